Background: an optimization exercise with open tools, aiming at small area. Do not read the settings as production practice. Where RTL was checked, it was by simulation tests only, not by an equivalence proof against the original. Runs are listed by start time; runs that overlapped did not see each other's results, and the first one shown may already differ from the original design. Not every run is shown, and edits may drop behaviour that the tests do not exercise. For runs 2 and 11, only the layout was checked, not whether the RTL still works. No activity file was given, so power comes from the tool's default toggle rates.

==> design/flow/design.v <==
module Decode_Queue(
  input         clock,
  input         reset,
  input         io_clk,
  input         io_reset,
  input  [95:0] io_decoded_insn1,
  input  [95:0] io_decoded_insn2,
  input         io_wr_en1,
  input         io_wr_en2,
  input  [1:0]  io_pop_count,
  output [95:0] io_entry_out1,
  output [95:0] io_entry_out2,
  output        io_fifo_full,
  output        io_fifo_empty,
  output [3:0]  io_head_ptr,
  output [3:0]  io_tail_ptr,
  output [1:0]  io_out_count
);
  reg [95:0] fifo_0;  
  reg [95:0] fifo_1;  
  reg [95:0] fifo_2;  
  reg [95:0] fifo_3;  
  reg [95:0] fifo_4;  
  reg [95:0] fifo_5;  
  reg [95:0] fifo_6;  
  reg [95:0] fifo_7;  
  reg [95:0] fifo_8;  
  reg [95:0] fifo_9;  
  reg [95:0] fifo_10;  
  reg [95:0] fifo_11;  
  reg [95:0] fifo_12;  
  reg [95:0] fifo_13;  
  reg [95:0] fifo_14;  
  reg [95:0] fifo_15;  
  reg [3:0] head;  
  reg [3:0] tail;  
  reg [4:0] count;  
  wire [4:0] _GEN_2 = io_reset ? 5'h0 : count;  
  wire  _T = ~io_fifo_full;  
  wire [95:0] _GEN_3 = 4'h0 == tail ? io_decoded_insn1 : fifo_0;  
  wire [95:0] _GEN_4 = 4'h1 == tail ? io_decoded_insn1 : fifo_1;  
  wire [95:0] _GEN_5 = 4'h2 == tail ? io_decoded_insn1 : fifo_2;  
  wire [95:0] _GEN_6 = 4'h3 == tail ? io_decoded_insn1 : fifo_3;  
  wire [95:0] _GEN_7 = 4'h4 == tail ? io_decoded_insn1 : fifo_4;  
  wire [95:0] _GEN_8 = 4'h5 == tail ? io_decoded_insn1 : fifo_5;  
  wire [95:0] _GEN_9 = 4'h6 == tail ? io_decoded_insn1 : fifo_6;  
  wire [95:0] _GEN_10 = 4'h7 == tail ? io_decoded_insn1 : fifo_7;  
  wire [95:0] _GEN_11 = 4'h8 == tail ? io_decoded_insn1 : fifo_8;  
  wire [95:0] _GEN_12 = 4'h9 == tail ? io_decoded_insn1 : fifo_9;  
  wire [95:0] _GEN_13 = 4'ha == tail ? io_decoded_insn1 : fifo_10;  
  wire [95:0] _GEN_14 = 4'hb == tail ? io_decoded_insn1 : fifo_11;  
  wire [95:0] _GEN_15 = 4'hc == tail ? io_decoded_insn1 : fifo_12;  
  wire [95:0] _GEN_16 = 4'hd == tail ? io_decoded_insn1 : fifo_13;  
  wire [95:0] _GEN_17 = 4'he == tail ? io_decoded_insn1 : fifo_14;  
  wire [95:0] _GEN_18 = 4'hf == tail ? io_decoded_insn1 : fifo_15;  
  wire [3:0] _tail_T_1 = tail + 4'h1;  
  wire [4:0] _count_T_1 = count + 5'h1;  
  wire [95:0] _GEN_19 = io_wr_en1 & ~io_fifo_full ? _GEN_3 : fifo_0;  
  wire [95:0] _GEN_20 = io_wr_en1 & ~io_fifo_full ? _GEN_4 : fifo_1;  
  wire [95:0] _GEN_21 = io_wr_en1 & ~io_fifo_full ? _GEN_5 : fifo_2;  
  wire [95:0] _GEN_22 = io_wr_en1 & ~io_fifo_full ? _GEN_6 : fifo_3;  
  wire [95:0] _GEN_23 = io_wr_en1 & ~io_fifo_full ? _GEN_7 : fifo_4;  
  wire [95:0] _GEN_24 = io_wr_en1 & ~io_fifo_full ? _GEN_8 : fifo_5;  
  wire [95:0] _GEN_25 = io_wr_en1 & ~io_fifo_full ? _GEN_9 : fifo_6;  
  wire [95:0] _GEN_26 = io_wr_en1 & ~io_fifo_full ? _GEN_10 : fifo_7;  
  wire [95:0] _GEN_27 = io_wr_en1 & ~io_fifo_full ? _GEN_11 : fifo_8;  
  wire [95:0] _GEN_28 = io_wr_en1 & ~io_fifo_full ? _GEN_12 : fifo_9;  
  wire [95:0] _GEN_29 = io_wr_en1 & ~io_fifo_full ? _GEN_13 : fifo_10;  
  wire [95:0] _GEN_30 = io_wr_en1 & ~io_fifo_full ? _GEN_14 : fifo_11;  
  wire [95:0] _GEN_31 = io_wr_en1 & ~io_fifo_full ? _GEN_15 : fifo_12;  
  wire [95:0] _GEN_32 = io_wr_en1 & ~io_fifo_full ? _GEN_16 : fifo_13;  
  wire [95:0] _GEN_33 = io_wr_en1 & ~io_fifo_full ? _GEN_17 : fifo_14;  
  wire [95:0] _GEN_34 = io_wr_en1 & ~io_fifo_full ? _GEN_18 : fifo_15;  
  wire [4:0] _GEN_36 = io_wr_en1 & ~io_fifo_full ? _count_T_1 : _GEN_2;  
  wire  _T_5 = ~io_fifo_empty;  
  wire [95:0] _GEN_72 = 4'h1 == head ? fifo_1 : fifo_0;  
  wire [95:0] _GEN_73 = 4'h2 == head ? fifo_2 : _GEN_72;  
  wire [95:0] _GEN_74 = 4'h3 == head ? fifo_3 : _GEN_73;  
  wire [95:0] _GEN_75 = 4'h4 == head ? fifo_4 : _GEN_74;  
  wire [95:0] _GEN_76 = 4'h5 == head ? fifo_5 : _GEN_75;  
  wire [95:0] _GEN_77 = 4'h6 == head ? fifo_6 : _GEN_76;  
  wire [95:0] _GEN_78 = 4'h7 == head ? fifo_7 : _GEN_77;  
  wire [95:0] _GEN_79 = 4'h8 == head ? fifo_8 : _GEN_78;  
  wire [95:0] _GEN_80 = 4'h9 == head ? fifo_9 : _GEN_79;  
  wire [95:0] _GEN_81 = 4'ha == head ? fifo_10 : _GEN_80;  
  wire [95:0] _GEN_82 = 4'hb == head ? fifo_11 : _GEN_81;  
  wire [95:0] _GEN_83 = 4'hc == head ? fifo_12 : _GEN_82;  
  wire [95:0] _GEN_84 = 4'hd == head ? fifo_13 : _GEN_83;  
  wire [95:0] _GEN_85 = 4'he == head ? fifo_14 : _GEN_84;  
  wire [95:0] _GEN_86 = 4'hf == head ? fifo_15 : _GEN_85;  
  wire [3:0] _head_T_1 = head + 4'h1;  
  wire [4:0] _count_T_5 = count - 5'h1;  
  wire [4:0] _GEN_93 = {{3'd0}, io_pop_count};  
  wire [4:0] _io_out_count_T_1 = _GEN_93 > count ? count : {{3'd0}, io_pop_count};  
  assign io_entry_out1 = io_pop_count >= 2'h1 & ~io_fifo_empty ? _GEN_86 : 96'h0;  
  assign io_entry_out2 = io_pop_count == 2'h2 & _T_5 ? _GEN_86 : 96'h0;  
  assign io_fifo_full = count == 5'h10;  
  assign io_fifo_empty = count == 5'h0;  
  assign io_head_ptr = head;  
  assign io_tail_ptr = tail;  
  assign io_out_count = _io_out_count_T_1[1:0];  
  always @(posedge clock) begin
    if (reset) begin  
      fifo_0 <= 96'h0;  
    end else if (io_wr_en2 & _T) begin  
      if (4'h0 == tail) begin  
        fifo_0 <= io_decoded_insn2;  
      end else begin
        fifo_0 <= _GEN_19;
      end
    end else begin
      fifo_0 <= _GEN_19;
    end
    if (reset) begin  
      fifo_1 <= 96'h0;  
    end else if (io_wr_en2 & _T) begin  
      if (4'h1 == tail) begin  
        fifo_1 <= io_decoded_insn2;  
      end else begin
        fifo_1 <= _GEN_20;
      end
    end else begin
      fifo_1 <= _GEN_20;
    end
    if (reset) begin  
      fifo_2 <= 96'h0;  
    end else if (io_wr_en2 & _T) begin  
      if (4'h2 == tail) begin  
        fifo_2 <= io_decoded_insn2;  
      end else begin
        fifo_2 <= _GEN_21;
      end
    end else begin
      fifo_2 <= _GEN_21;
    end
    if (reset) begin  
      fifo_3 <= 96'h0;  
    end else if (io_wr_en2 & _T) begin  
      if (4'h3 == tail) begin  
        fifo_3 <= io_decoded_insn2;  
      end else begin
        fifo_3 <= _GEN_22;
      end
    end else begin
      fifo_3 <= _GEN_22;
    end
    if (reset) begin  
      fifo_4 <= 96'h0;  
    end else if (io_wr_en2 & _T) begin  
      if (4'h4 == tail) begin  
        fifo_4 <= io_decoded_insn2;  
      end else begin
        fifo_4 <= _GEN_23;
      end
    end else begin
      fifo_4 <= _GEN_23;
    end
    if (reset) begin  
      fifo_5 <= 96'h0;  
    end else if (io_wr_en2 & _T) begin  
      if (4'h5 == tail) begin  
        fifo_5 <= io_decoded_insn2;  
      end else begin
        fifo_5 <= _GEN_24;
      end
    end else begin
      fifo_5 <= _GEN_24;
    end
    if (reset) begin  
      fifo_6 <= 96'h0;  
    end else if (io_wr_en2 & _T) begin  
      if (4'h6 == tail) begin  
        fifo_6 <= io_decoded_insn2;  
      end else begin
        fifo_6 <= _GEN_25;
      end
    end else begin
      fifo_6 <= _GEN_25;
    end
    if (reset) begin  
      fifo_7 <= 96'h0;  
    end else if (io_wr_en2 & _T) begin  
      if (4'h7 == tail) begin  
        fifo_7 <= io_decoded_insn2;  
      end else begin
        fifo_7 <= _GEN_26;
      end
    end else begin
      fifo_7 <= _GEN_26;
    end
    if (reset) begin  
      fifo_8 <= 96'h0;  
    end else if (io_wr_en2 & _T) begin  
      if (4'h8 == tail) begin  
        fifo_8 <= io_decoded_insn2;  
      end else begin
        fifo_8 <= _GEN_27;
      end
    end else begin
      fifo_8 <= _GEN_27;
    end
    if (reset) begin  
      fifo_9 <= 96'h0;  
    end else if (io_wr_en2 & _T) begin  
      if (4'h9 == tail) begin  
        fifo_9 <= io_decoded_insn2;  
      end else begin
        fifo_9 <= _GEN_28;
      end
    end else begin
      fifo_9 <= _GEN_28;
    end
    if (reset) begin  
      fifo_10 <= 96'h0;  
    end else if (io_wr_en2 & _T) begin  
      if (4'ha == tail) begin  
        fifo_10 <= io_decoded_insn2;  
      end else begin
        fifo_10 <= _GEN_29;
      end
    end else begin
      fifo_10 <= _GEN_29;
    end
    if (reset) begin  
      fifo_11 <= 96'h0;  
    end else if (io_wr_en2 & _T) begin  
      if (4'hb == tail) begin  
        fifo_11 <= io_decoded_insn2;  
      end else begin
        fifo_11 <= _GEN_30;
      end
    end else begin
      fifo_11 <= _GEN_30;
    end
    if (reset) begin  
      fifo_12 <= 96'h0;  
    end else if (io_wr_en2 & _T) begin  
      if (4'hc == tail) begin  
        fifo_12 <= io_decoded_insn2;  
      end else begin
        fifo_12 <= _GEN_31;
      end
    end else begin
      fifo_12 <= _GEN_31;
    end
    if (reset) begin  
      fifo_13 <= 96'h0;  
    end else if (io_wr_en2 & _T) begin  
      if (4'hd == tail) begin  
        fifo_13 <= io_decoded_insn2;  
      end else begin
        fifo_13 <= _GEN_32;
      end
    end else begin
      fifo_13 <= _GEN_32;
    end
    if (reset) begin  
      fifo_14 <= 96'h0;  
    end else if (io_wr_en2 & _T) begin  
      if (4'he == tail) begin  
        fifo_14 <= io_decoded_insn2;  
      end else begin
        fifo_14 <= _GEN_33;
      end
    end else begin
      fifo_14 <= _GEN_33;
    end
    if (reset) begin  
      fifo_15 <= 96'h0;  
    end else if (io_wr_en2 & _T) begin  
      if (4'hf == tail) begin  
        fifo_15 <= io_decoded_insn2;  
      end else begin
        fifo_15 <= _GEN_34;
      end
    end else begin
      fifo_15 <= _GEN_34;
    end
    if (reset) begin  
      head <= 4'h0;  
    end else if (io_pop_count == 2'h2 & _T_5) begin  
      head <= _head_T_1;  
    end else if (io_pop_count >= 2'h1 & ~io_fifo_empty) begin  
      head <= _head_T_1;  
    end else if (io_reset) begin  
      head <= 4'h0;  
    end
    if (reset) begin  
      tail <= 4'h0;  
    end else if (io_wr_en2 & _T) begin  
      tail <= _tail_T_1;  
    end else if (io_wr_en1 & ~io_fifo_full) begin  
      tail <= _tail_T_1;  
    end else if (io_reset) begin  
      tail <= 4'h0;  
    end
    if (reset) begin  
      count <= 5'h0;  
    end else if (io_pop_count == 2'h2 & _T_5) begin  
      count <= _count_T_5;  
    end else if (io_pop_count >= 2'h1 & ~io_fifo_empty) begin  
      count <= _count_T_5;  
    end else if (io_wr_en2 & _T) begin  
      count <= _count_T_1;  
    end else begin
      count <= _GEN_36;
    end
  end
endmodule
==> design/flow/run.sh <==
#!/bin/bash
# synth_recipe.tcl (not shown) runs the flow's synth.tcl, then flattens the netlist and writes it again
# the make line also repeats each setting of config.mk as NAME=value (left out here)
make -C /OpenROAD-flow-scripts/flow DESIGN_CONFIG=/design/flow/config.mk WORK_HOME=/design/flow/orfs CLKGATE_MAP_FILE= SYNTH_SCRIPT=/design/flow/synth_recipe.tcl finish
==> design/flow/config.mk <==
export PLATFORM = sky130hd
export DESIGN_NAME = Decode_Queue
export DESIGN_NICKNAME = Decode_Queue
export VERILOG_FILES = /design/flow/design.v
export SDC_FILE = /design/flow/constraint.sdc
export NUM_CORES = 4
export LEC_CHECK = 0
export CAP_MARGIN = 20
export CORE_MARGIN = 2
export CORE_UTILIZATION = 40
export SETUP_SLACK_MARGIN = 0.2
export SLEW_MARGIN = 20
==> design/flow/constraint.sdc <==
create_clock -name core_clock -period 8.0 [get_ports {clock}]
set_input_delay 1.6000 -clock core_clock [delete_from_list [all_inputs] [get_ports {clock}]]
set_output_delay 1.6000 -clock core_clock [all_outputs]
set_load 0.01 [all_outputs]
==> impl_metrics.yaml, run 1 <==
place:
  dp_cells: 12900
  dp_hpwl_um: 206000
  port_buffers: 402
  gp_congestion: 0.873
  pre_cts_slack_ns: 1.76
run:
  maxCapViolCount: 0
cts:
  clkLatencyLatePin_ns: 0.86
  numCtsBuffers: 176
  clk_path_buf_depth: 3
  post_cts_buffers: 0
  clock_sinks: 1549
  clk_pin_slew_ns: 0.06
  cts_resized: 0
  postCtsHoldBufs: 0
  cts_max_level: 4
  tritoncts: "built"
  cts-root-buf: "clkbuf_16"
sta:
  finalSetupTns_ns: 0
  drv_slew: 0
  relSlewSlack: 0.162
  rsz0062_at_grt: "no"
  worst_slack_ns: 0.718
  tightest_slew_ns: 1.26
  setup_violations: 0
  fin_skew_ns: 0.0302
  hold_ws_ns: 0.480
  timing.final.crit_share: 0.910
  max_freq_ghz: 0.137
  fin_crit_ns: 7.28
  hold_viol_final: 0
hold_path:
  min_to: "fifo_1[64]"
  hold_path_depth: 2
  min_from: "fifo_1[64]"
  hold_path_class: "reg2reg"
grt:
  antenna_found_initial: 49
  grt_overflow: 0
  grt_pass1_wl_um: 558000
  grt_pass1_vias: 82200
  grt_max_degree: 205
  grt_usage: 0.330
synth:
  synth_cells: 10900
  synth_top_cells_by_area: "dfxtp_1 (36%), mux2i_1 (15%), a211oi_1 (11%)"
  synth_area_per_cell_um2: 8.00
  netlist-cell-type-count: 64
  syn_area_um2: 86800
  synth-seq-area-share: 0.357
  synthArstFlopShare: 0
  synth-seq-cells: 1549
  postSynthNetCount: 11100
  ys.flop_type: "dfxtp_1"
  yosys_warnings: 1
  netlist.area_leader.share: 0.357
  post-synth-top-area-cell: "dfxtp_1"
  synth_edf_count: 0
detailed_routing:
  wl_um: 382000
  drtIter0Drc: 11300
  drt-vias-per-instance: 6.55
  routedWlPerCell_um: 28.9
  final_antenna_net_count: 0
  post-route-drc-count: 0
  vias: 86500
  first_pass_iters: 6
finish:
  final_cells: 13200
  drive_above_1_share: 0.0511
  area_delta_synth_final_pct: 11.7
  nNetsFinal: 10400
  mostFrequentLayoutCells: "nor2_1 (1832), dfxtp_1 (1547), mux2i_1 (1259), a211oi_1 (1258), nand2_1 (679)"
  layout.cells.most_common: "nor2_1"
die:
  initial_core_util: 0.403
  fp.dieW_um: 470
  dieArea_um2: 221000
  fp.dieH_um: 470
  io_pins: 404
  rows: 170
  core_area_um2: 215000
critical_path:
  cpLargestDelayFamily: "buffers and inverters"
  max_stage_delay_ns: 0.69
  setup.worst_path.start_class: "flop"
  reg2reg_setup_slack_ns: 3.98
  worstSetupEndpointType: "primary output"
  path_class: "reg2out"
  critPathRequiredTime_ns: 6.40
  worstPathCellList: "inv_1, ha_4, buf_4, nor4b_4, buf_12, a32oi_1, a31oi_1, a21oi_1, o22ai_1, and2_1, clkdlybuf4s50_1"
  critPathBufInv: 4
  critPathArrivalTime_ns: 5.68
  critPathSlowestCell: "ha_4"
  critPathMaxFanout: 60
  r2r_start: "count[0]"
  r2r_end: "fifo_12[94]"
  rr_worst_depth: 9
pwr:
  vdd_drop_max_mv: 0.251
  p_leak_nw: 29.9
  power_mw: 22.4
  p_per_area_nw_per_um2: 232
run_status:
  status: "complete, no violations"
layer usage:
metal	wire, um	GRT usage	vias up
li1	-	-	38100
met1	151000	0.428	41700
met2	164000	0.501	5432
met3	42300	0.0741	1277
met4	24200	0.193	32
met5	234	0	-
power breakdown:
| part | switching (mW) | leakage (nW) | internal [mW] |
|---|---|---|---|
| Clock | 3.56 | 2.83 | 4.75 |
| Sequential | 0.113 | 12.5 | 7.90 |
| Combinational | 4.08 | 14.6 | 2.04 |
| Total | 7.75 | 29.9 | 14.7 |
cell usage after synthesis (19+ instances only):
cell type and n:
nand2_1 682, o221ai_1 160, nor2_1 1848, nand2b_1 84, dfxtp_1 1549, a311oi_1 290, a211oi_1 1259, a21o_1 79
o21ai_0 493, clkbuf_1 1064, a31oi_1 83, o21a_1 81, a21oi_1 404, a221oi_1 107, nor2b_1 311, a221o_1 29
or3_1 19, mux2i_1 1259, buf_4 28, nand3_1 31, nor3_1 159, o21ai_1 33, o22ai_1 99, nor3b_1 81
buf_2 166, buf_1 127, o2111ai_1 74, inv_1 96
sequential cells by signal, summed over array words and instances, names as in the netlist:
name	count
fifo_6	96
count	5
fifo_4	96
fifo_0	96
fifo_5	96
fifo_8	96
tail	4
fifo_13	96
fifo_9	96
fifo_7	96
fifo_10	96
fifo_1	96
fifo_15	96
fifo_11	96
fifo_3	96
head	4
fifo_12	96
fifo_14	96
fifo_2	96
logic make-up (layout without fill, tap and decap cells):
logic type / count (synthesis) / after routing / share of synthesized area
AO/OA/AOI/OAI: 3269 / 3269 / 0.264
adder cells (fa/ha/maj): 12 / 12 / 0.00173
buffers and inverters: 1498 / 999 / 0.0701
flip-flops: 1549 / 1549 / 0.357
multiplexers: 1259 / 1259 / 0.145
other: 0 / 28 / 0
AND/OR/NAND/NOR: 3264 / 3264 / 0.162
cell type report:
type / instances / area (um2)
antenna: 28 / 70.1
clock inverter: 48 / 578
sequential: 1549 / 31000
multi-input combinational: 7804 / 50200
fill: 20700 / 118000
tap: 2838 / 3550
timing repair buffer: 587 / 5920
inverter: 98 / 383
clock buffer: 266 / 5180
worst max path at each step:
stage                        end  slack [ns]            start  depth (start not counted)
2_1_floorplan  io_entry_out1[94]        3.71  io_pop_count[1]                          6
3_3_place_gp   io_entry_out1[10]        1.53          head[3]                          7
3_5_place_dp   io_entry_out1[10]        1.76          head[1]                         10
4_1_cts        io_entry_out1[10]        0.85          head[0]                          9
5_1_grt        io_entry_out2[62]        0.75          head[0]                         10
6_report       io_entry_out2[62]        0.72          head[1]                         11
worst reg2reg max path, cell delays in order (launching register included):
cell and delay [ns]:
dfxtp_1 0.50, inv_1 0.11, ha_1 0.27, nand3_2 0.15, and3_1 0.57, nand3_4 0.83, buf_4 0.65, buf_4 0.46
nor2_1 0.24, a211oi_1 0.07
metrics by stage:
step | area (um2) | util
finish | 96900 | 0.450
global route | 96900 | 0.450
CTS | 96700 | 0.450
detailed placement | 91000 | 0.423
global placement | 90900 | 0.423
floorplan | 86800 | -
==> run 2: changes to the inputs <==
==> design/flow/design.v (replaced) <==
module Decode_Queue(
  input         clock,
  input         reset,
  input         io_clk,
  input         io_reset,
  input  [95:0] io_decoded_insn1,
  input  [95:0] io_decoded_insn2,
  input         io_wr_en1,
  input         io_wr_en2,
  input  [1:0]  io_pop_count,
  output [95:0] io_entry_out1,
  output [95:0] io_entry_out2,
  output        io_fifo_full,
  output        io_fifo_empty,
  output [3:0]  io_head_ptr,
  output [3:0]  io_tail_ptr,
  output [1:0]  io_out_count
);
  wire [95:0] fifo [0:15];
  reg [15:0] vld;
  reg [3:0]  head;
  reg [3:0]  tail;
  reg [4:0]  count;
  wire full  = count[4];
  wire empty = count == 5'h0;
  wire pop   = (io_pop_count != 2'h0) & ~empty;
  wire wr    = (io_wr_en1 | io_wr_en2) & ~full;
  wire [95:0] wdata = io_wr_en2 ? io_decoded_insn2 : io_decoded_insn1;
  genvar i;
  generate
    for (i = 0; i < 16; i = i + 1) begin : g_ent
      wire we  = wr & (tail == i);
      wire nwe = ~wr | (tail != i);
      dq_entry u_ent (.clock(clock), .we(we), .nwe(nwe), .d(wdata), .q(fifo[i]));
    end
  endgenerate
  always @(posedge clock) begin
    if (reset)
      vld <= 16'h0;
    else if (wr)
      vld <= vld | (16'h1 << tail);
  end
  wire [15:0] hsel = (16'h1 << head) & vld & {16{pop}};
  reg  [95:0] rd;
  integer k;
  always @(*) begin
    rd = 96'h0;
    for (k = 0; k < 16; k = k + 1)
      rd = rd | (fifo[k] & {96{hsel[k]}});
  end
  assign io_entry_out1 = rd;
  assign io_entry_out2 = rd & {96{io_pop_count == 2'h2}};
  assign io_fifo_full  = full;
  assign io_fifo_empty = empty;
  assign io_head_ptr   = head;
  assign io_tail_ptr   = tail;
  assign io_out_count  = (count[4:2] != 3'h0) ? io_pop_count :
                         ({3'h0, io_pop_count} > count) ? count[1:0] : io_pop_count;
  always @(posedge clock) begin
    if (reset) begin
      head  <= 4'h0;
      tail  <= 4'h0;
      count <= 5'h0;
    end else begin
      if (pop)
        head <= head + 4'h1;
      else if (io_reset)
        head <= 4'h0;
      if (wr)
        tail <= tail + 4'h1;
      else if (io_reset)
        tail <= 4'h0;
      if (pop)
        count <= count - 5'h1;
      else if (wr)
        count <= count + 5'h1;
      else if (io_reset)
        count <= 5'h0;
    end
  end
endmodule
module dq_entry(
  input         clock,
  input         we,
  input         nwe,
  input  [95:0] d,
  output [95:0] q
);
  reg [95:0] r;
  always @(posedge clock)
    r <= (r & {96{nwe}}) | (d & {96{we}});
  assign q = r;
endmodule
--- a/design/flow/config.mk
+++ b/design/flow/config.mk
@@ -8,5 +8,7 @@
 export CAP_MARGIN = 20
 export CORE_MARGIN = 2
-export CORE_UTILIZATION = 40
+export CORE_UTILIZATION = 60
+export CTS_BUF_LIST = sky130_fd_sc_hd__clkbuf_4 sky130_fd_sc_hd__clkbuf_8
 export SETUP_SLACK_MARGIN = 0.2
 export SLEW_MARGIN = 20
+export SYNTH_HIERARCHICAL = 1
==> impl_metrics.yaml, run 2 <==
synth:
  postSynthNetCount: 5678
  netlist-cell-type-count: 54
  syn_area_um2: 61600
  ys.flop_type: "dfxtp_1"
  synth-seq-cells: 1565
  post-synth-top-area-cell: "dfxtp_1"
  synth_area_per_cell_um2: 11.3
  yosys_warnings: 8
  synthTopCellsByCount: "dfxtp_1 (1565), a22o_1 (1537), a22oi_1 (376), nor2_1 (330), a221oi_1 (324)"
  synth_cells: 5461
  synth_top_cells_by_area: "dfxtp_1 (51%), a22o_1 (22%), a221oi_1 (4.6%)"
  synth-seq-area-share: 0.509
  synth_edf_count: 0
  yosysMostFrequentCell: "dfxtp_1"
  netlist.area_leader.share: 0.509
  synthArstFlopShare: 0
sta:
  worst_slack_ns: 0.956
  tightest_slew_ns: 1.22
  drv_slew: 0
  rsz0062_at_grt: "no"
  finalSetupTns_ns: 0
  relSlewSlack: 0.184
  timing.final.crit_share: 0.881
  setup_violations: 0
  hold_viol_final: 0
  fin_skew_ns: 0.0309
  fin_crit_ns: 7.04
  max_freq_ghz: 0.142
detailed_routing:
  wl_um: 217000
  first_pass_iters: 6
  post-route-drc-count: 0
  drtIter0Drc: 6050
  vias: 51700
  drt-vias-per-instance: 7.25
  final_antenna_net_count: 0
  routedWlPerCell_um: 30.4
grt:
  grt_overflow: 0
  grt_usage: 0.395
  grt_pass1_wl_um: 322000
  grt_max_degree: 98
  antenna_found_initial: 2
  grt_pass1_vias: 49900
critical_path:
  worstPathCellList: "buf_4, and4b_4, buf_4, a22oi_1, nand2_1, nor4_2, nor2_1, clkdlybuf4s50_1"
  critPathSlowestCell: "and4b_4"
  cp.depth: 8
  path_class: "reg2out"
  rr_worst_depth: 6
  worstSetupEndpointType: "primary output"
  max_stage_delay_ns: 1.23
  cpLargestDelayFamily: "buffers and inverters"
  critPathArrivalTime_ns: 5.44
  critPathBufInv: 3
  critPathMaxFanout: 50
  critPathRequiredTime_ns: 6.40
  path_common_cell: "buf_4"
  setup.worst_path.start_class: "flop"
pwr:
  seqPwrFrac: 0.473
  p_leak_nw: 26.5
  p_per_area_nw_per_um2: 318
  comb_power_share: 0.206
  swShare: 0.290
  power.switching_mw: 6.35
  clkPwrFrac: 0.321
  internal_power_mw: 15.6
  vdd_drop_max_mv: 0.217
cts:
  clkLatencyLatePin_ns: 0.97
  cts-root-buf: "clkbuf_8"
  clk_pin_slew_ns: 0.07
  cts_max_level: 4
  clk_path_buf_depth: 3
  postCtsHoldBufs: 0
  post_cts_buffers: 0
  clock_sinks: 1565
  tritoncts: "built"
  numCtsBuffers: 237
  cts_resized: 0
finish:
  layout.cells.most_common: "dfxtp_1"
  multi_input_area_um2: 26000
  nNetsFinal: 5782
  top_regs: "g_ent.u_ent.r x1536, vld x16, count x5"
  regMostFlops: "g_ent.u_ent.r"
  mostFrequentLayoutCells: "dfxtp_1 (1563), a22o_1 (1537), clkdlybuf4s50_1 (401), a22oi_1 (376), nor2_1 (330)"
  nFillCells: 7879
  area_delta_synth_final_pct: 12.1
  largest_register_ffs: 1536
  drive_above_1_share: 0.143
  seqCellArea_um2: 31300
die:
  fp.dieH_um: 324
  fp.dieW_um: 324
  initial_core_util: 0.605
  rows: 117
  io_pins: 404
  dieArea_um2: 105000
  core_area_um2: 102000
place:
  port_buffers: 402
  gp_congestion: 0.814
  pre_cts_slack_ns: 1.83
  dp_hpwl_um: 113000
run_status:
  status: "complete, no violations"
hold_path:
  hold_path_class: "reg2reg"
  hold_path_depth: 2
run:
  maxCapViolCount: 0
-- run 2: cell count changes after synthesis, sizes merged, moves of 173 or more --
| cell | delta |
|---|---|
| a22o | +1535 |
| nor2 | -1524 |
| mux2i | -1259 |
| a211oi | -1258 |
| clkbuf | -949 |
| nand2 | -563 |
| o21ai | -516 |
| a22oi | +360 |
| nor2b | -310 |
| a21oi | -295 |
| a311oi | -289 |
| a221oi | +268 |
| buf | +173 |
-- run 2: layer usage --
metal  track usage  wire length, um  up-vias
met5             0                0        -
met4         0.174             9140        0
met3        0.0884            24500      648
met2         0.610            95700     3339
met1         0.529            87600    25800
li1              -                -    21800
-- run 2: power groups by stage --
stage                     Sequential (mW)  Clock, mW  Combinational (mW)
after floorplan                      10.3          0                3.23
after global placement               10.4          0                4.35
after detailed placement             10.5          0                4.43
after CTS                            10.3       7.04                4.45
after global routing                 10.5       7.40                4.78
final                                10.4       7.03                4.52
-- run 2: area by class of cell --
type / instances / area share
diodes: 4 / 0.000145
clock buffers: 380 / 0.0692
inverters: 28 / 0.00221
repair buffers: 489 / 0.0682
clock inverters: 50 / 0.00524
multi-input cells: 3244 / 0.376
well taps: 1368 / 0.0248
flip-flops and latches: 1565 / 0.454
-- run 2: path summary, 6_finish.rpt --
kind / from / to / slack, ns
setup / recovery: head[2] / io_entry_out2[43] / 0.96
hold / removal: vld[12] / vld[12] / 0.48
setup reg to reg: count[4] / g_ent[6].u_ent.r[22] / 3.56
hold reg to reg: vld[12] / vld[12] / 0.48
-- run 2: cell families (layout without fill, tap and decap cells) --
logic type      after synthesis  count (layout)  synth area share
compound gates             2440            2440             0.338
other cells                   0               4                 0
flops                      1565            1565             0.509
simple gates                691             691            0.0601
mux                          96              96            0.0176
fa+ha+maj                    17              17           0.00346
buf+inv                     652             947            0.0724
-- run 2: worst min-delay path: cells and delay by family (launching register included) --
family	cells	cell delay [ns]
and+or+nand+nor	2	0.12
DFF	1	0.33
-- run 2: Yosys stat by module, one instance, submodules excluded --
module / cells / times used / flops+latches
Decode_Queue: 2037 / 1 / 29
dq_entry: 214 / 16 / 96
-- run 2: per-stage QoR --
| step | util | cell area [um2] | hold slack, ns | cells | total power [mW] |
|---|---|---|---|---|---|
| floorplan | - | 61600 | 0.431 | 5461 | 13.5 |
| global placement | 0.628 | 63900 | 0.451 | 6694 | 14.8 |
| detailed placement | 0.628 | 63900 | 0.463 | 6694 | 14.9 |
| CTS | 0.678 | 69000 | 0.478 | 7124 | 21.8 |
| global route | 0.678 | 69000 | 0.492 | 7127 | 22.7 |
| finish | 0.678 | 69000 | 0.477 | 7128 | 21.9 |
==> run 3: changes to the inputs <==
--- a/design/flow/design.v
+++ b/design/flow/design.v
@@ -17,5 +17,4 @@
   output [1:0]  io_out_count
 );
-  wire [95:0] fifo [0:15];
   reg [15:0] vld;
   reg [3:0]  head;
@@ -26,11 +25,17 @@
   wire pop   = (io_pop_count != 2'h0) & ~empty;
   wire wr    = (io_wr_en1 | io_wr_en2) & ~full;
-  wire [95:0] wdata = io_wr_en2 ? io_decoded_insn2 : io_decoded_insn1;
-  genvar i;
+  wire [95:0] wdata;
+  genvar i, j;
+  generate
+    for (j = 0; j < 96; j = j + 1) begin : g_wd
+      dq_ao22 u_wd (.a1(io_decoded_insn2[j]), .a2(io_wr_en2),
+                    .b1(io_decoded_insn1[j]), .b2(~io_wr_en2), .y(wdata[j]));
+    end
+  endgenerate
+  wire [95:0] fifo [0:15];
   generate
     for (i = 0; i < 16; i = i + 1) begin : g_ent
       wire we  = wr & (tail == i);
-      wire nwe = ~wr | (tail != i);
-      dq_entry u_ent (.clock(clock), .we(we), .nwe(nwe), .d(wdata), .q(fifo[i]));
+      dq_entry u_ent (.clock(clock), .we(we), .nwe(~we), .d(wdata), .q(fifo[i]));
     end
   endgenerate
@@ -42,13 +47,25 @@
   end
   wire [15:0] hsel = (16'h1 << head) & vld & {16{pop}};
-  reg  [95:0] rd;
-  integer k;
-  always @(*) begin
-    rd = 96'h0;
-    for (k = 0; k < 16; k = k + 1)
-      rd = rd | (fifo[k] & {96{hsel[k]}});
-  end
-  assign io_entry_out1 = rd;
-  assign io_entry_out2 = rd & {96{io_pop_count == 2'h2}};
+  wire        p2   = io_pop_count == 2'h2;
+  generate
+    for (j = 0; j < 96; j = j + 1) begin : g_rd
+      wire [5:0] t;
+      wire       a;
+      dq_aoi222 u_t0 (.a1(hsel[0]),  .a2(fifo[0][j]),  .b1(hsel[1]),  .b2(fifo[1][j]),
+                      .c1(hsel[2]),  .c2(fifo[2][j]),  .y(t[0]));
+      dq_aoi222 u_t1 (.a1(hsel[3]),  .a2(fifo[3][j]),  .b1(hsel[4]),  .b2(fifo[4][j]),
+                      .c1(hsel[5]),  .c2(fifo[5][j]),  .y(t[1]));
+      dq_aoi222 u_t2 (.a1(hsel[6]),  .a2(fifo[6][j]),  .b1(hsel[7]),  .b2(fifo[7][j]),
+                      .c1(hsel[8]),  .c2(fifo[8][j]),  .y(t[2]));
+      dq_aoi222 u_t3 (.a1(hsel[9]),  .a2(fifo[9][j]),  .b1(hsel[10]), .b2(fifo[10][j]),
+                      .c1(hsel[11]), .c2(fifo[11][j]), .y(t[3]));
+      dq_aoi222 u_t4 (.a1(hsel[12]), .a2(fifo[12][j]), .b1(hsel[13]), .b2(fifo[13][j]),
+                      .c1(hsel[14]), .c2(fifo[14][j]), .y(t[4]));
+      dq_nand2  u_t5 (.a(hsel[15]), .b(fifo[15][j]), .y(t[5]));
+      dq_and3   u_a  (.a(t[0]), .b(t[1]), .c(t[2]), .y(a));
+      dq_nand4  u_o1 (.a(a), .b(t[3]), .c(t[4]), .d(t[5]), .y(io_entry_out1[j]));
+      dq_and2   u_o2 (.a(io_entry_out1[j]), .b(p2), .y(io_entry_out2[j]));
+    end
+  endgenerate
   assign io_fifo_full  = full;
   assign io_fifo_empty = empty;
@@ -92,2 +109,20 @@
   assign q = r;
 endmodule
+module dq_ao22(input a1, input a2, input b1, input b2, output y);
+  assign y = (a1 & a2) | (b1 & b2);
+endmodule
+module dq_aoi222(input a1, input a2, input b1, input b2, input c1, input c2, output y);
+  assign y = ~((a1 & a2) | (b1 & b2) | (c1 & c2));
+endmodule
+module dq_nand2(input a, input b, output y);
+  assign y = ~(a & b);
+endmodule
+module dq_and2(input a, input b, output y);
+  assign y = a & b;
+endmodule
+module dq_and3(input a, input b, input c, output y);
+  assign y = a & b & c;
+endmodule
+module dq_nand4(input a, input b, input c, input d, output y);
+  assign y = ~(a & b & c & d);
+endmodule
==> impl_metrics.yaml, run 3 <==
place:
  port_buffers: 402
  gp_congestion: 0.796
  dp_cells: 6011
  dp_hpwl_um: 104000
die:
  io_pins: 404
  fp.dieH_um: 311
  dieArea_um2: 96900
  core_area_um2: 93500
  initial_core_util: 0.606
  fp.dieW_um: 311
  rows: 112
finish:
  drive_above_1_share: 0.113
  largest_register_ffs: 1536
  nFillCells: 6837
  layout.cells.most_common: "a22o_1"
  area_delta_synth_final_pct: 16.2
  top_regs: "g_ent.u_ent.r x1536, vld x16, count x5"
  mostFrequentLayoutCells: "a22o_1 (1632), dfxtp_1 (1565), a222oi_1 (480), clkdlybuf4s50_1 (400), clkbuf_8 (313)"
  final_cells: 6439
  nNetsFinal: 5209
  regMostFlops: "g_ent.u_ent.r"
cts:
  cts_resized: 0
  clk_path_buf_depth: 3
  cts-root-buf: "clkbuf_8"
  clkLatencyLatePin_ns: 0.92
  cts_max_level: 4
  postCtsHoldBufs: 0
  clk_pin_slew_ns: 0.06
  post_cts_buffers: 0
  tritoncts: "built"
  clock_sinks: 1565
  numCtsBuffers: 233
pwr:
  seqPwrFrac: 0.486
  internal_power_mw: 15.2
  power.switching_mw: 5.66
  clkPwrFrac: 0.340
  swShare: 0.272
  p_per_area_nw_per_um2: 317
  comb_power_share: 0.174
  vdd_drop_max_mv: 0.208
  p_leak_nw: 25.0
synth:
  synth-compound-area-share: 0.342
  yosys_warnings: 8
  synth_edf_count: 0
  ys.flop_type: "dfxtp_1"
  synth_cells: 4613
  synth-seq-cells: 1565
  synth_top_family_by_area: "compound AO/OA/AOI/OAI gates"
  synth_xor_area_frac: 0.000309
  post-synth-top-area-cell: "dfxtp_1"
  synth_top_cells_by_area: "dfxtp_1 (55%), a22o_1 (25%), a222oi_1 (8.5%)"
  postSynthNetCount: 4830
  synth_area_per_cell_um2: 12.3
  syn_area_um2: 56600
  synth-seq-area-share: 0.553
  synth.mux.area_fraction: 0.000177
  netlist.area_leader.share: 0.553
  yosysMostFrequentCell: "a22o_1"
  synthAdderAreaFrac: 0.00376
  netlist-cell-type-count: 40
  synthArstFlopShare: 0
  synthSimpleGateAreaFrac: 0.0462
  synthTopCellsByCount: "a22o_1 (1632), dfxtp_1 (1565), a222oi_1 (480), buf_2 (180), buf_6 (177)"
critical_path:
  critPathMaxFanout: 38
  reg2reg_setup_slack_ns: 3.88
  crit_path_start: "io_pop_count[0]"
  max_stage_delay_ns: 0.74
  worstPathCellList: "clkdlybuf4s50_1, nor2_1, a21o_4, nor3_2, and3_4, buf_4, a222oi_1, and3_1, nand4_1, and2_1, clkdlybuf4s50_1"
  r2r_start: "count[4]"
  cpLargestDelayFamily: "simple AND/OR/NAND/NOR gates"
  critPathSlowestCell: "and3_4"
  critPathBufInv: 3
  r2r_end: "g_ent[5].u_ent.r[95]"
  critPathRequiredTime_ns: 6.40
  worstSetupEndpointType: "primary output"
  cp.depth: 11
  setup.worst_path.start_class: "input pin"
  path_class: "in2out"
  crit_end: "io_entry_out2[39]"
  critPathArrivalTime_ns: 5.37
  path_common_cell: "clkdlybuf4s50_1"
  rr_worst_depth: 5
grt:
  antenna_found_initial: 3
  grt_overflow: 0
  grt_max_degree: 97
  grt_pass1_wl_um: 295000
  grt_pass1_vias: 46600
  grt_usage: 0.392
run:
  maxCapViolCount: 0
sta:
  tightest_slew_ns: 1.25
  fin_skew_ns: 0.0314
  finalSetupTns_ns: 0
  rsz0062_at_grt: "no"
  setup_violations: 0
  fin_crit_ns: 6.97
  timing.final.crit_share: 0.871
  hold_viol_final: 0
  relSlewSlack: 0.164
  drv_slew: 0
  max_freq_ghz: 0.143
detailed_routing:
  drtIter0Drc: 7328
  drt-vias-per-instance: 7.41
  routedWlPerCell_um: 30.8
  final_antenna_net_count: 0
  vias: 47700
  post-route-drc-count: 0
  wl_um: 199000
  first_pass_iters: 8
run_status:
  status: "complete, no violations"
hold_path:
  min_from: "vld[14]"
  hold_path_class: "reg2reg"
-- run 3: power by group through the flow --
stage | clock network, mW | registers [mW] | logic [mW]
after floorplan | 0 | 10.0 | 2.55
after global placement | 0 | 10.2 | 3.48
after detailed placement | 0 | 10.2 | 3.58
after CTS | 7.10 | 10.1 | 3.58
after global routing | 7.46 | 10.3 | 3.84
final | 7.08 | 10.1 | 3.63
-- run 3: kinds of logic (layout without fill, tap and decap cells) --
| family | count (synthesis) | after routing |
|---|---|---|
| buf+inv | 404 | 973 |
| mux | 1 | 1 |
| flops | 1565 | 1565 |
| xor+xnor | 2 | 2 |
| compound gates | 2156 | 2156 |
| fa+ha+maj | 17 | 17 |
| other cells | 0 | 3 |
| simple gates | 468 | 468 |
-- run 3: worst register-to-register path, cell delays in order (launching register included) --
cell	delay, ns
dfxtp_1	0.37
o21ba_2	0.91
nand3_4	0.91
inv_4	1.19
buf_4	0.51
a22o_1	0.19
-- run 3: per-layer routing --
metal,vias up,track usage,part of all wire
li1,20100,-,-
met1,23600,0.536,0.40
met2,3426,0.600,0.44
met3,567,0.0895,0.13
met4,0,0.160,0.039
met5,-,0,0
-- run 3: cell type report --
cell class,count,area [um2],share of cell area
Sequential cell,1565,31300,0.476
Multi-Input combinational cell,2644,22500,0.341
Timing Repair Buffer,508,5070,0.0771
Clock buffer,376,4780,0.0726
Tap cell,1254,1570,0.0238
Clock inverter,49,422,0.00640
Inverter,40,193,0.00293
Antenna cell,3,7.51,0.000114
-- run 3: metrics by stage --
stage	utilization	cell area [um2]	hold WS [ns]	total power, mW	setup WS, ns
global route	0.704	65800	0.474	21.6	0.956
CTS	0.704	65800	0.450	20.8	1.13
detailed placement	0.649	60600	0.441	13.8	1.12
global placement	0.649	60600	0.439	13.7	1.19
floorplan	-	56600	0.421	12.6	0.384
finish	0.704	65800	0.451	20.8	1.03
-- run 3: Yosys stat by module, one instance, submodules excluded, a selection --
| module | cell area [um2] | flip-flops and latches | times used |
|---|---|---|---|
| dq_entry | 2940 | 96 | 16 |
| Decode_Queue | 1770 | 29 | 1 |
| dq_ao22 | 8.76 | 0 | 96 |
| dq_and3 | 6.26 | 0 | 96 |
| dq_and2 | 6.26 | 0 | 96 |
| dq_nand2 | 3.75 | 0 | 96 |
-- run 3: worst min-delay path by stage --
| stage | to | slack, ns | depth (start not counted) |
|---|---|---|---|
| floorplan | vld[0] | 0.42 | 2 |
| global placement | vld[12] | 0.44 | 2 |
| detailed placement | vld[14] | 0.44 | 2 |
| CTS | vld[14] | 0.45 | 2 |
| global route | vld[13] | 0.47 | 2 |
| finish | vld[14] | 0.45 | 2 |
==> run 4: changes to the inputs <==
==> design/flow/flow/run.sh (new file) <==
#!/bin/bash
# Standard layout, with smaller port buffers and a clock tree without dummy loads.
set -euo pipefail
CTS="-sink_clustering_enable -repair_clock_nets -dont_use_dummy_load -buf_list {sky130_fd_sc_hd__clkbuf_4 sky130_fd_sc_hd__clkbuf_8}"
bash standard.sh "BUFFER_PORTS_ARGS=-buffer_cell sky130_fd_sc_hd__buf_1" "CTS_ARGS=$CTS" finish > make_finish.log 2>&1
==> design/flow/standard.sh (new file) <==
#!/bin/bash
# synth_recipe.tcl (not shown) runs the flow's synth.tcl, then flattens the netlist and writes it again
# the make line also repeats each setting of config.mk as NAME=value (left out here)
make -C /OpenROAD-flow-scripts/flow DESIGN_CONFIG=/design/flow/config.mk WORK_HOME=/design/flow/orfs CLKGATE_MAP_FILE= SYNTH_SCRIPT=/design/flow/synth_recipe.tcl "${@:-finish}"
removed: design/flow/run.sh
==> impl_metrics.yaml, run 4 <==
hold_path:
  min_from: "vld[1]"
  hold_path_depth: 2
  min_to: "vld[1]"
  hold_path_class: "reg2reg"
detailed_routing:
  final_antenna_net_count: 0
  vias: 47000
  first_pass_iters: 11
  drt-vias-per-instance: 7.53
  wl_um: 197000
  post-route-drc-count: 0
  routedWlPerCell_um: 31.5
  drtIter0Drc: 6841
critical_path:
  worstSetupEndpointType: "primary output"
  setup.worst_path.start_class: "input pin"
  r2r_start: "count[4]"
  max_stage_delay_ns: 0.80
  r2r_end: "g_ent[4].u_ent.r[42]"
  critPathArrivalTime_ns: 5.01
  rr_worst_depth: 5
  reg2reg_setup_slack_ns: 3.53
  critPathSlowestCell: "and3_4"
  cpLargestDelayFamily: "simple AND/OR/NAND/NOR gates"
  path_class: "in2out"
  worstPathCellList: "buf_1, nor2_1, a21oi_2, and3_1, and3_4, buf_4, a222oi_1, and3_1, nand4_1, and2_1, buf_1"
  critPathMaxFanout: 48
  critPathRequiredTime_ns: 6.40
  critPathBufInv: 3
run_status:
  status: "complete, no violations"
synth:
  synth_cells: 4613
  post-synth-top-area-cell: "dfxtp_1"
  syn_area_um2: 56600
  synthTopCellsByCount: "a22o_1 (1632), dfxtp_1 (1565), a222oi_1 (480), buf_2 (180), buf_6 (177)"
  synth_area_per_cell_um2: 12.3
  synth_top_cells_by_area: "dfxtp_1 (55%), a22o_1 (25%), a222oi_1 (8.5%)"
  synthArstFlopShare: 0
  yosys_warnings: 8
  synth-seq-cells: 1565
  ys.flop_type: "dfxtp_1"
  postSynthNetCount: 4830
  netlist.area_leader.share: 0.553
  synth_edf_count: 0
  netlist-cell-type-count: 40
  synth-seq-area-share: 0.553
  yosysMostFrequentCell: "a22o_1"
run:
  maxCapViolCount: 0
place:
  dp_cells: 5999
  port_buffers: 402
  postPlaceCellArea_um2: 58000
  dp_hpwl_um: 101000
  gp_congestion: 0.813
sta:
  drv_slew: 0
  hold_viol_final: 0
  relSlewSlack: 0.167
  finalSetupTns_ns: 0
  fin_crit_ns: 6.61
  hold_ws_ns: 0.445
  timing.final.crit_share: 0.826
  setup_violations: 0
  fin_skew_ns: 0.0551
  max_freq_ghz: 0.151
  tightest_slew_ns: 1.25
  rsz0062_at_grt: "no"
finish:
  fin_util: 0.656
  nNetsFinal: 5202
  top_regs: "g_ent.u_ent.r x1536, vld x16, count x5"
  area_delta_synth_final_pct: 8.17
  largest_register_ffs: 1536
  drive_above_1_share: 0.0779
  final_area_um2: 61300
  regMostFlops: "g_ent.u_ent.r"
  layout.cells.most_common: "a22o_1"
  mostFrequentLayoutCells: "a22o_1 (1632), dfxtp_1 (1565), a222oi_1 (480), buf_1 (401), clkbuf_8 (237)"
  final_cells: 6240
  nFillCells: 7320
die:
  io_pins: 404
  rows: 112
  core_area_um2: 93500
  fp.dieW_um: 311
  initial_core_util: 0.606
  fp.dieH_um: 311
  dieArea_um2: 96900
grt:
  grt_usage: 0.390
  grt_use_met1: 0.539
  grt_pass1_wl_um: 293000
  grt_max_degree: 85
  grt_pass1_vias: 45600
  grt_overflow: 0
  antenna_found_initial: 5
  use_met3: 0.0898
  use_met2: 0.596
  grt-busiest-layer: "met2"
pwr:
  vdd_drop_max_mv: 0.211
  p_leak_nw: 22.9
  p_per_area_nw_per_um2: 308
cts:
  tritoncts: "built"
  cts-root-buf: "clkbuf_8"
  clkLatencyLatePin_ns: 0.91
  clock_sinks: 1565
  cts_max_level: 4
  cts_resized: 0
  numCtsBuffers: 237
  postCtsHoldBufs: 0
  clk_pin_slew_ns: 0.05
  post_cts_buffers: 0
  clk_path_buf_depth: 3
[run 4: cell counts after synthesis]
No cell type changed its count.
[run 4: kinds of logic after synthesis]
family,after synthesis,share of synthesized area
AO/OA/AOI/OAI,2156,0.342
flip-flops,1565,0.553
AND/OR/NAND/NOR,468,0.0462
buffers and inverters,404,0.0543
adder cells (fa/ha/maj),17,0.00376
XOR/XNOR,2,0.000309
multiplexers,1,0.000177
[run 4: metal layers]
metal  vias to the layer above  wire [um]
met5                         -         24
met1                     23300      80000
met3                       534      24100
met4                         4       6880
met2                      3265      85500
li1                      19900          -
[run 4: where the power goes]
group,internal [mW],switching (mW)
clock,2.59,2.77
combinational,1.67,1.73
sequential,9.31,0.810
total,13.6,5.30
[run 4: area by class of cell]
type,instances,area [um2],area share
Antenna cell,3,7.51,0.000123
Clock buffer,237,3260,0.0532
Inverter,40,195,0.00319
Multi-Input combinational cell,2644,22500,0.367
Sequential cell,1565,31300,0.511
Tap cell,1254,1570,0.0256
Timing Repair Buffer,497,2440,0.0398
[run 4: Yosys stat by module, one instance, submodules excluded]
module / flip-flops and latches / cells inside
Decode_Queue: 29 / 229
dq_aoi222: 0 / 1
dq_ao22: 0 / 1
dq_nand4: 0 / 1
dq_and3: 0 / 1
dq_entry: 96 / 214
dq_and2: 0 / 1
dq_nand2: 0 / 1
[run 4: stage by stage]
stage               power (mW)  worst slack [ns]
detailed placement        13.6              1.51
global placement          13.4              1.56
global route              19.6              1.34
CTS                       18.8              1.51
floorplan                 12.6             0.384
finish                    18.9              1.39
[run 4: worst max-delay path by stage]
stage / start / endpoint / slack, ns / cells after the start
after global placement: io_pop_count[0] / io_entry_out2[59] / 1.56 / 11
after global routing: io_pop_count[0] / io_entry_out2[61] / 1.34 / 11
after detailed placement: io_pop_count[0] / io_entry_out2[59] / 1.51 / 11
final: io_pop_count[0] / io_entry_out2[59] / 1.39 / 11
after floorplan: io_pop_count[0] / io_entry_out2[0] / 0.38 / 8
after CTS: io_pop_count[0] / io_entry_out2[59] / 1.51 / 11
[run 4: worst min-delay path: cells and delay by family (launching register included)]
family | cells | cell delay [ns]
AO/OA/AOI/OAI | 1 | 0.05
flip-flops | 1 | 0.30
buffers and inverters | 1 | 0.05
==> run 5: changes to the inputs <==
==> design/flow/flow/run.sh (replaced) <==
#!/bin/bash
# Standard layout, with the smallest buffer on the ports and a clock tree
# without dummy loads, built from clkbuf_8 leaves over clusters of up to 16 sinks.
set -euo pipefail
CTS="-sink_clustering_enable -repair_clock_nets -dont_use_dummy_load -buf_list {sky130_fd_sc_hd__clkbuf_8} -sink_clustering_size 16 -sink_clustering_max_diameter 50"
bash standard.sh "BUFFER_PORTS_ARGS=-buffer_cell sky130_fd_sc_hd__buf_1" "CTS_ARGS=$CTS" finish > make_finish.log 2>&1
--- a/design/flow/config.mk
+++ b/design/flow/config.mk
@@ -8,6 +8,5 @@
 export CAP_MARGIN = 20
 export CORE_MARGIN = 2
-export CORE_UTILIZATION = 60
-export CTS_BUF_LIST = sky130_fd_sc_hd__clkbuf_4 sky130_fd_sc_hd__clkbuf_8
+export CORE_UTILIZATION = 70
 export SETUP_SLACK_MARGIN = 0.2
 export SLEW_MARGIN = 20
==> impl_metrics.yaml, run 5 <==
die:
  initial_core_util: 0.706
  fp.dieW_um: 288
  rows: 104
  dieArea_um2: 83200
  core_area_um2: 80300
  io_pins: 404
  fp.dieH_um: 288
sta:
  rsz0062_at_grt: "no"
  finalSetupTns_ns: 0
  fin_crit_ns: 6.46
  setup_violations: 0
  hold_ws_ns: 0.454
  worst_slack_ns: 1.54
  hold_viol_final: 0
  relSlewSlack: 0.196
  max_freq_ghz: 0.155
  tightest_slew_ns: 1.21
  timing.final.crit_share: 0.808
  fin_skew_ns: 0.0713
  drv_slew: 0
critical_path:
  critPathMaxFanout: 53
  critPathRequiredTime_ns: 6.40
  critPathArrivalTime_ns: 4.86
  path_class: "in2out"
  rr_worst_depth: 5
  worstSetupEndpointType: "primary output"
  r2r_start: "count[4]"
  r2r_end: "g_ent[7].u_ent.r[37]"
  reg2reg_setup_slack_ns: 3.99
  setup.worst_path.start_class: "input pin"
synth:
  synth_area_per_cell_um2: 12.3
  yosys_warnings: 8
  syn_area_um2: 56600
  postSynthNetCount: 4830
  synth_cells: 4613
  ys.flop_type: "dfxtp_1"
  synth_top_cells_by_area: "dfxtp_1 (55%), a22o_1 (25%), a222oi_1 (8.5%)"
  post-synth-top-area-cell: "dfxtp_1"
  synth-seq-cells: 1565
  synth_edf_count: 0
  netlist-cell-type-count: 40
  synthArstFlopShare: 0
  yosysMostFrequentCell: "a22o_1"
  synth-seq-area-share: 0.553
  netlist.area_leader.share: 0.553
  synthTopCellsByCount: "a22o_1 (1632), dfxtp_1 (1565), a222oi_1 (480), buf_2 (180), buf_6 (177)"
grt:
  use_met2: 0.638
  grt_use_met1: 0.598
  grt_pass1_wl_um: 276000
  grt_usage: 0.430
  grt_overflow: 0
  grt-busiest-layer: "met2"
  grt_pass1_vias: 44700
  use_met3: 0.108
  grt_max_degree: 98
  antenna_found_initial: 3
finish:
  largest_register_ffs: 1536
  nFillCells: 5640
  mostFrequentLayoutCells: "a22o_1 (1632), dfxtp_1 (1565), a222oi_1 (480), buf_1 (401), clkbuf_8 (132)"
  top_regs: "g_ent.u_ent.r x1536, vld x16, count x5"
  multi_input_area_um2: 22500
  fin_util: 0.742
  regMostFlops: "g_ent.u_ent.r"
  area_delta_synth_final_pct: 5.21
  seqCellArea_um2: 31300
  drive_above_1_share: 0.0590
  layout.cells.most_common: "a22o_1"
  nNetsFinal: 5102
place:
  pre_cts_slack_ns: 1.74
  port_buffers: 402
  dp_hpwl_um: 97100
  gp_congestion: 0.825
cts:
  postCtsHoldBufs: 0
  post_cts_buffers: 0
  cts_resized: 0
  clkLatencyLatePin_ns: 0.84
  clk_pin_slew_ns: 0.10
  clk_path_buf_depth: 3
  tritoncts: "built"
  clock_sinks: 1565
  cts_max_level: 4
  numCtsBuffers: 132
  cts-root-buf: "clkbuf_8"
run:
  maxCapViolCount: 0
pwr:
  internal_power_mw: 12.4
  comb_power_share: 0.193
  clkPwrFrac: 0.225
  vdd_drop_max_mv: 0.273
  p_per_area_nw_per_um2: 292
  p_leak_nw: 22.2
  power.switching_mw: 4.95
  swShare: 0.285
  seqPwrFrac: 0.581
detailed_routing:
  drtIter0Drc: 7706
  vias: 47000
  first_pass_iters: 9
  final_antenna_net_count: 0
  drt-vias-per-instance: 7.90
  post-route-drc-count: 0
  routedWlPerCell_um: 31.4
  wl_um: 186000
hold_path:
  min_to: "vld[0]"
  hold_path_class: "reg2reg"
  min_from: "vld[0]"
  hold_path_depth: 2
run_status:
  status: "complete, no violations"
## run 5: cell types whose count changed in the layout (fill, tap and decap cells not counted)
cell	previous run	this run
clkbuf_8	237	132
inv_6	1	2
buf_12	14	12
diode_2	3	1
buf_4	79	86
inv_4	16	15
## run 5: worst max path at each step
stage          cells past startpoint           endpoint       startpoint
3_3_place_gp                      11  io_entry_out2[68]  io_pop_count[0]
2_1_floorplan                      8   io_entry_out2[0]  io_pop_count[0]
6_report                          11  io_entry_out2[89]  io_pop_count[0]
5_1_grt                           11  io_entry_out2[89]  io_pop_count[0]
3_5_place_dp                      11  io_entry_out2[68]  io_pop_count[0]
4_1_cts                           11  io_entry_out2[68]  io_pop_count[0]
## run 5: logic make-up (layout without fill, tap and decap cells)
| logic type | count (synthesis) | after routing | synth area share |
|---|---|---|---|
| compound gates | 2156 | 2156 | 0.342 |
| xor+xnor | 2 | 2 | 0.000309 |
| fa+ha+maj | 17 | 17 | 0.00376 |
| buf+inv | 404 | 674 | 0.0543 |
| flops | 1565 | 1565 | 0.553 |
| mux | 1 | 1 | 0.000177 |
| other cells | 0 | 1 | 0 |
| simple gates | 468 | 468 | 0.0462 |
## run 5: Yosys stat by module (local to each module, per instance)
module        flops+latches  area (um2)
dq_entry                 96        2940
Decode_Queue             29        1770
dq_aoi222                 0        10.0
dq_ao22                   0        8.76
dq_and2                   0        6.26
dq_and3                   0        6.26
dq_nand4                  0        6.26
dq_nand2                  0        3.75
## run 5: power by group through the flow
| stage | Combinational (mW) | Sequential (mW) | Clock (mW) |
|---|---|---|---|
| after floorplan | 2.55 | 10.0 | 0 |
| after global placement | 3.18 | 10.2 | 0 |
| after detailed placement | 3.28 | 10.2 | 0 |
| after CTS | 3.29 | 10.1 | 3.92 |
| after global routing | 3.56 | 10.3 | 4.19 |
| final | 3.36 | 10.1 | 3.92 |
## run 5: per-stage QoR
stage	cells	cell area, um2	total power [mW]
after floorplan	4613	56600	12.6
after global placement	5809	57700	13.4
after detailed placement	5809	57700	13.5
after CTS	5941	59500	17.3
after global routing	5944	59600	18.0
final	5944	59600	17.4
## run 5: final cells by class
cell class,instances,share of cell area
Clock buffer,132,0.0305
Antenna cell,1,0.0000420
Inverter,40,0.00332
Tap cell,1060,0.0223
Sequential cell,1565,0.526
Timing Repair Buffer,502,0.0412
Multi-Input combinational cell,2644,0.377
## run 5: routing by layer
metal  share of wire  vias to the layer above
li1                -                    19700
met1            0.38                    23000
met2            0.43                     3691
met3            0.15                      625
met4           0.042                        2
met5        0.000070                        -
## run 5: worst max-delay path, stage by stage
cell      delay (ns)
buf_1           0.20
nor2_1          0.15
a21o_4          0.27
nor2_1          0.29
and4_4          1.00
buf_4           0.38
a222oi_1        0.14
and3_1          0.20
nand4_1         0.28
and2_1          0.18
buf_1           0.14
==> run 6: changes to the inputs <==
--- a/design/flow/design.v
+++ b/design/flow/design.v
@@ -17,5 +17,5 @@
   output [1:0]  io_out_count
 );
-  reg [15:0] vld;
+  reg [4:0]  nwr;
   reg [3:0]  head;
   reg [3:0]  tail;
@@ -42,9 +42,10 @@
   always @(posedge clock) begin
     if (reset)
-      vld <= 16'h0;
-    else if (wr)
-      vld <= vld | (16'h1 << tail);
+      nwr <= 5'h0;
+    else if (wr && {1'b0, tail} == nwr)
+      nwr <= nwr + 5'h1;
   end
-  wire [15:0] hsel = (16'h1 << head) & vld & {16{pop}};
+  wire        ren  = pop & ({1'b0, head} < nwr);
+  wire [15:0] hsel = (16'h1 << head) & {16{ren}};
   wire        p2   = io_pop_count == 2'h2;
   generate
==> impl_metrics.yaml, run 6 <==
pwr:
  p_per_area_nw_per_um2: 302
  vdd_drop_max_mv: 0.237
  p_leak_nw: 22.1
  power_mw: 17.9
critical_path:
  critPathMaxFanout: 23
  critPathRequiredTime_ns: 6.40
  critPathBufInv: 3
  max_stage_delay_ns: 0.98
  setup.worst_path.start_class: "input pin"
  worstSetupEndpointType: "primary output"
  worstPathCellList: "buf_1, nor2_4, nor2_4, o2111ai_2, nor2_4, buf_12, a222oi_1, and3_1, nand4_1, and2_1, buf_1"
  critPathSlowestCell: "nor2_4"
  path_class: "in2out"
  cpLargestDelayFamily: "simple AND/OR/NAND/NOR gates"
  rr_worst_depth: 5
  critPathArrivalTime_ns: 5.08
  path_common_cell: "nor2_4"
  cp.depth: 11
die:
  fp.dieW_um: 288
  io_pins: 404
  rows: 104
  fp.dieH_um: 288
  core_area_um2: 80300
  initial_core_util: 0.704
  dieArea_um2: 83000
synth:
  yosys_warnings: 8
  post-synth-top-area-cell: "dfxtp_1"
  synth_cells: 4617
  synth-seq-cells: 1554
  synth_area_per_cell_um2: 12.2
  synth_top_cells_by_area: "dfxtp_1 (55%), a22o_1 (25%), a222oi_1 (8.5%)"
  yosysMostFrequentCell: "a22o_1"
  netlist.area_leader.share: 0.551
  ys.flop_type: "dfxtp_1"
  synth_edf_count: 0
  syn_area_um2: 56500
  synth-seq-area-share: 0.551
  postSynthNetCount: 4836
  synthArstFlopShare: 0
  synthTopCellsByCount: "a22o_1 (1633), dfxtp_1 (1554), a222oi_1 (480), buf_6 (178), buf_2 (176)"
  netlist-cell-type-count: 43
sta:
  max_freq_ghz: 0.150
  hold_viol_final: 0
  drv_slew: 0
  tightest_slew_ns: 1.23
  finalSetupTns_ns: 0
  fin_skew_ns: 0.0424
  rsz0062_at_grt: "no"
  setup_violations: 0
  timing.final.crit_share: 0.835
  hold_ws_ns: 0.485
  fin_crit_ns: 6.68
  relSlewSlack: 0.178
detailed_routing:
  vias: 46900
  post-route-drc-count: 0
  first_pass_iters: 10
  drt-vias-per-instance: 7.91
  drtIter0Drc: 7391
  final_antenna_net_count: 0
  routedWlPerCell_um: 31.5
  wl_um: 187000
finish:
  nNetsFinal: 5093
  regMostFlops: "g_ent.u_ent.r"
  largest_register_ffs: 1536
  area_delta_synth_final_pct: 5.19
  drive_above_1_share: 0.0558
  nFillCells: 5692
  top_regs: "g_ent.u_ent.r x1536, count x5, nwr x5"
  layout.cells.most_common: "a22o_1"
  mostFrequentLayoutCells: "a22o_1 (1633), dfxtp_1 (1554), a222oi_1 (480), buf_1 (401), clkbuf_8 (132)"
hold_path:
  hold_path_class: "reg2reg"
  hold_path_depth: 1
run:
  maxCapViolCount: 0
grt:
  antenna_found_initial: 2
  grt_pass1_vias: 44500
  grt_max_degree: 97
  grt_pass1_wl_um: 278000
  grt_overflow: 0
  grt_usage: 0.434
cts:
  post_cts_buffers: 0
  cts_resized: 0
  clkLatencyLatePin_ns: 0.81
  postCtsHoldBufs: 0
  cts_max_level: 4
  clk_pin_slew_ns: 0.06
  numCtsBuffers: 132
  tritoncts: "built"
  clock_sinks: 1554
  cts-root-buf: "clkbuf_8"
  clk_path_buf_depth: 3
place:
  port_buffers: 402
  dp_hpwl_um: 94000
  gp_congestion: 0.808
run_status:
  status: "complete, no violations"
[run 6: cell types whose count changed in the layout (fill, tap and decap cells not counted), sizes merged, moves of 5 or more]
| cell | before | now |
|---|---|---|
| buf | 501 | 483 |
| nor2 | 21 | 35 |
| dfxtp | 1565 | 1554 |
| a21oi | 23 | 13 |
| and3 | 107 | 97 |
| nand2 | 104 | 114 |
| inv | 40 | 34 |
| nand3 | 23 | 17 |
| a31oi | 8 | 3 |
| and4 | 5 | 0 |
| nor2b | 3 | 8 |
[run 6: Yosys stat by module, one instance, submodules excluded]
module	cell area [um2]	cells	flip-flops and latches	copies in the design
dq_nand2	3.75	1	0	96
Decode_Queue	1630	233	18	1
dq_and2	6.26	1	0	96
dq_and3	6.26	1	0	96
dq_nand4	6.26	1	0	96
dq_aoi222	10.0	1	0	480
dq_ao22	8.76	1	0	96
dq_entry	2940	214	96	16
[run 6: worst register-to-register path, stage by stage, from the launching register on]
cell	delay [ns]
dfxtp_1	0.60
nor2b_1	0.67
nand3_4	0.90
inv_4	1.08
buf_4	0.88
a22o_1	0.29
[run 6: cells by family after synthesis]
kind of cell               share of synthesized area
AOI/OAI and AO/OA                              0.342
DFF                                            0.551
and+or+nand+nor                               0.0481
buffers and inverters                         0.0539
adders and majority gates                    0.00421
muxes                                       0.000775
xor gates and xnor gates                    0.000155
[run 6: per-layer routing]
layer | wire [um] | share of wire | track usage | vias up
li1 | - | - | - | 19700
met1 | 71000 | 0.38 | 0.583 | 22900
met2 | 81400 | 0.44 | 0.666 | 3586
met3 | 25200 | 0.13 | 0.102 | 751
met4 | 9170 | 0.049 | 0.198 | 4
met5 | 51 | 0.00027 | 0.00341 | -
[run 6: final cells by class]
cell class                      instances  area, um2  area share
Antenna cell                            1       2.50   0.0000421
Clock buffer                          132       1820      0.0306
Inverter                               35        181     0.00305
Multi-Input combinational cell       2667      22600       0.381
Sequential cell                      1554      31100       0.523
Tap cell                             1060       1330      0.0223
Timing Repair Buffer                  484       2370      0.0398
[run 6: report_power, final]
part / total [mW] / internal (mW) / switching, mW
Clock: 3.91 / 1.48 / 2.43
Sequential: 10.1 / 9.27 / 0.843
Combinational: 3.92 / 1.88 / 2.04
[run 6: through the flow]
stage,instances,utilization,setup WS [ns],instance area [um2]
detailed placement,5800,0.718,1.54,57600
global placement,5800,0.718,1.54,57600
CTS,5932,0.740,1.52,59400
global route,5933,0.740,1.25,59400
finish,5933,0.740,1.32,59400
floorplan,4617,-,0.269,56500
[run 6: path summary, 6_finish.rpt]
check | start | slack [ns] | end
setup / recovery | io_pop_count[0] | 1.32 | io_entry_out2[1]
hold / removal | g_ent[13].u_ent.r[19] | 0.49 | g_ent[13].u_ent.r[19]
setup reg to reg | tail[3] | 3.51 | g_ent[10].u_ent.r[58]
hold reg to reg | g_ent[13].u_ent.r[19] | 0.49 | g_ent[13].u_ent.r[19]
==> run 7: changes to the inputs <==
--- a/design/flow/config.mk
+++ b/design/flow/config.mk
@@ -6,8 +6,8 @@
 export NUM_CORES = 4
 export LEC_CHECK = 0
-export CAP_MARGIN = 20
+export CAP_MARGIN = 5
 export CORE_MARGIN = 2
-export CORE_UTILIZATION = 70
+export CORE_UTILIZATION = 75
 export SETUP_SLACK_MARGIN = 0.2
-export SLEW_MARGIN = 20
+export SLEW_MARGIN = 5
 export SYNTH_HIERARCHICAL = 1
==> impl_metrics.yaml, run 7 <==
run_status:
  status: "complete, no violations"
detailed_routing:
  drtIter0Drc: 8037
  wl_um: 184000
  final_antenna_net_count: 0
  post-route-drc-count: 0
  vias: 47400
  first_pass_iters: 9
  routedWlPerCell_um: 31.5
  drt-vias-per-instance: 8.12
sta:
  fin_crit_ns: 6.80
  finalSetupTns_ns: 0
  drv_slew: 0
  tightest_slew_ns: 1.20
  fin_skew_ns: 0.0554
  hold_viol_final: 0
  rsz0062_at_grt: "no"
  relSlewSlack: 0.200
  setup_violations: 0
  max_freq_ghz: 0.147
  worst_slack_ns: 1.20
  timing.final.crit_share: 0.850
synth:
  synthTopCellsByCount: "a22o_1 (1633), dfxtp_1 (1554), a222oi_1 (480), buf_6 (178), buf_2 (176)"
  ys.flop_type: "dfxtp_1"
  postSynthNetCount: 4836
  post-synth-top-area-cell: "dfxtp_1"
  synthArstFlopShare: 0
  yosys_warnings: 8
  yosysMostFrequentCell: "a22o_1"
  synth_top_cells_by_area: "dfxtp_1 (55%), a22o_1 (25%), a222oi_1 (8.5%)"
  netlist.area_leader.share: 0.551
  synth_area_per_cell_um2: 12.2
  synth_cells: 4617
  netlist-cell-type-count: 43
  synth_edf_count: 0
  syn_area_um2: 56500
  synth-seq-cells: 1554
  synth-seq-area-share: 0.551
finish:
  largest_register_ffs: 1536
  area_delta_synth_final_pct: 4.70
  layout.cells.most_common: "a22o_1"
  nNetsFinal: 5088
  final_area_um2: 59200
  final_cells: 5837
  drive_above_1_share: 0.0549
  regMostFlops: "g_ent.u_ent.r"
  top_regs: "g_ent.u_ent.r x1536, count x5, nwr x5"
  mostFrequentLayoutCells: "a22o_1 (1633), dfxtp_1 (1554), a222oi_1 (480), buf_1 (401), clkbuf_8 (120)"
critical_path:
  max_stage_delay_ns: 1.07
  critPathArrivalTime_ns: 5.20
  worstSetupEndpointType: "primary output"
  critPathSlowestCell: "nor2_4"
  cpLargestDelayFamily: "simple AND/OR/NAND/NOR gates"
  critPathRequiredTime_ns: 6.40
  critPathMaxFanout: 24
  reg2reg_setup_slack_ns: 3.67
  worstPathCellList: "buf_1, nor2_4, nor2_4, o2111ai_2, nor2_4, buf_4, buf_4, a222oi_1, and3_1, nand4_1, and2_1, buf_1"
  setup.worst_path.start_class: "input pin"
  r2r_end: "g_ent[1].u_ent.r[12]"
  rr_worst_depth: 5
  path_class: "in2out"
  path_common_cell: "nor2_4"
  r2r_start: "tail[3]"
  critPathBufInv: 4
place:
  pre_cts_slack_ns: 1.41
  dp_hpwl_um: 96500
  gp_congestion: 0.821
  postPlaceCellArea_um2: 57500
  dp_cells: 5716
  port_buffers: 402
cts:
  post_cts_buffers: 0
  clkLatencyLatePin_ns: 0.79
  tritoncts: "built"
  clk_pin_slew_ns: 0.06
  cts_resized: 0
  cts_max_level: 3
  clock_sinks: 1554
  postCtsHoldBufs: 0
  cts-root-buf: "clkbuf_8"
  numCtsBuffers: 120
  clk_path_buf_depth: 3
pwr:
  p_leak_nw: 22.0
  vdd_drop_max_mv: 0.235
  p_per_area_nw_per_um2: 302
die:
  initial_core_util: 0.758
  core_area_um2: 74600
  fp.dieW_um: 278
  dieArea_um2: 77600
  rows: 100
  fp.dieH_um: 278
  io_pins: 404
grt:
  grt_usage: 0.456
  antenna_found_initial: 2
  grt_overflow: 0
  grt_max_degree: 97
  grt_pass1_wl_um: 278000
  grt_pass1_vias: 46400
hold_path:
  hold_path_class: "reg2reg"
  hold_path_depth: 1
  min_to: "g_ent[2].u_ent.r[0]"
  min_from: "g_ent[2].u_ent.r[0]"
run:
  maxCapViolCount: 0
## run 7: cell counts after synthesis
Identical to the previous run, type by type.
## run 7: cell type report
class	instances	area, um2
antenna	1	2.50
clock buffer	120	1650
fill	4890	15400
inverter	35	179
multi-input combinational	2667	22600
sequential	1554	31100
tap	969	1210
timing repair buffer	491	2370
## run 7: per-layer routing
layer	track usage	part of all wire	vias up
met5	0	0.000087	-
met4	0.228	0.056	2
met3	0.105	0.14	829
met2	0.713	0.44	4057
met1	0.598	0.36	22900
li1	-	-	19700
## run 7: how the worst max path moves through the flow
stage / start / cells after the start / slack [ns] / to
CTS: io_pop_count[0] / 12 / 1.38 / io_entry_out2[82]
finish: io_pop_count[0] / 12 / 1.20 / io_entry_out2[82]
global route: io_pop_count[0] / 12 / 1.16 / io_entry_out2[82]
floorplan: io_pop_count[1] / 8 / 0.27 / io_entry_out2[0]
global placement: io_pop_count[0] / 12 / 1.41 / io_entry_out2[83]
detailed placement: io_pop_count[0] / 12 / 1.41 / io_entry_out2[82]
## run 7: metrics by stage
step / power [mW] / hold WS, ns / util
5_1_grt: 18.4 / 0.496 / 0.793
4_1_cts: 17.7 / 0.487 / 0.793
3_3_place_gp: 13.9 / 0.462 / 0.771
3_5_place_dp: 14.1 / 0.467 / 0.771
2_1_floorplan: 12.9 / 0.448 / -
6_report: 17.9 / 0.487 / 0.793
## run 7: cell families (layout without fill, tap and decap cells)
group	after synthesis	after routing	synth area share
xor+xnor	1	1	0.000155
flops	1554	1554	0.551
other cells	0	1	0
simple gates	494	494	0.0481
buf+inv	396	646	0.0539
fa+ha+maj	19	19	0.00421
compound gates	2149	2149	0.342
mux	4	4	0.000775
## run 7: worst reg2reg max path, stage by stage, from the launching register on
cell	delay [ns]
dfxtp_1	0.48
nor2_1	0.67
nand3_4	0.93
inv_4	1.08
buf_4	0.86
a22o_1	0.24
## run 7: power breakdown
group          leakage, nW  internal, mW  total, mW  switching (mW)
logic                 8.45          1.90       4.01            2.11
registers             12.7          9.27       10.1           0.867
clock network        0.863          1.33       3.71            2.38
total                 22.0          12.5       17.9            5.35
## run 7: per-module statistics from Yosys, one instance, submodules excluded
| module | cell area (um2) | cells inside |
|---|---|---|
| dq_ao22 | 8.76 | 1 |
| dq_nand2 | 3.75 | 1 |
| dq_and3 | 6.26 | 1 |
| dq_and2 | 6.26 | 1 |
| dq_entry | 2940 | 214 |
| Decode_Queue | 1630 | 233 |
| dq_nand4 | 6.26 | 1 |
| dq_aoi222 | 10.0 | 1 |
==> run 8: changes to the inputs <==
--- a/design/flow/config.mk
+++ b/design/flow/config.mk
@@ -8,5 +8,5 @@
 export CAP_MARGIN = 5
 export CORE_MARGIN = 2
-export CORE_UTILIZATION = 75
+export CORE_UTILIZATION = 85
 export SETUP_SLACK_MARGIN = 0.2
 export SLEW_MARGIN = 5
==> impl_metrics.yaml, run 8 <==
run_status:
  status: "complete, no violations"
critical_path:
  critPathMaxFanout: 28
  path_common_cell: "nor2_4"
  max_stage_delay_ns: 1.15
  critPathArrivalTime_ns: 5.41
  path_class: "reg2out"
  critPathSlowestCell: "nor2_4"
  critPathRequiredTime_ns: 6.40
  setup.worst_path.start_class: "flop"
  worstPathCellList: "inv_1, ha_1, or4b_4, clkinv_4, nor2_4, o2111ai_2, nor2_4, buf_4, a222oi_1, and3_1, nand4_1, and2_1, buf_1"
  worstSetupEndpointType: "primary output"
synth:
  postSynthNetCount: 4836
  synth-seq-cells: 1554
  ys.flop_type: "dfxtp_1"
  synthArstFlopShare: 0
  synth-seq-area-share: 0.551
  synth_area_per_cell_um2: 12.2
  synthTopCellsByCount: "a22o_1 (1633), dfxtp_1 (1554), a222oi_1 (480), buf_6 (178), buf_2 (176)"
  synth_edf_count: 0
  synth_cells: 4617
  yosys_warnings: 8
  yosysMostFrequentCell: "a22o_1"
  synth_top_cells_by_area: "dfxtp_1 (55%), a22o_1 (25%), a222oi_1 (8.5%)"
  netlist-cell-type-count: 43
  syn_area_um2: 56500
  netlist.area_leader.share: 0.551
  post-synth-top-area-cell: "dfxtp_1"
sta:
  worst_slack_ns: 0.991
  fin_crit_ns: 7.01
  rsz0062_at_grt: "no"
  timing.final.crit_share: 0.876
  tightest_slew_ns: 1.46
  drv_slew: 0
  finalSetupTns_ns: 0
  max_freq_ghz: 0.143
  relSlewSlack: 0.0215
  hold_viol_final: 0
  fin_skew_ns: 0.0834
  setup_violations: 0
detailed_routing:
  routedWlPerCell_um: 34.0
  post-route-drc-count: 0
  drt-vias-per-instance: 8.75
  final_antenna_net_count: 0
  first_pass_iters: 14
  vias: 50300
  drtIter0Drc: 11700
  wl_um: 196000
die:
  initial_core_util: 0.859
  fp.dieW_um: 262
  io_pins: 404
  fp.dieH_um: 262
  core_area_um2: 65700
  dieArea_um2: 68600
  rows: 94
finish:
  top_regs: "g_ent.u_ent.r x1536, count x5, nwr x5"
  area_delta_synth_final_pct: 4.60
  layout.cells.most_common: "a22o_1"
  regMostFlops: "g_ent.u_ent.r"
  drive_above_1_share: 0.0568
  nNetsFinal: 5098
  mostFrequentLayoutCells: "a22o_1 (1633), dfxtp_1 (1554), a222oi_1 (480), buf_1 (401), clkbuf_8 (115)"
  largest_register_ffs: 1536
pwr:
  vdd_drop_max_mv: 0.224
  p_leak_nw: 22.1
  p_per_area_nw_per_um2: 304
run:
  maxCapViolCount: 0
grt:
  antenna_found_initial: 2
  grt_overflow: 0
  grt_usage: 0.545
  grt_pass1_vias: 50100
  grt_max_degree: 97
  grt_pass1_wl_um: 289000
place:
  dp_hpwl_um: 101000
  pre_cts_slack_ns: 1.38
  port_buffers: 402
  gp_congestion: 0.867
cts:
  numCtsBuffers: 115
  tritoncts: "built"
  clk_path_buf_depth: 3
  clock_sinks: 1554
  postCtsHoldBufs: 0
  cts-root-buf: "clkbuf_8"
  cts_resized: 0
  post_cts_buffers: 0
  clkLatencyLatePin_ns: 0.82
  cts_max_level: 3
  clk_pin_slew_ns: 0.08
hold_path:
  hold_path_class: "reg2reg"
run 8: path summary, 6_finish.rpt:
check	startpoint	to	slack [ns]	depth (start not counted)
worst max-delay path	count[0]	io_entry_out2[89]	0.99	13
worst min-delay path	g_ent[7].u_ent.r[42]	g_ent[7].u_ent.r[42]	0.49	1
worst max register to register	tail[3]	g_ent[10].u_ent.r[92]	3.49	5
worst min register to register	g_ent[7].u_ent.r[42]	g_ent[7].u_ent.r[42]	0.49	1
run 8: final cells by class:
class / instances / area (um2)
Tap cell: 864 / 1080
Antenna cell: 4 / 10.0
Timing Repair Buffer: 506 / 2510
Multi-Input combinational cell: 2667 / 22600
Inverter: 35 / 179
Sequential cell: 1554 / 31100
Clock buffer: 115 / 1580
Fill cell: 2824 / 6640
run 8: power by group:
group | switching [mW] | internal [mW] | leakage, nW
Combinational | 2.21 | 1.90 | 8.54
Sequential | 0.932 | 9.27 | 12.7
Clock | 2.39 | 1.28 | 0.827
Total | 5.53 | 12.4 | 22.1
run 8: logic make-up after synthesis:
family          synth area share
compound gates             0.342
fa+ha+maj                0.00421
flops                      0.551
buf+inv                   0.0539
mux                     0.000775
simple gates              0.0481
xor+xnor                0.000155
run 8: per-layer routing:
layer | vias to the layer above | GRT usage | share of wire
li1 | 19700 | - | -
met3 | 1682 | 0.199 | 0.19
met5 | - | 0 | 0
met1 | 23300 | 0.669 | 0.32
met4 | 0 | 0.385 | 0.087
met2 | 5593 | 0.796 | 0.41
run 8: stage by stage:
| step | power (mW) | utilization | hold slack [ns] | cells | instance area, um2 |
|---|---|---|---|---|---|
| final | 18.0 | 0.899 | 0.488 | 5745 | 59100 |
| after global routing | 18.4 | 0.899 | 0.499 | 5742 | 59100 |
| after CTS | 17.7 | 0.899 | 0.488 | 5741 | 59100 |
| after detailed placement | 14.2 | 0.875 | 0.467 | 5626 | 57500 |
| after global placement | 13.9 | 0.875 | 0.461 | 5626 | 57500 |
| after floorplan | 12.9 | - | 0.448 | 4617 | 56500 |
run 8: critical path: cells and delay by family, from the launching register on:
family	cells	cell delay [ns]
and+or+nand+nor	6	2.23
AOI/OAI and AO/OA	2	0.70
adders and majority gates	1	0.23
buffers and inverters	4	0.93
DFF	1	0.46
run 8: modules after synthesis, one instance, submodules excluded:
module	cells inside	cell area [um2]
dq_aoi222	1	10.0
dq_entry	214	2940
dq_nand4	1	6.26
dq_nand2	1	3.75
dq_ao22	1	8.76
dq_and3	1	6.26
Decode_Queue	233	1630
dq_and2	1	6.26
==> run 9: changes to the inputs <==
==> design/flow/flow/run.sh (replaced) <==
#!/bin/bash
# Standard layout, with the smallest buffer on the ports and a clock tree
# without dummy loads, built from clkbuf_4 buffers over clusters of up to 10 sinks.
set -euo pipefail
CTS="-sink_clustering_enable -repair_clock_nets -dont_use_dummy_load -buf_list {sky130_fd_sc_hd__clkbuf_4} -sink_clustering_size 10 -sink_clustering_max_diameter 40"
bash standard.sh "BUFFER_PORTS_ARGS=-buffer_cell sky130_fd_sc_hd__buf_1" "CTS_ARGS=$CTS" finish > make_finish.log 2>&1
--- a/design/flow/config.mk
+++ b/design/flow/config.mk
@@ -8,5 +8,5 @@
 export CAP_MARGIN = 5
 export CORE_MARGIN = 2
-export CORE_UTILIZATION = 85
+export CORE_UTILIZATION = 75
 export SETUP_SLACK_MARGIN = 0.2
 export SLEW_MARGIN = 5
==> impl_metrics.yaml, run 9 <==
synth:
  synth_top_cells_by_area: "dfxtp_1 (55%), a22o_1 (25%), a222oi_1 (8.5%)"
  synth_top_family_by_area: "compound AO/OA/AOI/OAI gates"
  netlist-cell-type-count: 43
  synth-compound-area-share: 0.342
  synth.mux.area_fraction: 0.000775
  synthArstFlopShare: 0
  synth-seq-cells: 1554
  postSynthNetCount: 4836
  synth_area_per_cell_um2: 12.2
  ys.flop_type: "dfxtp_1"
  synth_edf_count: 0
  yosysMostFrequentCell: "a22o_1"
  post-synth-top-area-cell: "dfxtp_1"
  syn_area_um2: 56500
  synth_xor_area_frac: 0.000155
  synthTopCellsByCount: "a22o_1 (1633), dfxtp_1 (1554), a222oi_1 (480), buf_6 (178), buf_2 (176)"
  synthSimpleGateAreaFrac: 0.0481
  yosys_warnings: 8
  synth_cells: 4617
  netlist.area_leader.share: 0.551
  synth-seq-area-share: 0.551
  synthAdderAreaFrac: 0.00421
cts:
  numCtsBuffers: 181
  clkLatencyLatePin_ns: 1.16
  postCtsHoldBufs: 0
  clk_path_buf_depth: 3
  clock_sinks: 1554
  tritoncts: "built"
  cts_max_level: 4
  post_cts_buffers: 0
  clk_pin_slew_ns: 0.08
  cts_resized: 0
  cts-root-buf: "clkbuf_4"
sta:
  rsz0062_at_grt: "no"
  tightest_slew_ns: 1.19
  fin_skew_ns: 0.120
  hold_viol_final: 0
  setup_violations: 0
  timing.final.crit_share: 0.883
  hold_ws_ns: 0.488
  finalSetupTns_ns: 0
  max_freq_ghz: 0.142
  drv_slew: 0
  fin_crit_ns: 7.06
  relSlewSlack: 0.208
  worst_slack_ns: 0.937
place:
  dp_hpwl_um: 96500
  dp_cells: 5716
  port_buffers: 402
  pre_cts_slack_ns: 1.41
  gp_congestion: 0.821
  postPlaceCellArea_um2: 57500
die:
  core_area_um2: 74600
  fp.dieH_um: 278
  io_pins: 404
  initial_core_util: 0.758
  dieArea_um2: 77600
  fp.dieW_um: 278
  rows: 100
finish:
  final_cells: 5905
  regMostFlops: "g_ent.u_ent.r"
  mostFrequentLayoutCells: "a22o_1 (1633), dfxtp_1 (1554), a222oi_1 (480), buf_1 (401), clkbuf_4 (182)"
  top_regs: "g_ent.u_ent.r x1536, count x5, nwr x5"
  final_area_um2: 58900
  largest_register_ffs: 1536
  layout.cells.most_common: "a22o_1"
  nNetsFinal: 5149
  drive_above_1_share: 0.0666
  fin_util: 0.790
  area_delta_synth_final_pct: 4.21
  nFillCells: 4973
detailed_routing:
  drt-vias-per-instance: 8.08
  first_pass_iters: 10
  routedWlPerCell_um: 31.2
  post-route-drc-count: 0
  final_antenna_net_count: 0
  drtIter0Drc: 8014
  vias: 47700
  wl_um: 184000
grt:
  grt_pass1_wl_um: 277000
  grt_max_degree: 97
  grt_pass1_vias: 46700
  grt_overflow: 0
  grt_usage: 0.457
  antenna_found_initial: 5
critical_path:
  critPathSlowestCell: "nor2_4"
  critPathBufInv: 5
  cpLargestDelayFamily: "simple AND/OR/NAND/NOR gates"
  max_stage_delay_ns: 1.04
  worstPathCellList: "inv_1, ha_1, or4b_4, clkinv_4, nor2_4, o2111ai_2, nor2_4, buf_4, buf_4, a222oi_1, and3_1, nand4_1, and2_1, buf_1"
  critPathMaxFanout: 24
  path_class: "reg2out"
  critPathArrivalTime_ns: 5.46
  worstSetupEndpointType: "primary output"
  critPathRequiredTime_ns: 6.40
  setup.worst_path.start_class: "flop"
pwr:
  p_per_area_nw_per_um2: 299
  vdd_drop_max_mv: 0.217
  power_mw: 17.6
  p_leak_nw: 22.0
hold_path:
  hold_path_class: "reg2reg"
run_status:
  status: "complete, no violations"
run:
  maxCapViolCount: 0
-- run 9: cell types whose count changed in the layout (fill, tap and decap cells not counted), sizes merged --
| cell | delta |
|---|---|
| clkbuf | +66 |
| buf | -15 |
| diode | +4 |
-- run 9: per-layer routing --
metal	part of all wire	track usage	wire, um	vias up
met5	0.00030	0	56	-
met4	0.055	0.235	10200	6
met3	0.14	0.106	25900	843
met2	0.44	0.710	80900	4013
met1	0.36	0.600	66900	23000
li1	-	-	-	19900
-- run 9: area by class of cell --
cell class,count,area [um2],share of cell area
clock buffer,181,1360,0.0231
timing repair buffer,491,2370,0.0402
sequential,1554,31100,0.528
inverter,35,179,0.00304
antenna,8,20.0,0.000340
tap,969,1210,0.0206
multi-input combinational,2667,22600,0.384
-- run 9: cells by family after synthesis --
family,after synthesis
compound gates,2149
flops,1554
buf+inv,396
xor+xnor,1
simple gates,494
mux,4
fa+ha+maj,19
-- run 9: worst paths after layout --
check                           slack, ns                     to  cells past startpoint             startpoint
worst min register to register       0.49  g_ent[10].u_ent.r[54]                      1  g_ent[10].u_ent.r[54]
worst max-delay path                 0.94      io_entry_out2[82]                     14               count[0]
worst min-delay path                 0.49  g_ent[10].u_ent.r[54]                      1  g_ent[10].u_ent.r[54]
worst max register to register       3.59   g_ent[1].u_ent.r[53]                      5                tail[3]
-- run 9: modules after synthesis, one instance, submodules excluded --
module	flip-flops and latches	cell area [um2]	times used	cells
dq_and3	0	6.26	96	1
dq_aoi222	0	10.0	480	1
dq_nand4	0	6.26	96	1
Decode_Queue	18	1630	1	233
dq_nand2	0	3.75	96	1
dq_entry	96	2940	16	214
dq_and2	0	6.26	96	1
dq_ao22	0	8.76	96	1
-- run 9: power by group --
group	switching, mW	internal (mW)
registers	0.862	9.27
logic	2.11	1.90
clock network	2.43	1.04
==> run 10: changes to the inputs <==
==> design/flow/flow/run.sh (replaced) <==
#!/bin/bash
# Standard layout, with the smallest buffer on the ports, a clock tree
# without dummy loads built from clkbuf_8 leaves over clusters of up to 16
# sinks, and downsizing of gates with positive slack after global routing.
set -euo pipefail
CTS="-sink_clustering_enable -repair_clock_nets -dont_use_dummy_load -buf_list {sky130_fd_sc_hd__clkbuf_8} -sink_clustering_size 16 -sink_clustering_max_diameter 50"
bash standard.sh "BUFFER_PORTS_ARGS=-buffer_cell sky130_fd_sc_hd__buf_1" "CTS_ARGS=$CTS" "RECOVER_POWER=100" finish > make_finish.log 2>&1
==> impl_metrics.yaml, run 10 <==
run_status:
  status: "failed layout checks"
  so_faults: "max-capacitance violations, max-slew violations"
critical_path:
  critPathRequiredTime_ns: 8.67
  worstSetupEndpointType: "flop"
  setup.worst_path.start_class: "input pin"
  critPathArrivalTime_ns: 8.09
  path_class: "in2reg"
  critPathMaxFanout: 58
synth:
  synthArstFlopShare: 0
  synth_xor_area_frac: 0.000155
  netlist-cell-type-count: 43
  synth-seq-cells: 1554
  syn_area_um2: 56500
  synth-compound-area-share: 0.342
  synth_area_per_cell_um2: 12.2
  synth_edf_count: 0
  synth.mux.area_fraction: 0.000775
  synth_top_cells_by_area: "dfxtp_1 (55%), a22o_1 (25%), a222oi_1 (8.5%)"
  synth-seq-area-share: 0.551
  ys.flop_type: "dfxtp_1"
  postSynthNetCount: 4836
  synthTopCellsByCount: "a22o_1 (1633), dfxtp_1 (1554), a222oi_1 (480), buf_6 (178), buf_2 (176)"
  synthAdderAreaFrac: 0.00421
  netlist.area_leader.share: 0.551
  yosysMostFrequentCell: "a22o_1"
  yosys_warnings: 8
  synthSimpleGateAreaFrac: 0.0481
  synth_top_family_by_area: "compound AO/OA/AOI/OAI gates"
  post-synth-top-area-cell: "dfxtp_1"
  synth_cells: 4617
grt:
  antenna_found_initial: 1
  grt_max_degree: 97
  grt_pass1_vias: 46400
  grt_usage: 0.456
  grt_use_met1: 0.598
  grt_overflow: 0
  grt_pass1_wl_um: 278000
  use_met2: 0.713
  use_met3: 0.105
  grt-busiest-layer: "met2"
die:
  core_area_um2: 74600
  initial_core_util: 0.758
  fp.dieH_um: 278
  rows: 100
  fp.dieW_um: 278
  dieArea_um2: 77600
  io_pins: 404
pwr:
  clkPwrFrac: 0.208
  power_mw: 17.8
  power.switching_mw: 5.35
  internal_power_mw: 12.5
  p_per_area_nw_per_um2: 302
  swShare: 0.300
  vdd_drop_max_mv: 0.235
  comb_power_share: 0.224
  p_leak_nw: 21.9
  seqPwrFrac: 0.568
cts:
  post_cts_buffers: 0
  tritoncts: "built"
  cts-root-buf: "clkbuf_8"
  clkLatencyLatePin_ns: 0.79
  postCtsHoldBufs: 0
  clk_path_buf_depth: 3
  clk_pin_slew_ns: 0.09
  numCtsBuffers: 120
  cts_max_level: 3
  clock_sinks: 1554
  cts_resized: 0
sta:
  finalSetupTns_ns: 0
  fin_skew_ns: 0.0565
  timing.final.crit_share: 0.928
  drv_slew: 937
  tightest_slew_ns: 3.80
  rsz0062_at_grt: "no"
  max_freq_ghz: 0.135
  setup_violations: 0
  relSlewSlack: -1.54
  fin_crit_ns: 7.42
  hold_viol_final: 0
detailed_routing:
  routedWlPerCell_um: 31.5
  final_antenna_net_count: 0
  drtIter0Drc: 8166
  drt-vias-per-instance: 8.10
  vias: 47300
  first_pass_iters: 9
  wl_um: 184000
  post-route-drc-count: 0
run:
  maxCapViolCount: 21
finish:
  regMostFlops: "g_ent.u_ent.r"
  top_regs: "g_ent.u_ent.r x1536, count x5, nwr x5"
  layout.cells.most_common: "a22o_1"
  area_delta_synth_final_pct: 4.51
  nFillCells: 4916
  mostFrequentLayoutCells: "a22o_1 (1633), dfxtp_1 (1554), a222oi_1 (480), buf_1 (399), clkbuf_8 (120)"
  nNetsFinal: 5088
  largest_register_ffs: 1536
  drive_above_1_share: 0.0524
  final_cells: 5837
hold_path:
  hold_path_class: "reg2reg"
place:
  dp_hpwl_um: 96500
  port_buffers: 402
  gp_congestion: 0.821
  dp_cells: 5716
==> run 10: routing by layer <==
| layer | wire length (um) | vias to the layer above |
|---|---|---|
| li1 | - | 19700 |
| met1 | 66300 | 22800 |
| met2 | 80800 | 4044 |
| met3 | 26800 | 822 |
| met4 | 10200 | 0 |
| met5 | 0 | - |
==> run 10: cell families after synthesis <==
kind of cell / Yosys count
buf+inv: 396
flops: 1554
mux: 4
xor+xnor: 1
simple gates: 494
fa+ha+maj: 19
compound gates: 2149
==> run 10: area by class of cell <==
| type | count | area [um2] | share of cell area |
|---|---|---|---|
| well taps | 969 | 1210 | 0.0205 |
| repair buffers | 491 | 2310 | 0.0390 |
| flip-flops and latches | 1554 | 31100 | 0.527 |
| inverters | 35 | 165 | 0.00280 |
| diodes | 1 | 2.50 | 0.0000424 |
| multi-input cells | 2667 | 22600 | 0.383 |
| clock buffers | 120 | 1650 | 0.0280 |
==> run 10: power groups by stage <==
stage	Clock [mW]	Sequential [mW]	Combinational (mW)
after floorplan	0	10.0	2.87
after global placement	0	10.2	3.75
after detailed placement	0	10.2	3.88
after CTS	3.69	10.1	3.90
after global routing	3.97	10.3	4.18
final	3.71	10.1	3.99
==> run 10: worst max-delay path, stage by stage <==
cell	delay [ns]
clkbuf_1	1.71
o21ba_1	0.99
and2_0	0.62
nand3_4	0.15
clkbuf_2	0.87
clkbuf_2	1.44
a22o_1	0.64
==> run 10: Yosys stat by module (local to each module, per instance) <==
module,cells,cell area (um2)
dq_entry,214,2940
dq_nand4,1,6.26
dq_nand2,1,3.75
Decode_Queue,233,1630
dq_and3,1,6.26
dq_ao22,1,8.76
dq_aoi222,1,10.0
dq_and2,1,6.26
==> run 10: worst paths after layout <==
path                           end  cells past startpoint  slack (ns)                start
max          g_ent[15].u_ent.r[93]                      7        0.58            io_wr_en2
min            g_ent[2].u_ent.r[0]                      1        0.49  g_ent[2].u_ent.r[0]
max reg2reg  g_ent[10].u_ent.r[34]                      5        2.41             count[4]
min reg2reg    g_ent[2].u_ent.r[0]                      1        0.49  g_ent[2].u_ent.r[0]
==> run 10: per-stage QoR <==
step	util	setup slack [ns]	hold WS (ns)	instance area [um2]
6_report	0.792	0.577	0.489	59100
5_1_grt	0.792	0.616	0.496	59100
4_1_cts	0.793	1.38	0.487	59200
3_5_place_dp	0.771	1.41	0.467	57500
3_3_place_gp	0.771	1.41	0.462	57500
2_1_floorplan	-	0.269	0.448	56500
==> run 11: changes to the inputs <==
--- a/design/flow/design.v
+++ b/design/flow/design.v
@@ -36,6 +36,5 @@
   generate
     for (i = 0; i < 16; i = i + 1) begin : g_ent
-      wire we  = wr & (tail == i);
-      dq_entry u_ent (.clock(clock), .we(we), .nwe(~we), .d(wdata), .q(fifo[i]));
+      dq_entry u_ent (.clock(clock), .wr(wr), .tm(tail == i), .d(wdata), .q(fifo[i]));
     end
   endgenerate
@@ -100,12 +99,29 @@
 module dq_entry(
   input         clock,
-  input         we,
-  input         nwe,
+  input         wr,
+  input         tm,
   input  [95:0] d,
   output [95:0] q
 );
-  reg [95:0] r;
+  genvar g;
+  generate
+    for (g = 0; g < 4; g = g + 1) begin : g_q
+      wire we, nwe;
+      dq_and2  u_we  (.a(wr), .b(tm), .y(we));
+      dq_nand2 u_nwe (.a(wr), .b(tm), .y(nwe));
+      dq_hold  u_r   (.clock(clock), .we(we), .nwe(nwe), .d(d[24*g+23:24*g]), .q(q[24*g+23:24*g]));
+    end
+  endgenerate
+endmodule
+module dq_hold(
+  input         clock,
+  input         we,
+  input         nwe,
+  input  [23:0] d,
+  output [23:0] q
+);
+  reg [23:0] r;
   always @(posedge clock)
-    r <= (r & {96{nwe}}) | (d & {96{we}});
+    r <= (r & {24{nwe}}) | (d & {24{we}});
   assign q = r;
 endmodule
==> design/flow/flow/run.sh (replaced) <==
#!/bin/bash
# Standard layout, with the smallest buffer on the ports and a clock tree
# without dummy loads, built from clkbuf_4 buffers over clusters of up to 9 sinks.
set -euo pipefail
CTS="-sink_clustering_enable -repair_clock_nets -dont_use_dummy_load -buf_list {sky130_fd_sc_hd__clkbuf_4} -sink_clustering_size 9 -sink_clustering_max_diameter 35"
bash standard.sh "BUFFER_PORTS_ARGS=-buffer_cell sky130_fd_sc_hd__buf_1" "CTS_ARGS=$CTS" finish > make_finish.log 2>&1
==> impl_metrics.yaml, run 11 <==
run_status:
  status: "complete, no violations"
sta:
  fin_skew_ns: 0.111
  finalSetupTns_ns: 0
  max_freq_ghz: 0.141
  tightest_slew_ns: 1.36
  relSlewSlack: 0.0899
  timing.final.crit_share: 0.888
  drv_slew: 0
  hold_viol_final: 0
  fin_crit_ns: 7.11
  rsz0062_at_grt: "no"
  setup_violations: 0
detailed_routing:
  routedWlPerCell_um: 29.8
  post-route-drc-count: 0
  drt-vias-per-instance: 7.90
  final_antenna_net_count: 0
  wl_um: 183000
  vias: 48300
  drtIter0Drc: 7734
  first_pass_iters: 10
pwr:
  p_per_area_nw_per_um2: 292
  comb_power_share: 0.224
  power_mw: 17.6
  internal_power_mw: 12.2
  vdd_drop_max_mv: 0.280
  seqPwrFrac: 0.569
  p_leak_nw: 22.5
  clkPwrFrac: 0.207
  power.switching_mw: 5.34
  swShare: 0.304
finish:
  layout.cells.most_common: "dfxtp_1"
  drive_above_1_share: 0.118
  mostFrequentLayoutCells: "dfxtp_1 (1554), a22o_1 (1376), a222oi_1 (480), buf_1 (401), a22o_2 (256)"
  final_cells: 6122
  top_regs: "g_ent.u_ent.g_q.u_r.r x1536, count x5, nwr x5"
  regMostFlops: "g_ent.u_ent.g_q.u_r.r"
  largest_register_ffs: 1536
  area_delta_synth_final_pct: 4.54
  nNetsFinal: 5310
synth:
  ys.flop_type: "dfxtp_1"
  netlist.area_leader.share: 0.541
  synth-seq-area-share: 0.541
  netlist-cell-type-count: 46
  synth-seq-cells: 1554
  synth_area_per_cell_um2: 12.4
  synthArstFlopShare: 0
  yosysMostFrequentCell: "dfxtp_1"
  yosys_warnings: 8
  synth_edf_count: 0
  post-synth-top-area-cell: "dfxtp_1"
  postSynthNetCount: 4856
  syn_area_um2: 57500
  synth_top_cells_by_area: "dfxtp_1 (54%), a22o_1 (21%), a222oi_1 (8.4%)"
  synth_cells: 4637
  synthTopCellsByCount: "dfxtp_1 (1554), a22o_1 (1376), a222oi_1 (480), buf_6 (257), a22o_2 (256)"
grt:
  grt_overflow: 0
  grt_pass1_wl_um: 274000
  grt_max_degree: 97
  grt_pass1_vias: 46500
  antenna_found_initial: 5
  grt_usage: 0.447
critical_path:
  worstPathCellList: "inv_1, ha_1, a21o_1, a21oi_1, o21ai_4, nor2_4, buf_12, a222oi_1, and3_1, nand4_1, and2_1, buf_1"
  max_stage_delay_ns: 1.02
  setup.worst_path.start_class: "flop"
  critPathArrivalTime_ns: 5.51
  critPathMaxFanout: 65
  worstSetupEndpointType: "primary output"
  critPathRequiredTime_ns: 6.40
  path_class: "reg2out"
  critPathSlowestCell: "nor2_4"
cts:
  tritoncts: "built"
  post_cts_buffers: 0
  postCtsHoldBufs: 0
  cts-root-buf: "clkbuf_4"
  cts_max_level: 4
  clkLatencyLatePin_ns: 1.15
  clk_pin_slew_ns: 0.09
  clock_sinks: 1554
  numCtsBuffers: 205
  clk_path_buf_depth: 3
  cts_resized: 0
die:
  initial_core_util: 0.756
  io_pins: 404
  rows: 101
  fp.dieH_um: 281
  dieArea_um2: 78800
  core_area_um2: 75900
  fp.dieW_um: 281
place:
  dp_hpwl_um: 101000
  dp_cells: 5914
  gp_congestion: 0.832
  port_buffers: 402
hold_path:
  hold_path_class: "reg2reg"
run:
  maxCapViolCount: 0
run 11: through the flow:
stage                     worst slack, ns  area, um2  hold WS, ns  utilization
after detailed placement             1.16      58500        0.467        0.770
after floorplan                     0.208      57500        0.453            -
after CTS                            1.03      60100        0.486        0.791
after global placement               1.26      58500        0.464        0.770
after global routing                0.762      60100        0.499        0.791
final                               0.895      60100        0.486        0.791
run 11: final cells by class:
type | count | area [um2]
Timing Repair Buffer | 513 | 2560
Clock buffer | 205 | 1540
Multi-Input combinational cell | 2800 | 23500
Sequential cell | 1554 | 31100
Antenna cell | 3 | 7.51
Tap cell | 1030 | 1290
Fill cell | 5015 | 15900
Inverter | 17 | 67.6
run 11: final timing paths:
kind	from	end	slack, ns	cells past startpoint
setup / recovery	count[0]	io_entry_out2[89]	0.89	12
hold / removal	g_ent[11].u_ent.g_q[3].u_r.r[6]	g_ent[11].u_ent.g_q[3].u_r.r[6]	0.49	1
setup reg to reg	tail[0]	g_ent[15].u_ent.g_q[3].u_r.r[21]	4.73	4
hold reg to reg	g_ent[11].u_ent.g_q[3].u_r.r[6]	g_ent[11].u_ent.g_q[3].u_r.r[6]	0.49	1
run 11: power by group through the flow:
stage                     Combinational [mW]  Clock (mW)  Sequential, mW
after floorplan                         2.93           0            9.90
after global placement                  3.71           0            10.1
after detailed placement                3.83           0            10.1
after CTS                               3.84        3.62            9.95
after global routing                    4.15        3.94            10.1
final                                   3.93        3.63            9.99
run 11: logic make-up (layout without fill, tap and decap cells):
kind of cell,Yosys count,in the layout,share of synthesized area
xor gates and xnor gates,6,6,0.000915
DFF,1554,1554,0.541
buffers and inverters,283,735,0.0522
other,0,3,0
adders and majority gates,19,19,0.00414
AOI/OAI and AO/OA,2151,2151,0.342
muxes,3,3,0.000544
and+or+nand+nor,621,621,0.0584
run 11: routing by layer:
metal	vias up	global-route usage	routed length, um
met2	4060	0.665	78100
met1	23200	0.587	67200
li1	20300	-	-
met3	741	0.138	28300
met4	6	0.226	9060
met5	-	0.00500	59
run 11: Yosys stat by module (local to each module, per instance), excerpt:
module        area (um2)  copies in the design  cells inside  flops+latches
dq_ao22             8.76                    96             1              0
dq_nand2            3.75                   160             1              0
dq_and2             6.26                   160             1              0
dq_nand4            6.26                    96             1              0
Decode_Queue        1600                     1           221             18
dq_aoi222           10.0                   480             1              0
dq_and3             6.26                    96             1              0
dq_hold              741                    64            52             24
run 11: worst max-delay path, delay by kind of cell (launching register included):
| kind | cells | cell delay [ns] |
|---|---|---|
| and+or+nand+nor | 4 | 1.67 |
| AOI/OAI and AO/OA | 4 | 1.05 |
| buffers and inverters | 3 | 0.78 |
| DFF | 1 | 0.49 |
| adders and majority gates | 1 | 0.27 |
==> run 12: changes to the inputs <==
--- a/design/flow/design.v
+++ b/design/flow/design.v
@@ -36,5 +36,6 @@
   generate
     for (i = 0; i < 16; i = i + 1) begin : g_ent
-      dq_entry u_ent (.clock(clock), .wr(wr), .tm(tail == i), .d(wdata), .q(fifo[i]));
+      wire we  = wr & (tail == i);
+      dq_entry u_ent (.clock(clock), .we(we), .nwe(~we), .d(wdata), .q(fifo[i]));
     end
   endgenerate
@@ -99,29 +100,12 @@
 module dq_entry(
   input         clock,
-  input         wr,
-  input         tm,
+  input         we,
+  input         nwe,
   input  [95:0] d,
   output [95:0] q
 );
-  genvar g;
-  generate
-    for (g = 0; g < 4; g = g + 1) begin : g_q
-      wire we, nwe;
-      dq_and2  u_we  (.a(wr), .b(tm), .y(we));
-      dq_nand2 u_nwe (.a(wr), .b(tm), .y(nwe));
-      dq_hold  u_r   (.clock(clock), .we(we), .nwe(nwe), .d(d[24*g+23:24*g]), .q(q[24*g+23:24*g]));
-    end
-  endgenerate
-endmodule
-module dq_hold(
-  input         clock,
-  input         we,
-  input         nwe,
-  input  [23:0] d,
-  output [23:0] q
-);
-  reg [23:0] r;
+  reg [95:0] r;
   always @(posedge clock)
-    r <= (r & {24{nwe}}) | (d & {24{we}});
+    r <= (r & {96{nwe}}) | (d & {96{we}});
   assign q = r;
 endmodule
==> impl_metrics.yaml, run 12 <==
synth:
  yosys_warnings: 8
  synth-seq-area-share: 0.551
  post-synth-top-area-cell: "dfxtp_1"
  ys.flop_type: "dfxtp_1"
  yosysMostFrequentCell: "a22o_1"
  synth-seq-cells: 1554
  postSynthNetCount: 4836
  synthArstFlopShare: 0
  netlist.area_leader.share: 0.551
  synth_cells: 4617
  synthTopCellsByCount: "a22o_1 (1633), dfxtp_1 (1554), a222oi_1 (480), buf_6 (178), buf_2 (176)"
  netlist-cell-type-count: 43
  synth_area_per_cell_um2: 12.2
  synth_top_cells_by_area: "dfxtp_1 (55%), a22o_1 (25%), a222oi_1 (8.5%)"
  syn_area_um2: 56500
  synth_edf_count: 0
detailed_routing:
  wl_met3_um: 26700
  drtIter0Drc: 8046
  routedWlPerCell_um: 31.1
  final_antenna_net_count: 0
  post-route-drc-count: 0
  drt-vias-per-instance: 8.07
  route.met2.wl_um: 80600
  vias: 47800
  first_pass_iters: 11
  wl_um: 184000
  wl_met1_um: 67100
  top_layer: "met5"
finish:
  fin_util: 0.792
  layout.cells.most_common: "a22o_1"
  drive_above_1_share: 0.0713
  area_delta_synth_final_pct: 4.52
  final_area_um2: 59100
  mostFrequentLayoutCells: "a22o_1 (1633), dfxtp_1 (1554), a222oi_1 (480), buf_1 (401), clkbuf_4 (207)"
  largest_register_ffs: 1536
  nNetsFinal: 5174
  regMostFlops: "g_ent.u_ent.r"
  top_regs: "g_ent.u_ent.r x1536, count x5, nwr x5"
  nFillCells: 4948
grt:
  grt_usage: 0.458
  antenna_found_initial: 4
  grt_pass1_wl_um: 278000
  grt_overflow: 0
  grt_max_degree: 97
  grt_pass1_vias: 46800
cts:
  clk_pin_slew_ns: 0.08
  cts_max_level: 4
  clkLatencyLatePin_ns: 1.11
  clk_path_buf_depth: 3
  numCtsBuffers: 206
  cts-root-buf: "clkbuf_4"
  post_cts_buffers: 0
  postCtsHoldBufs: 0
  tritoncts: "built"
  clock_sinks: 1554
  cts_resized: 0
critical_path:
  worstPathCellList: "inv_1, ha_1, or4b_4, clkinv_4, nor2_4, o2111ai_2, nor2_4, buf_4, buf_4, a222oi_1, and3_1, nand4_1, and2_1, buf_1"
  cpLargestDelayFamily: "simple AND/OR/NAND/NOR gates"
  critPathRequiredTime_ns: 6.40
  setup.worst_path.start_class: "flop"
  critPathArrivalTime_ns: 5.42
  max_stage_delay_ns: 1.05
  critPathBufInv: 5
  critPathMaxFanout: 24
  critPathSlowestCell: "nor2_4"
  worstSetupEndpointType: "primary output"
  path_class: "reg2out"
sta:
  finalSetupTns_ns: 0
  setup_violations: 0
  relSlewSlack: 0.205
  timing.final.crit_share: 0.878
  fin_crit_ns: 7.02
  tightest_slew_ns: 1.19
  hold_viol_final: 0
  fin_skew_ns: 0.127
  drv_slew: 0
  worst_slack_ns: 0.975
  rsz0062_at_grt: "no"
  max_freq_ghz: 0.142
place:
  dp_hpwl_um: 96500
  gp_congestion: 0.821
  pre_cts_slack_ns: 1.41
  port_buffers: 402
  postPlaceCellArea_um2: 57500
die:
  initial_core_util: 0.758
  fp.dieW_um: 278
  dieArea_um2: 77600
  fp.dieH_um: 278
  rows: 100
  io_pins: 404
  core_area_um2: 74600
run:
  maxCapViolCount: 0
pwr:
  vdd_drop_max_mv: 0.229
  p_leak_nw: 22.1
  p_per_area_nw_per_um2: 301
run_status:
  status: "complete, no violations"
hold_path:
  hold_path_class: "reg2reg"
-- run 12: final cells by class --
type,instances,area (um2),area share
diodes,4,10.0,0.000169
clock buffers,206,1550,0.0262
inverters,35,179,0.00303
multi-input cells,2667,22600,0.383
flip-flops and latches,1554,31100,0.527
well taps,969,1210,0.0205
repair buffers,491,2370,0.0401
-- run 12: report_power, final --
| group | switching [mW] | internal [mW] |
|---|---|---|
| Sequential | 0.864 | 9.27 |
| Combinational | 2.11 | 1.90 |
| Clock | 2.44 | 1.18 |
| Total | 5.41 | 12.3 |
-- run 12: kinds of logic after synthesis --
family	share of synthesized area
simple gates	0.0481
xor+xnor	0.000155
compound gates	0.342
flops	0.551
fa+ha+maj	0.00421
buf+inv	0.0539
mux	0.000775
-- run 12: modules after synthesis (local to each module, per instance) --
module        flip-flops and latches  times used  cells inside
dq_ao22                            0          96             1
dq_and2                            0          96             1
dq_aoi222                          0         480             1
dq_entry                          96          16           214
Decode_Queue                      18           1           233
dq_and3                            0          96             1
dq_nand4                           0          96             1
dq_nand2                           0          96             1
-- run 12: layer usage --
metal / global-route usage / up-vias
li1: - / 19900
met1: 0.598 / 23000
met2: 0.711 / 4126
met3: 0.113 / 840
met4: 0.230 / 2
met5: 0 / -
-- run 12: worst reg2reg max path: cells and delay by family, from the launching register on --
family,cells,cell delay (ns)
and+or+nand+nor,2,1.60
AOI/OAI and AO/OA,1,0.24
DFF,1,0.48
buffers and inverters,2,1.90
-- run 12: path summary, 6_finish.rpt --
kind | from | endpoint | slack, ns | cells after the start
worst max-delay path | count[0] | io_entry_out2[82] | 0.98 | 14
worst min-delay path | g_ent[1].u_ent.r[37] | g_ent[1].u_ent.r[37] | 0.49 | 1
worst max register to register | tail[3] | g_ent[1].u_ent.r[10] | 3.59 | 5
worst min register to register | g_ent[1].u_ent.r[37] | g_ent[1].u_ent.r[37] | 0.49 | 1
-- run 12: per-stage QoR --
stage	hold WS, ns	power, mW	cells
final	0.486	17.8	5926
after detailed placement	0.467	14.1	5716
after global placement	0.462	13.9	5716
after floorplan	0.448	12.9	4617
after CTS	0.487	17.6	5922
after global routing	0.496	18.4	5926
==> run 13: changes to the inputs <==
--- a/design/flow/config.mk
+++ b/design/flow/config.mk
@@ -8,5 +8,5 @@
 export CAP_MARGIN = 5
 export CORE_MARGIN = 2
-export CORE_UTILIZATION = 75
+export CORE_UTILIZATION = 80
 export SETUP_SLACK_MARGIN = 0.2
 export SLEW_MARGIN = 5
==> impl_metrics.yaml, run 13 <==
place:
  port_buffers: 402
  dp_hpwl_um: 96200
  dp_cells: 5684
  gp_congestion: 0.822
critical_path:
  setup.worst_path.start_class: "flop"
  worstSetupEndpointType: "primary output"
  critPathMaxFanout: 24
  critPathRequiredTime_ns: 6.40
  critPathArrivalTime_ns: 5.34
  path_class: "reg2out"
cts:
  clk_path_buf_depth: 3
  post_cts_buffers: 0
  numCtsBuffers: 201
  clk_pin_slew_ns: 0.06
  postCtsHoldBufs: 0
  tritoncts: "built"
  cts-root-buf: "clkbuf_4"
  clkLatencyLatePin_ns: 1.07
  cts_max_level: 4
  cts_resized: 0
  clock_sinks: 1554
finish:
  regMostFlops: "g_ent.u_ent.r"
  area_delta_synth_final_pct: 4.47
  layout.cells.most_common: "a22o_1"
  top_regs: "g_ent.u_ent.r x1536, count x5, nwr x5"
  drive_above_1_share: 0.0698
  mostFrequentLayoutCells: "a22o_1 (1633), dfxtp_1 (1554), a222oi_1 (480), buf_1 (401), clkbuf_4 (202)"
  nNetsFinal: 5166
  final_cells: 5890
  largest_register_ffs: 1536
die:
  core_area_um2: 70000
  fp.dieW_um: 270
  fp.dieH_um: 270
  dieArea_um2: 72800
  io_pins: 404
  rows: 97
  initial_core_util: 0.807
synth:
  synth-seq-cells: 1554
  synthArstFlopShare: 0
  yosysMostFrequentCell: "a22o_1"
  netlist-cell-type-count: 43
  ys.flop_type: "dfxtp_1"
  syn_area_um2: 56500
  synth-seq-area-share: 0.551
  post-synth-top-area-cell: "dfxtp_1"
  postSynthNetCount: 4836
  synth_area_per_cell_um2: 12.2
  synth_cells: 4617
  synth_top_cells_by_area: "dfxtp_1 (55%), a22o_1 (25%), a222oi_1 (8.5%)"
  synth_edf_count: 0
  synthTopCellsByCount: "a22o_1 (1633), dfxtp_1 (1554), a222oi_1 (480), buf_6 (178), buf_2 (176)"
  yosys_warnings: 8
  netlist.area_leader.share: 0.551
sta:
  setup_violations: 0
  relSlewSlack: 0.127
  tightest_slew_ns: 1.31
  hold_viol_final: 0
  fin_crit_ns: 6.94
  max_freq_ghz: 0.144
  rsz0062_at_grt: "no"
  finalSetupTns_ns: 0
  drv_slew: 0
  fin_skew_ns: 0.0873
  timing.final.crit_share: 0.867
grt:
  grt_pass1_vias: 48400
  antenna_found_initial: 3
  grt_usage: 0.498
  grt_max_degree: 97
  use_met3: 0.152
  grt-busiest-layer: "met2"
  use_met2: 0.752
  grt_pass1_wl_um: 285000
  grt_overflow: 0
  grt_use_met1: 0.640
hold_path:
  hold_path_class: "reg2reg"
pwr:
  vdd_drop_max_mv: 0.203
  power.switching_mw: 5.45
  p_per_area_nw_per_um2: 300
  p_leak_nw: 22.1
  swShare: 0.307
  internal_power_mw: 12.3
  clkPwrFrac: 0.203
  comb_power_share: 0.225
  seqPwrFrac: 0.572
  power_mw: 17.7
run:
  maxCapViolCount: 0
detailed_routing:
  drt-vias-per-instance: 8.31
  vias: 48900
  routedWlPerCell_um: 31.9
  final_antenna_net_count: 0
  first_pass_iters: 8
  wl_um: 188000
  drtIter0Drc: 9214
  post-route-drc-count: 0
run_status:
  status: "complete, no violations"
run 13: per-stage QoR:
stage          worst slack, ns  hold slack [ns]  cell area [um2]  utilization
3_5_place_dp              1.45            0.464            57500        0.821
3_3_place_gp              1.48            0.461            57500        0.821
5_1_grt                  0.980            0.499            59000        0.843
4_1_cts                   1.24            0.486            59000        0.843
2_1_floorplan            0.269            0.448            56500            -
6_report                  1.06            0.486            59000        0.843
run 13: critical path: stages (launching register included):
cell and delay, ns:
dfxtp_1 0.41, inv_1 0.14, ha_1 0.21, or4b_4 0.24, clkinv_4 0.09, nor2_4 0.23
o2111ai_2 0.55, nor2_4 0.94, buf_4 0.52, a222oi_1 0.20, and3_1 0.21, nand4_1 0.20
and2_1 0.16, buf_1 0.16
run 13: metal layers:
metal  wire length [um]  share of wire
met1              64400           0.34
met5                  0              0
met2              79900           0.43
met4              12000          0.064
met3              31600           0.17
run 13: worst paths after layout:
| kind | slack [ns] | cells after the start | to | start |
|---|---|---|---|---|
| worst max register to register | 3.40 | 6 | g_ent[11].u_ent.r[60] | count[4] |
| worst min-delay path | 0.49 | 1 | g_ent[10].u_ent.r[77] | g_ent[10].u_ent.r[77] |
| worst max-delay path | 1.06 | 13 | io_entry_out2[17] | count[0] |
| worst min register to register | 0.49 | 1 | g_ent[10].u_ent.r[77] | g_ent[10].u_ent.r[77] |
run 13: power groups by stage:
stage          Clock (mW)  Sequential [mW]  Combinational, mW
4_1_cts              3.55             10.1               3.85
5_1_grt              3.87             10.3               4.16
6_report             3.60             10.2               3.99
2_1_floorplan           0             10.0               2.87
3_5_place_dp            0             10.3               3.84
3_3_place_gp            0             10.2               3.69
run 13: per-module statistics from Yosys, one instance, submodules excluded:
module,cell area [um2],cells,flops+latches,times used
dq_aoi222,10.0,1,0,480
dq_ao22,8.76,1,0,96
dq_nand2,3.75,1,0,96
Decode_Queue,1630,233,18,1
dq_entry,2940,214,96,16
dq_and2,6.26,1,0,96
dq_nand4,6.26,1,0,96
dq_and3,6.26,1,0,96
run 13: cells by family after synthesis:
group / synth area share
AOI/OAI and AO/OA: 0.342
DFF: 0.551
and+or+nand+nor: 0.0481
buffers and inverters: 0.0539
adders and majority gates: 0.00421
muxes: 0.000775
xor gates and xnor gates: 0.000155
run 13: cell type report:
cell class / count / area (um2)
inverters: 35 / 179
fillers: 4089 / 11000
flip-flops and latches: 1554 / 31100
clock buffers: 201 / 1510
repair buffers: 488 / 2410
well taps: 940 / 1180
multi-input cells: 2667 / 22600
diodes: 5 / 12.5
==> run 14: changes to the inputs <==
--- a/design/flow/config.mk
+++ b/design/flow/config.mk
@@ -6,8 +6,8 @@
 export NUM_CORES = 4
 export LEC_CHECK = 0
-export CAP_MARGIN = 5
+export CAP_MARGIN = 0
 export CORE_MARGIN = 2
-export CORE_UTILIZATION = 80
+export CORE_UTILIZATION = 75
 export SETUP_SLACK_MARGIN = 0.2
-export SLEW_MARGIN = 5
+export SLEW_MARGIN = 0
 export SYNTH_HIERARCHICAL = 1
==> impl_metrics.yaml, run 14 <==
die:
  io_pins: 404
  fp.dieW_um: 278
  core_area_um2: 74600
  dieArea_um2: 77600
  fp.dieH_um: 278
  rows: 100
  initial_core_util: 0.758
grt:
  grt_max_degree: 97
  grt_pass1_wl_um: 278000
  grt_usage: 0.458
  antenna_found_initial: 4
  grt_pass1_vias: 46800
  grt_overflow: 0
synth:
  yosysMostFrequentCell: "a22o_1"
  post-synth-top-area-cell: "dfxtp_1"
  synth-seq-area-share: 0.551
  synthTopCellsByCount: "a22o_1 (1633), dfxtp_1 (1554), a222oi_1 (480), buf_6 (178), buf_2 (176)"
  synth_area_per_cell_um2: 12.2
  syn_area_um2: 56500
  postSynthNetCount: 4836
  yosys_warnings: 8
  netlist.area_leader.share: 0.551
  synth_edf_count: 0
  synth-seq-cells: 1554
  ys.flop_type: "dfxtp_1"
  synth_cells: 4617
  synthArstFlopShare: 0
  synth_top_cells_by_area: "dfxtp_1 (55%), a22o_1 (25%), a222oi_1 (8.5%)"
  netlist-cell-type-count: 43
critical_path:
  worstSetupEndpointType: "primary output"
  reg2reg_setup_slack_ns: 3.59
  critPathMaxFanout: 24
  rr_worst_depth: 5
  critPathArrivalTime_ns: 5.42
  setup.worst_path.start_class: "flop"
  critPathRequiredTime_ns: 6.40
  path_class: "reg2out"
finish:
  top_regs: "g_ent.u_ent.r x1536, count x5, nwr x5"
  nNetsFinal: 5174
  drive_above_1_share: 0.0713
  largest_register_ffs: 1536
  area_delta_synth_final_pct: 4.52
  mostFrequentLayoutCells: "a22o_1 (1633), dfxtp_1 (1554), a222oi_1 (480), buf_1 (401), clkbuf_4 (207)"
  layout.cells.most_common: "a22o_1"
  final_cells: 5926
  regMostFlops: "g_ent.u_ent.r"
cts:
  clk_pin_slew_ns: 0.08
  cts-root-buf: "clkbuf_4"
  post_cts_buffers: 0
  clkLatencyLatePin_ns: 1.11
  clock_sinks: 1554
  cts_max_level: 4
  numCtsBuffers: 206
  tritoncts: "built"
  postCtsHoldBufs: 0
  clk_path_buf_depth: 3
  cts_resized: 0
run:
  maxCapViolCount: 0
sta:
  fin_crit_ns: 7.02
  hold_ws_ns: 0.486
  finalSetupTns_ns: 0
  setup_violations: 0
  tightest_slew_ns: 1.19
  hold_viol_final: 0
  rsz0062_at_grt: "no"
  worst_slack_ns: 0.975
  max_freq_ghz: 0.142
  relSlewSlack: 0.205
  timing.final.crit_share: 0.878
  drv_slew: 0
  fin_skew_ns: 0.127
place:
  dp_hpwl_um: 96500
  gp_congestion: 0.821
  dp_cells: 5716
  port_buffers: 402
  pre_cts_slack_ns: 1.41
pwr:
  seqPwrFrac: 0.571
  power.switching_mw: 5.41
  vdd_drop_max_mv: 0.229
  swShare: 0.305
  internal_power_mw: 12.3
  clkPwrFrac: 0.204
  p_leak_nw: 22.1
  p_per_area_nw_per_um2: 301
  comb_power_share: 0.225
detailed_routing:
  drt-vias-per-instance: 8.07
  first_pass_iters: 11
  final_antenna_net_count: 0
  routedWlPerCell_um: 31.1
  post-route-drc-count: 0
  wl_um: 184000
  vias: 47800
  drtIter0Drc: 8046
run_status:
  status: "complete, no violations"
hold_path:
  hold_path_depth: 1
  hold_path_class: "reg2reg"
[run 14: cell counts after synthesis]
No cell type changed its count.
[run 14: worst paths after layout]
check | from | to
hold reg to reg | g_ent[1].u_ent.r[37] | g_ent[1].u_ent.r[37]
setup reg to reg | tail[3] | g_ent[1].u_ent.r[10]
setup / recovery | count[0] | io_entry_out2[82]
hold / removal | g_ent[1].u_ent.r[37] | g_ent[1].u_ent.r[37]
[run 14: critical path: stages (launching register included)]
cell and delay (ns):
dfxtp_1 0.42, inv_1 0.15, ha_1 0.23, or4b_4 0.25, clkinv_4 0.09, nor2_4 0.24
o2111ai_2 0.57, nor2_4 1.05, buf_4 0.32, buf_4 0.21, a222oi_1 0.12, and3_1 0.23
nand4_1 0.12, and2_1 0.14, buf_1 0.16
[run 14: through the flow]
step                       util  power [mW]  cell area [um2]
after detailed placement  0.771        14.1            57500
after floorplan               -        12.9            56500
final                     0.792        17.8            59100
after CTS                 0.792        17.6            59100
after global routing      0.792        18.4            59100
after global placement    0.771        13.9            57500
[run 14: layout make-up]
class,instances,area (um2)
Clock buffer,206,1550
Multi-Input combinational cell,2667,22600
Antenna cell,4,10.0
Timing Repair Buffer,491,2370
Sequential cell,1554,31100
Tap cell,969,1210
Fill cell,4948,15500
Inverter,35,179
[run 14: cells by family after synthesis]
group / after synthesis / synth area share
compound gates: 2149 / 0.342
flops: 1554 / 0.551
simple gates: 494 / 0.0481
buf+inv: 396 / 0.0539
fa+ha+maj: 19 / 0.00421
mux: 4 / 0.000775
xor+xnor: 1 / 0.000155
[run 14: per-module statistics from Yosys (local to each module, per instance)]
module	times used	cell area (um2)	cells inside	flops+latches
Decode_Queue	1	1630	233	18
dq_and2	96	6.26	1	0
dq_and3	96	6.26	1	0
dq_ao22	96	8.76	1	0
dq_aoi222	480	10.0	1	0
dq_entry	16	2940	214	96
dq_nand2	96	3.75	1	0
dq_nand4	96	6.26	1	0
[run 14: power by group through the flow]
stage          sequential [mW]  clock (mW)  combinational (mW)
5_1_grt                   10.3        3.92                4.19
3_3_place_gp              10.2           0                3.75
2_1_floorplan             10.0           0                2.87
6_report                  10.1        3.62                4.00
4_1_cts                   10.1        3.61                3.89
3_5_place_dp              10.2           0                3.88
[run 14: per-layer routing]
metal | vias up | wire length [um] | global-route usage
met1 | 23000 | 67100 | 0.598
met3 | 840 | 26700 | 0.113
met2 | 4126 | 80600 | 0.711
met4 | 2 | 9950 | 0.230
met5 | - | 11 | 0
li1 | 19900 | - | -

[static timing again, ports no longer ideal]
No port has a modelled driver above. Below, the same layouts with a new extraction and two added sets of constraints.
Step 1 sets driving cells, clkbuf_16 on the clock port and buf_2 on the other inputs (assumed; they add their load-dependent delay and slew).
Step 2 adds t to the input delays and takes it off the output delays; t is the mean of the earliest and latest rising clock arrival at the registers after step 1. Input paths then give back, and output paths get back, about the clock's delay inside the block.
Slacks: ideal / step 1 / step 2; pairs: ideal / step 1.
run	t, ns	slack for setup (ns)	worst hold slack (ns)
run 1	0.931	0.718 / 0.623 / 1.555	0.480 / 0.480 / 0.480
run 2	1.013	0.956 / 0.884 / 1.735	0.477 / 0.477 / 0.477
run 3	0.969	1.030 / 1.007 / 1.007	0.451 / 0.451 / 0.451
run 4	0.953	1.389 / 1.365 / 1.365	0.445 / 0.445 / 0.445
run 5	0.867	1.538 / 1.517 / 1.517	0.454 / 0.454 / 0.454
run 6	0.878	1.319 / 1.289 / 1.289	0.485 / 0.485 / 0.485
run 7	0.838	1.203 / 1.180 / 1.180	0.487 / 0.487 / 0.487
run 8	0.853	0.991 / 0.920 / 1.042	0.488 / 0.488 / 0.488
run 9	1.175	0.937 / 0.864 / 1.233	0.488 / 0.488 / 0.488
run 10	0.835	0.577 / 0.608 / -0.226	0.489 / 0.489 / 0.489
run 11	1.156	0.895 / 0.826 / 0.938	0.486 / 0.486 / 0.486
run 12	1.127	0.975 / 0.904 / 1.223	0.486 / 0.486 / 0.486
run 13	1.122	1.064 / 0.995 / 1.217	0.486 / 0.486 / 0.486
run 14	1.127	0.975 / 0.904 / 1.223	0.486 / 0.486 / 0.486
The setup slack of run 10, which loses most, moves by +0.031 ns with the drivers and by -0.803 ns with both steps.
